This design comes from an exercise in tuning for small area on the open sky130 flow, not from production work.
In this exercise RTL edits were held to simulation tests only and were not proved equivalent to the original.
Runs are listed by start time; runs that overlapped did not see each other's results, and the first one shown may already differ from the original design.
The series may have gaps, and a smaller design here may also do less where the tests do not look.
No activity file was given, so power comes from the tool's default toggle rates.

==> flow/design.v <==
`timescale 1ns / 1ps
module topModule(
    input         topCLK,  
    input         rst,  
    input         switch0,  
    input         buttonUp,  
    input         buttonDown,  
    output  LED_Red, 
    output  LED_Red2,
    output  LED_Blue,
    output  LED_Blue2, 
    input         Temperature_SDA_in,  
    output        Temperature_SDA_out,  
    output        Temperature_SDA_oe,  
    output        Temperature_SCL,  
    output [6:0]  SEG,  
    output [7:0]  AN  
    );
    wire clk2;  
    wire clk2_rise;  
    wire [7:0] celsius_8_bits;  
    wire [7:0] fahrenheit_8_bits;  
    i2c i1(
        .CLK(topCLK),
        .rst(rst),
        .CE(clk2_rise),
        .Temperature_8_Bit(celsius_8_bits),
        .SDA_in(Temperature_SDA_in),
        .SDA_out(Temperature_SDA_out),
        .SDA_oe(Temperature_SDA_oe),
        .SCL(Temperature_SCL)
    );
    clock_divider c1(
        .main_clk(topCLK),
        .rst(rst),
        .slow_clk(clk2),
        .slow_clk_rise(clk2_rise)
    );    
    seven_seg_decoder s1(
        .main_clk(topCLK),
        .rst(rst),
        .switch0(switch0),
        .buttonUp(buttonUp),
        .buttonDown(buttonDown),
        .LED_Red(LED_Red),
        .LED_Red2(LED_Red2),
        .LED_Blue(LED_Blue),
        .LED_Blue2(LED_Blue2),
        .celsius_8_bits(celsius_8_bits),
        .fahrenheit_8_bits(fahrenheit_8_bits),
        .SEG(SEG),
        .AN(AN)
    );    
    Temperature_Converter t1(
        .celsius(celsius_8_bits),
        .fahrenheit(fahrenheit_8_bits)
    );
endmodule
`timescale 1ns / 1ps
module i2c(
    input CLK,  
    input rst,  
    input CE,  
    input SDA_in,  
    output SDA_out,  
    output SDA_oe,  
    output [7:0] Temperature_8_Bit,  
    output SCL  
    );
    wire SDA_Direction;
    wire i_bit;
    reg [3:0] counter; 
    reg CLK_Reg;      
    assign SCL = CLK_Reg;   
    parameter [7:0] SensorAddress = 8'b1001_0111;
    reg [7:0] MSB_temp;                                  
    reg [7:0] LSB_temp;                                  
    reg o_bit;                                       
    reg [11:0] count;                               
    reg [7:0] Temperature_8_Bit_Reg;
    parameter [4:0]  POWER_UP   = 5'b00000,
                     START      = 5'b00001,
                     Address_6 = 5'b00010,
					 Address_5 = 5'b00011,
					 Address_4 = 5'b00100,
					 Address_3 = 5'b00101,
					 Address_2 = 5'b00110,
					 Address_1 = 5'b00111,
					 Address_0 = 5'b01000,
					 RW     = 5'b01001,
                     Acknowledge_Receive    = 5'b01010,
                     MSB_7  = 5'b01011,
					 MSB_6	= 5'b01100,
					 MSB_5	= 5'b01101,
					 MSB_4	= 5'b01110,
					 MSB_3	= 5'b01111,
					 MSB_2	= 5'b10000,
					 MSB_1	= 5'b10001,
					 MSB_0	= 5'b10010,
                     Acknowledge_Send   = 5'b10011,
                     LSB_7  = 5'b10100,
					 LSB_6	= 5'b10101,
					 LSB_5	= 5'b10110,
					 LSB_4	= 5'b10111,
					 LSB_3	= 5'b11000,
					 LSB_2	= 5'b11001,
					 LSB_1	= 5'b11010,
					 LSB_0	= 5'b11011,
                     NACK   = 5'b11100;      
    reg [4:0] state_reg;                   
    always @(posedge CLK) begin
        if (rst) begin
            counter <= 4'b0;
            CLK_Reg <= 1'b1;
            MSB_temp <= 8'b0;
            LSB_temp <= 8'b0;
            o_bit <= 1'b1;
            count <= 12'b0;
            state_reg <= POWER_UP;
        end
        else if (CE) begin
            if(counter == 9) begin
                counter <= 4'b0;
                CLK_Reg <= ~CLK_Reg;
            end
            else
                counter <= counter + 1;
			count <= count + 1;
            case(state_reg)
                POWER_UP    : begin
                                if(count == 12'd1999)
                                    state_reg <= START;
                end
                START       : begin
                                if(count == 12'd2004)
                                    o_bit <= 1'b0;  
                                if(count == 12'd2013)
                                    state_reg <= Address_6; 
                end
                Address_6  : begin
                                o_bit <= SensorAddress[7];
                                if(count == 12'd2033)
                                    state_reg <= Address_5;
                end
				Address_5  : begin
                                o_bit <= SensorAddress[6];
                                if(count == 12'd2053)
                                    state_reg <= Address_4;
                end
				Address_4  : begin
                                o_bit <= SensorAddress[5];
                                if(count == 12'd2073)
                                    state_reg <= Address_3;
                end
				Address_3  : begin
                                o_bit <= SensorAddress[4];
                                if(count == 12'd2093)
                                    state_reg <= Address_2;
                end
				Address_2  : begin
                                o_bit <= SensorAddress[3];
                                if(count == 12'd2113)
                                    state_reg <= Address_1;
                end
				Address_1  : begin
                                o_bit <= SensorAddress[2];
                                if(count == 12'd2133)
                                    state_reg <= Address_0;
                end
				Address_0  : begin
                                o_bit <= SensorAddress[1];
                                if(count == 12'd2153)
                                    state_reg <= RW;
                end
				RW     : begin
                                o_bit <= SensorAddress[0];
				if(count == 12'd2169)
                                    state_reg <= Acknowledge_Receive;
                end
                Acknowledge_Receive     : begin
                                if(count == 12'd2189)
                                    state_reg <= MSB_7;
                end
                MSB_7     : begin
                                MSB_temp[7] <= i_bit;
                                if(count == 12'd2209)
                                    state_reg <= MSB_6;
                end
				MSB_6     : begin
                                MSB_temp[6] <= i_bit;
                                if(count == 12'd2229)
                                    state_reg <= MSB_5;
                end
				MSB_5     : begin
                                MSB_temp[5] <= i_bit;
                                if(count == 12'd2249)
                                    state_reg <= MSB_4;
                end
				MSB_4     : begin
                                MSB_temp[4] <= i_bit;
                                if(count == 12'd2269)
                                    state_reg <= MSB_3;
                end
				MSB_3     : begin
                                MSB_temp[3] <= i_bit;
                                if(count == 12'd2289)
                                    state_reg <= MSB_2;
                end
				MSB_2     : begin
                                MSB_temp[2] <= i_bit;
                                if(count == 12'd2309)
                                    state_reg <= MSB_1;
                end
				MSB_1     : begin
                                MSB_temp[1] <= i_bit;
                                if(count == 12'd2329)
                                    state_reg <= MSB_0;
                end
				MSB_0     : begin
								o_bit <= 1'b0;
                                MSB_temp[0] <= i_bit;
                                if(count == 12'd2349)
                                    state_reg <= Acknowledge_Send;
                end
                Acknowledge_Send   : begin
                                if(count == 12'd2369)
                                    state_reg <= LSB_7;
                end
                LSB_7    : begin
                                LSB_temp[7] <= i_bit;
                                if(count == 12'd2389)
									state_reg <= LSB_6;
                end
                LSB_6    : begin
                                LSB_temp[6] <= i_bit;
                                if(count == 12'd2409)
									state_reg <= LSB_5;
                end
				LSB_5    : begin
                                LSB_temp[5] <= i_bit;
                                if(count == 12'd2429)
									state_reg <= LSB_4;
                end
				LSB_4    : begin
                                LSB_temp[4] <= i_bit;
                                if(count == 12'd2449)
									state_reg <= LSB_3;
                end
				LSB_3    : begin
                                LSB_temp[3] <= i_bit;
                                if(count == 12'd2469)
									state_reg <= LSB_2;
                end
				LSB_2    : begin
                                LSB_temp[2] <= i_bit;
                                if(count == 12'd2489)
									state_reg <= LSB_1;
                end
				LSB_1    : begin
                                LSB_temp[1] <= i_bit;
                                if(count == 12'd2509)
									state_reg <= LSB_0;
                end
				LSB_0    : begin
								o_bit <= 1'b1;
                                LSB_temp[0] <= i_bit;
                                if(count == 12'd2529)
									state_reg <= NACK;
                end
                NACK        : begin
                                if(count == 12'd2559) begin
									count <= 12'd2000;
                                    state_reg <= START;
								end
                end
            endcase     
        end
    end      
    always @(posedge CLK)
        if (rst)
            Temperature_8_Bit_Reg <= 8'b0;
        else if(CE && state_reg == NACK)
            Temperature_8_Bit_Reg <= { MSB_temp[6:0], LSB_temp[7] };
    assign SDA_Direction = (state_reg == POWER_UP || state_reg == START || state_reg == Address_6 || state_reg == Address_5 ||
					  state_reg == Address_4 || state_reg == Address_3 || state_reg == Address_2 || state_reg == Address_1 ||
                      state_reg == Address_0 || state_reg == RW || state_reg == Acknowledge_Send || state_reg == NACK) ? 1 : 0;
    assign SDA_oe = SDA_Direction;
    assign SDA_out = o_bit;
    assign i_bit = SDA_in;
    assign Temperature_8_Bit = Temperature_8_Bit_Reg;
endmodule
`timescale 1ns / 1ps
module clock_divider(
    input main_clk,
    input rst,
    output slow_clk,
    output slow_clk_rise
    );
    reg [7:0] counter;
    reg clk_reg;
    always @(posedge main_clk) begin
        if (rst) begin
            counter <= 8'h00;
            clk_reg <= 1'b1;
        end
        else if(counter == 249) begin
            counter <= 8'h00;
            clk_reg <= ~clk_reg;
        end
        else
            counter <= counter + 1;
    end
    assign slow_clk = clk_reg;
    assign slow_clk_rise = (counter == 249) && !clk_reg;
endmodule
`timescale 1ns / 1ps
module seven_seg_decoder(
    input main_clk,
    input rst,
    input switch0,
    input buttonUp,
    input buttonDown, 
    input [7:0] celsius_8_bits, 
    input [7:0] fahrenheit_8_bits,
    output reg LED_Red, 
    output reg LED_Red2,
    output reg LED_Blue,
    output reg LED_Blue2,
    output reg [6:0] SEG, 
    output reg [7:0] AN  
    );
    reg [7:0] valueF;  
    wire [3:0] valueF_tens, valueF_ones;
    assign valueF_tens = valueF / 10;  
    assign valueF_ones = valueF % 10;  
    reg [7:0] valueC;  
    wire [3:0] valueC_tens, valueC_ones;
    assign valueC_tens = valueC / 10;  
    assign valueC_ones = valueC % 10;  
    wire [3:0] celsius_tens, celsius_ones; 
    assign celsius_tens = celsius_8_bits / 10;  
    assign celsius_ones = celsius_8_bits % 10;  
    wire [3:0] fahrenheit_tens, fahrenheit_ones;
    assign fahrenheit_tens = fahrenheit_8_bits / 10;  
    assign fahrenheit_ones = fahrenheit_8_bits % 10;  
    parameter ZERO  = 7'b000_0001;   
    parameter ONE   = 7'b100_1111;   
    parameter TWO   = 7'b001_0010;   
    parameter THREE = 7'b000_0110;   
    parameter FOUR  = 7'b100_1100;   
    parameter FIVE  = 7'b010_0100;   
    parameter SIX   = 7'b010_0000;   
    parameter SEVEN = 7'b000_1111;   
    parameter EIGHT = 7'b000_0000;   
    parameter NINE  = 7'b000_0100;   
    parameter DEG   = 7'b001_1100;   
    parameter C     = 7'b011_0001;   
    parameter F     = 7'b011_1000;   
    parameter BLANK = 7'b111_1111;   
    reg [2:0] anode_select;
    reg [16:0] anode_timer;
    reg buttonUp_prev;
    reg buttonDown_prev;
    reg [7:0] debounce_counter;
    always @(posedge main_clk) begin
    if (rst) begin
        LED_Red = 1'b0;
        LED_Red2 = 1'b0;
        LED_Blue = 1'b0;
        LED_Blue2 = 1'b0;
        valueF <= 8'b0101_0000;
        valueC <= 8'b0000_1111;
        debounce_counter <= 8'b0000_0000;
        buttonUp_prev <= 1'b0;
        buttonDown_prev <= 1'b0;
    end
    else if (switch0 == 1'b0) begin
        if (valueF < fahrenheit_8_bits) begin
            LED_Red = 1'b0;
            LED_Red2 = 1'b0;
            LED_Blue = 1'b1; 
            LED_Blue2 = 1'b1;
            end
        if(valueF > fahrenheit_8_bits) begin
            LED_Red = 1'b1;
            LED_Red2 = 1'b1;
            LED_Blue = 1'b0;
            LED_Blue2 = 1'b0;
            end
        if(valueF == fahrenheit_8_bits) begin
            LED_Red = 1'b0;
            LED_Red2 = 1'b0;
            LED_Blue = 1'b0;
            LED_Blue2 = 1'b0;
            end
        if (buttonUp != buttonUp_prev) begin
            debounce_counter <= 8'b0000_0000;
        end else if (buttonUp && (debounce_counter == 8'b0000_0000)) begin
                valueF <= valueF + 1;  
            debounce_counter <= 8'b1111_1111;
        end
        if (buttonDown != buttonDown_prev) begin
            debounce_counter <= 8'b0000_0000;
        end else if (buttonDown && (debounce_counter == 8'b0000_0000)) begin
                valueF <= valueF - 1;  
            debounce_counter <= 8'b1111_1111;
        end
        buttonUp_prev <= buttonUp;
        buttonDown_prev <= buttonDown;
    end
    else if (switch0 == 1'b1) begin 
        if (valueC < celsius_8_bits) begin
            LED_Red = 1'b0;
            LED_Red2 = 1'b0;
            LED_Blue = 1'b1;
            LED_Blue2 = 1'b1;
            end
        if(valueC > celsius_8_bits) begin
            LED_Red = 1'b1;
            LED_Red2 = 1'b1;
            LED_Blue = 1'b0;
            LED_Blue2 = 1'b0;
            end
        if(valueC == celsius_8_bits) begin
            LED_Red = 1'b0;
            LED_Red2 = 1'b0;
            LED_Blue = 1'b0;
            LED_Blue2 = 1'b0;
            end
        if (buttonUp != buttonUp_prev) begin
            debounce_counter <= 8'b0000_0000;
        end else if (buttonUp && (debounce_counter == 8'b0000_0000)) begin
                valueC <= valueC + 1;  
            debounce_counter <= 8'b1111_1111;
        end
        if (buttonDown != buttonDown_prev) begin
            debounce_counter <= 8'b0000_0000;
        end else if (buttonDown && (debounce_counter == 8'b0000_0000)) begin
                valueC <= valueC - 1;  
            debounce_counter <= 8'b1111_1111;
        end
        buttonUp_prev <= buttonUp;
        buttonDown_prev <= buttonDown;
    end
end
    always @(posedge main_clk) begin
        if (rst) begin
            anode_timer <= 0;
            anode_select <= 0;
        end
        else if(anode_timer == 99_999) begin
            anode_timer <= 0;
            anode_select <=  anode_select + 1;
        end
        else
            anode_timer <=  anode_timer + 1;
    end
    always @(anode_select) begin
        case(anode_select)
            3'o0 : AN = 8'b1111_1110;
            3'o1 : AN = 8'b1111_1101;
            3'o2 : AN = 8'b1111_1011;
            3'o3 : AN = 8'b1111_0111;
            3'o4 : AN = 8'b1110_1111;
            3'o5 : AN = 8'b1101_1111;
            3'o6 : AN = 8'b1011_1111;
            3'o7 : AN = 8'b0111_1111;
        endcase
    end    
    always @* 
        case(anode_select)
            3'o0 : begin
                        if (switch0 == 1)
                            SEG = C;
                        else
                            SEG = F;
                   end
            3'o1 : SEG = DEG;
            3'o2 : begin
                        if (switch0 == 1'b1)
                            case(celsius_ones)
                                4'b0000 : SEG = ZERO;
                                4'b0001 : SEG = ONE;
                                4'b0010 : SEG = TWO;
                                4'b0011 : SEG = THREE;
                                4'b0100 : SEG = FOUR;
                                4'b0101 : SEG = FIVE;
                                4'b0110 : SEG = SIX;
                                4'b0111 : SEG = SEVEN;
                                4'b1000 : SEG = EIGHT;
                                4'b1001 : SEG = NINE;
                                default : SEG = BLANK;
                            endcase
                        else
                            case(fahrenheit_ones)
                                4'b0000 : SEG = ZERO;
                                4'b0001 : SEG = ONE;
                                4'b0010 : SEG = TWO;
                                4'b0011 : SEG = THREE;
                                4'b0100 : SEG = FOUR;
                                4'b0101 : SEG = FIVE;
                                4'b0110 : SEG = SIX;
                                4'b0111 : SEG = SEVEN;
                                4'b1000 : SEG = EIGHT;
                                4'b1001 : SEG = NINE;
                                default : SEG = BLANK;
                            endcase
                    end
            3'o3 : begin 
                        if (switch0 == 1'b1)
                            case(celsius_tens)
                                4'b0000 : SEG = ZERO;
                                4'b0001 : SEG = ONE;
                                4'b0010 : SEG = TWO;
                                4'b0011 : SEG = THREE;
                                4'b0100 : SEG = FOUR;
                                4'b0101 : SEG = FIVE;
                                4'b0110 : SEG = SIX;
                                4'b0111 : SEG = SEVEN;
                                4'b1000 : SEG = EIGHT;
                                4'b1001 : SEG = NINE;
                                default : SEG = BLANK;
                            endcase
                        else
                            case(fahrenheit_tens)
                                4'b0000 : SEG = ZERO;
                                4'b0001 : SEG = ONE;
                                4'b0010 : SEG = TWO;
                                4'b0011 : SEG = THREE;
                                4'b0100 : SEG = FOUR;
                                4'b0101 : SEG = FIVE;
                                4'b0110 : SEG = SIX;
                                4'b0111 : SEG = SEVEN;
                                4'b1000 : SEG = EIGHT;
                                4'b1001 : SEG = NINE;
                                default : SEG = BLANK;
                            endcase
                    end
            3'o4 : begin
                        if (switch0 == 1)
                            SEG = C;
                        else
                            SEG = F;
                   end
            3'o5 : SEG = DEG;
            3'o6 : begin
                        if (switch0 == 1'b1)
                            case(valueC_ones)
                                4'b0000 : SEG = ZERO;
                                4'b0001 : SEG = ONE;
                                4'b0010 : SEG = TWO;
                                4'b0011 : SEG = THREE;
                                4'b0100 : SEG = FOUR;
                                4'b0101 : SEG = FIVE;
                                4'b0110 : SEG = SIX;
                                4'b0111 : SEG = SEVEN;
                                4'b1000 : SEG = EIGHT;
                                4'b1001 : SEG = NINE;
                                default : SEG = BLANK;
                            endcase
                        else
                            case(valueF_ones)
                                4'b0000 : SEG = ZERO;
                                4'b0001 : SEG = ONE;
                                4'b0010 : SEG = TWO;
                                4'b0011 : SEG = THREE;
                                4'b0100 : SEG = FOUR;
                                4'b0101 : SEG = FIVE;
                                4'b0110 : SEG = SIX;
                                4'b0111 : SEG = SEVEN;
                                4'b1000 : SEG = EIGHT;
                                4'b1001 : SEG = NINE;
                                default : SEG = BLANK;
                            endcase
                    end
            3'o7 : begin 
                        if (switch0 == 1'b1)
                            case(valueC_tens)
                                4'b0000 : SEG = ZERO;
                                4'b0001 : SEG = ONE;
                                4'b0010 : SEG = TWO;
                                4'b0011 : SEG = THREE;
                                4'b0100 : SEG = FOUR;
                                4'b0101 : SEG = FIVE;
                                4'b0110 : SEG = SIX;
                                4'b0111 : SEG = SEVEN;
                                4'b1000 : SEG = EIGHT;
                                4'b1001 : SEG = NINE;
                                default : SEG = BLANK;
                            endcase
                        else
                            case(valueF_tens)
                                4'b0000 : SEG = ZERO;
                                4'b0001 : SEG = ONE;
                                4'b0010 : SEG = TWO;
                                4'b0011 : SEG = THREE;
                                4'b0100 : SEG = FOUR;
                                4'b0101 : SEG = FIVE;
                                4'b0110 : SEG = SIX;
                                4'b0111 : SEG = SEVEN;
                                4'b1000 : SEG = EIGHT;
                                4'b1001 : SEG = NINE;
                                default : SEG = BLANK;
                            endcase
                    end    
        endcase  
endmodule
`timescale 1ns / 1ps
module Temperature_Converter(
    input [7:0] celsius,
    output [7:0] fahrenheit
    );
    Convert_To_F f1(.celsius_value(celsius), .fahrenheit_value(fahrenheit)); 
endmodule
`timescale 1ns / 1ps
module Convert_To_F(
    input [7:0] celsius_value,
    output reg [15:0] fahrenheit_value
    );
    reg [15:0] temp;
    reg [15:0] temp2;
    always @(*) begin
        temp = celsius_value * 9;  
        temp2 = temp / 5;  
        fahrenheit_value = temp2 + 32;  
    end
endmodule
==> flow/constraint.sdc <==
create_clock -name core_clock -period 20.0 [get_ports {topCLK}]
set_input_delay 4.0000 -clock core_clock [delete_from_list [all_inputs] [get_ports {topCLK}]]
set_output_delay 4.0000 -clock core_clock [all_outputs]
set_load 0.01 [all_outputs]
==> flow/config.mk <==
export PLATFORM = sky130hd
export DESIGN_NAME = topModule
export DESIGN_NICKNAME = topModule
export VERILOG_FILES = /design/flow/design.v
export SDC_FILE = /design/flow/constraint.sdc
export NUM_CORES = 4
export LEC_CHECK = 0
export CAP_MARGIN = 20
export CORE_MARGIN = 2
export CORE_UTILIZATION = 40
export SLEW_MARGIN = 20
==> flow/run.sh <==
#!/bin/bash
# synth_recipe.tcl (not shown) runs the flow's synth.tcl, then flattens the netlist and writes it again
# the make line also repeats each setting of config.mk as NAME=value (left out here)
make -C /OpenROAD-flow-scripts/flow DESIGN_CONFIG=/design/flow/config.mk WORK_HOME=/design/flow/orfs CLKGATE_MAP_FILE= SYNTH_SCRIPT=/design/flow/synth_recipe.tcl finish
==> impl_metrics.env, run 1 <==
export IMPL_status="no timing/DRC/antenna violations"
export IMPL_cts_tree="yes"
export IMPL_ant_nets=0
export IMPL_yosysSeqAreaShare=0.169
export IMPL_drv_slew=0
export IMPL_wire_per_inst_um=15.4
export IMPL_holdWs_ps=451
export IMPL_rows=62
export IMPL_dieArea_um2=30100
export IMPL_regMostFlops="s1.anode_timer"
export IMPL_portBuffers=27
export IMPL_period_share=0.825
export IMPL_largest_register_ffs=17
export IMPL_crit_path_frequent_cell="ha_1"
export IMPL_synth_warnings=5
export IMPL_grt_pass1_wl_um=49800
export IMPL_max_stage_delay_ps=770
export IMPL_postCtsHoldBufs=0
export IMPL_clock_skew_ps=8.67
export IMPL_synth_cell_types=106
export IMPL_antenna_found_initial=0
export IMPL_cp_data_arrival_time_ps=12490
export IMPL_reg_top3="s1.anode_timer x17, i1.count x12"
export IMPL_async_reset_ff_frac=0
export IMPL_dieHeight_um=173
export IMPL_drive_gt1_frac=0.0629
export IMPL_cp_max_fo=19
export IMPL_clock_path_buffers=2
export IMPL_fp_coreArea_um2=28500
export IMPL_ir_worst_vdd_uv=49.2
export IMPL_grt_max_degree=66
export IMPL_gr_total_overflow=0
export IMPL_yosysTopAreaCell="dfxtp_1"
export IMPL_cp_slowest_cell="dfxtp_1"
export IMPL_hold_path_class="flop to flop"
export IMPL_crit_path_end_kind="output port"
export IMPL_synth_main_ff_cell="dfxtp_1"
export IMPL_num_vias=11283
export IMPL_avgSynthCellArea_um2=7.23
export IMPL_finalWirelength_um=29700
export IMPL_areaGrowthSynthToFinish_pct=6.23
export IMPL_p_leak_nw=4.49
export IMPL_nets=1654
export IMPL_layout_commonest_cell="nor2_1"
export IMPL_utilization=0.428
export IMPL_first_pass_iters=5
export IMPL_crit_type="flop to output port"
export IMPL_die_w_um=173
export IMPL_finalHoldViolations=0
export IMPL_powerDensity_nw_per_um2=37.2
export IMPL_cp_required_ps=16000
export IMPL_cts_made_buffers=9
export IMPL_worstMarginPinSlew_ps=921
export IMPL_start_kind="flop"
export IMPL_timing_setup_tns_ps=0
export IMPL_first_global_vias=10207
export IMPL_netlist_instances=1588
export IMPL_ys_ff_latch=97
export IMPL_synth_area_um2=11500
export IMPL_drv_cap=0
export IMPL_synth_top_cell_area_share=0.169
export IMPL_final_cell_mix="162 x nor2_1, 148 x nand2_1, 114 x a21oi_1, 109 x ha_1, 97 x dfxtp_1"
export IMPL_synthTopCellsByArea="dfxtp_1 17%, ha_1 12%, nor2_1 5.3%, a21oi_1 5.0%, nand2_1 4.8%"
export IMPL_post_cts_repair_setup_buffers=0
export IMPL_antenna_cells=0
export IMPL_ios=28
export IMPL_dpl_hpwl_um=22000
export IMPL_cts_sinks=97
export IMPL_fin_crit_ps=16490
export IMPL_synth_edf_count=0
export IMPL_root_buffer="clkbuf_16"
export IMPL_grt_use_total=0.192
export IMPL_clk_pin_slew_worst_paths_ps=70
export IMPL_vias_per_cell=5.86
export IMPL_start_util=0.403
export IMPL_syn_nets=1704
export IMPL_gp_congestion=0.893
export IMPL_slew_headroom=0.382
export IMPL_rsz0062_at_grt="false"
export IMPL_ctsResizeCount=0
export IMPL_drc_errors=0
export IMPL_setup_viol=0
export IMPL_drt_iter0_drc=916
export IMPL_clock_latency_ps=340
export IMPL_clock_fmax_mhz=60.6
export IMPL_htree_levels=3
power breakdown:
group | internal [W] | switching (W)
Combinational | 0.0000299 | 0.0000464
Sequential | 0.000196 | 0.00000506
Clock | 0.000101 | 0.0000762
metrics by stage:
stage | setup slack [ps] | cells | instance area, um2 | total power [W]
2_1_floorplan | 6370 | 1588 | 11500 | 0.000264
3_5_place_dp | 4090 | 1911 | 11900 | 0.000281
4_1_cts | 3640 | 1926 | 12200 | 0.000459
5_1_grt | 2480 | 1926 | 12200 | 0.000478
3_3_place_gp | 4490 | 1911 | 11900 | 0.000279
6_report | 3510 | 1926 | 12200 | 0.000454
final timing paths:
kind | cells past startpoint | start | to | slack [ps]
worst min register to register | 2 | i1.MSB_temp[4] | i1.Temperature_8_Bit_Reg[5] | 450
worst max register to register | 39 | i1.Temperature_8_Bit_Reg[2] | s1.LED_Blue2 | 9850
worst min-delay path | 2 | i1.MSB_temp[4] | i1.Temperature_8_Bit_Reg[5] | 450
worst max-delay path | 41 | i1.Temperature_8_Bit_Reg[2] | SEG[1] | 3510
layer usage:
metal,vias up,share of wire,global-route usage
met5,-,0,0
met4,0,0.016,0.0473
met3,48,0.043,0.0147
met2,306,0.45,0.316
met1,5211,0.49,0.272
li1,5718,-,-
synth_stat cells (all sizes together), types with 32 or more instances:
cell / count
a21oi: 117
dfxtp: 97
ha: 109
xnor2: 49
nand2: 149
nand3: 70
clkbuf: 77
nor4: 32
xor2: 32
nor2: 162
inv: 70
nor3: 53
o21ai: 90
worst max-delay path: cells and delay by family (launching register included):
family | cells | cell delay (ps)
adders and majority gates | 7 | 1980
DFF | 1 | 770
AOI/OAI and AO/OA | 16 | 4260
xor gates and xnor gates | 1 | 550
buffers and inverters | 4 | 760
and+or+nand+nor | 13 | 3830
logic make-up (layout without fill, tap and decap cells):
| logic type | Yosys count | in the layout | share of synthesized area |
|---|---|---|---|
| mux | 39 | 39 | 0.0350 |
| compound gates | 441 | 441 | 0.264 |
| flops | 97 | 97 | 0.169 |
| fa+ha+maj | 119 | 119 | 0.129 |
| buf+inv | 169 | 123 | 0.0590 |
| simple gates | 642 | 642 | 0.283 |
| xor+xnor | 81 | 81 | 0.0618 |
final cells by class:
class | count | area (um2)
flip-flops and latches | 97 | 1940
multi-input cells | 1322 | 8870
inverters | 73 | 279
well taps | 384 | 480
clock buffers | 10 | 239
clock inverters | 5 | 62.6
repair buffers | 35 | 320
fillers | 2943 | 16300
==> run 2, diff against run 1 <==
==> flow/design.v (replaced) <==
`timescale 1ns / 1ps
module topModule(
    input         topCLK,
    input         rst,
    input         switch0,
    input         buttonUp,
    input         buttonDown,
    output        LED_Red,
    output        LED_Red2,
    output        LED_Blue,
    output        LED_Blue2,
    input         Temperature_SDA_in,
    output        Temperature_SDA_out,
    output        Temperature_SDA_oe,
    output        Temperature_SCL,
    output [6:0]  SEG,
    output [7:0]  AN
    );
    reg [8:0] a;
    reg [3:0] r;
    reg [4:0] bhi;
    reg [2:0] sel;
    reg [7:0] q;
    wire ce   = (a == 9'd499);
    wire r9   = (r == 4'd9);
    wire dec  = ce & r9;
    always @(posedge topCLK) begin
        if (rst) begin
            a <= 9'd0;
            r <= 4'd0;
            bhi <= 5'd0;
            sel <= 3'd0;
            q <= 8'd0;
        end else begin
            a <= ce ? 9'd0 : a + 9'd1;
            if (ce)
                r <= r9 ? 4'd0 : r + 4'd1;
            if (dec) begin
                bhi <= (bhi == 5'd19) ? 5'd0 : bhi + 5'd1;
                if (bhi == 5'd19)
                    sel <= sel + 3'd1;
                q <= (q == 8'd255) ? 8'd200 : q + 8'd1;
            end
        end
    end
    wire h = (r >= 4'd5);
    assign Temperature_SCL = ~q[0];
    assign Temperature_SDA_oe = (q < 8'd217) | (q == 8'd235) | (q == 8'd236) | (q >= 8'd253);
    reg sda_o;
    always @* begin
        case (q)
            8'd200: sda_o = ~h;
            8'd201: sda_o = h;
            8'd203: sda_o = ~h;
            8'd204, 8'd205, 8'd206: sda_o = 1'b0;
            8'd207: sda_o = h;
            8'd209: sda_o = ~h;
            8'd210: sda_o = 1'b0;
            8'd211: sda_o = h;
            8'd235, 8'd236: sda_o = 1'b0;
            default: sda_o = 1'b1;
        endcase
    end
    assign Temperature_SDA_out = sda_o;
    reg [7:0] acc;
    wire samp = dec & ~q[0] & ((q[7:4] == 4'hE & q[3:1] != 3'd6) | q == 8'd222);
    always @(posedge topCLK)
        if (samp)
            acc <= {acc[6:0], Temperature_SDA_in};
    reg [7:0] tc;
    always @(posedge topCLK)
        if (rst)
            tc <= 8'd0;
        else if (ce & (q >= 8'd253))
            tc <= acc;
    wire [15:0] f9 = tc * 9;
    wire [15:0] f95 = f9 / 5;
    wire [7:0] tf = f95[7:0] + 8'd32;
    reg [7:0] vF, vC;
    reg bu_p, bd_p, db;
    wire [7:0] tsel = switch0 ? tc : tf;
    wire [7:0] spsel = switch0 ? vC : vF;
    wire up_act = (buttonUp == bu_p) & buttonUp & ~db;
    wire dn_act = (buttonDown == bd_p) & buttonDown & ~db;
    wire [7:0] spnew = dn_act ? spsel - 8'd1 : spsel + 8'd1;
    reg red, blue;
    always @(posedge topCLK) begin
        if (rst) begin
            vF <= 8'd80;
            vC <= 8'd15;
            bu_p <= 1'b0;
            bd_p <= 1'b0;
            db <= 1'b0;
            red <= 1'b0;
            blue <= 1'b0;
        end else begin
            if (up_act | dn_act) begin
                if (switch0) vC <= spnew;
                else vF <= spnew;
            end
            if (buttonDown != bd_p) db <= 1'b0;
            else if (buttonDown & ~db) db <= 1'b1;
            else if (buttonUp != bu_p) db <= 1'b0;
            else if (buttonUp & ~db) db <= 1'b1;
            bu_p <= buttonUp;
            bd_p <= buttonDown;
            red <= spsel > tsel;
            blue <= spsel < tsel;
        end
    end
    assign LED_Red = red;
    assign LED_Red2 = red;
    assign LED_Blue = blue;
    assign LED_Blue2 = blue;
    assign AN = ~(8'd1 << sel);
    wire [7:0] dv = sel[2] ? spsel : tsel;
    wire [3:0] ones = dv % 10;
    wire [7:0] tens = dv / 10;
    wire [3:0] dig = sel[0] ? tens[3:0] : ones;
    reg [6:0] dseg;
    always @* begin
        case (dig)
            4'd0: dseg = 7'b0000001;
            4'd1: dseg = 7'b1001111;
            4'd2: dseg = 7'b0010010;
            4'd3: dseg = 7'b0000110;
            4'd4: dseg = 7'b1001100;
            4'd5: dseg = 7'b0100100;
            4'd6: dseg = 7'b0100000;
            4'd7: dseg = 7'b0001111;
            4'd8: dseg = 7'b0000000;
            4'd9: dseg = 7'b0000100;
            default: dseg = 7'b1111111;
        endcase
    end
    assign SEG = sel[1] ? dseg : (sel[0] ? 7'b0011100 : (switch0 ? 7'b0110001 : 7'b0111000));
endmodule
--- a/flow/config.mk
+++ b/flow/config.mk
@@ -7,2 +7,3 @@
 export LEC_CHECK = 0
+export ABC_AREA = 1
 export CAP_MARGIN = 20
==> run 2 against run 1 <==
Still clean on timing, DRC and antenna. Synthesized cell count is 40% lower. Flip-flop and latch count is 31 lower. Non-clock buffer count is 7 lower. Combinational power is about 40% higher. Cell count is 39% lower. Global-route usage is 1.8 points lower. Count of clock-buffer cells in the layout is 1 lower. Wire length is 54% lower. Clock skew is 1.7 ps higher. Fmax is 8.8% higher. Register-to-register slack better by 2900 ps. Sequential share of layout area is 4.7 points higher. Largest cell class unchanged. Largest power group is now clock.
==> impl_metrics.env, run 2 <==
export IMPL_synthTopCellsByArea="dfxtp_1 19%, nand2_1 15%, ha_1 11%, inv_1 8.4%, nand3_1 6.7%"
export IMPL_drive_gt1_frac=0.104
export IMPL_yosysTopAreaCell="dfxtp_1"
export IMPL_worstReg2RegStart="tc[1]"
export IMPL_rows=45
export IMPL_p_leak_nw=3.37
export IMPL_swShare=0.338
export IMPL_drt_iter0_drc=337
export IMPL_synth_warnings=1
export IMPL_synth_area_um2=6070
export IMPL_synth_top_cell_area_share=0.191
export IMPL_layout_commonest_cell="nand2_1"
export IMPL_synth_xor_area_frac=0.0260
export IMPL_drv_slew=0
export IMPL_yosys_cell_count_top_type="nand2_1"
export IMPL_synth_common_cells="236 x nand2_1, 136 x inv_1, 81 x nand3_1, 67 x nor2_1"
export IMPL_drc_errors=0
export IMPL_holdWs_ps=444
export IMPL_clock_path_buffers=2
export IMPL_cp_data_arrival_time_ps=11150
export IMPL_muxShareOfSynthArea=0
export IMPL_finalWirelength_um=13600
export IMPL_p_sw_w=0.000132
export IMPL_avgSynthCellArea_um2=6.35
export IMPL_htree_levels=3
export IMPL_stdcell_area_um2=6790
export IMPL_antenna_found_initial=0
export IMPL_vias_per_cell=4.89
export IMPL_synth_top_family_by_area="simple AND/OR/NAND/NOR gates"
export IMPL_crit_type="input pin to output port"
export IMPL_setup_viol=0
export IMPL_hold_path_class="flop to flop"
export IMPL_netlist_instances=956
export IMPL_postCtsHoldBufs=0
export IMPL_regMostFlops="a"
export IMPL_cts_made_buffers=9
export IMPL_seq_power_share=0.354
export IMPL_first_global_vias=5280
export IMPL_synth_compound_area_frac=0.141
export IMPL_cp_slowest_cell="clkdlybuf4s50_1"
export IMPL_ant_nets=0
export IMPL_grt_pass1_wl_um=23700
export IMPL_cp_required_ps=16000
export IMPL_gr_total_overflow=0
export IMPL_clock_fmax_mhz=66.0
export IMPL_largest_register_ffs=9
export IMPL_power_total_w=0.000392
export IMPL_status="no timing/DRC/antenna violations"
export IMPL_areaGrowthSynthToFinish_pct=12.0
export IMPL_slew_headroom=0.408
export IMPL_fin_crit_ps=15150
export IMPL_num_vias=5737
export IMPL_root_buffer="clkbuf_16"
export IMPL_crit_path_end_kind="output port"
export IMPL_powerDensity_nw_per_um2=57.7
export IMPL_clk_pin_slew_worst_paths_ps=60
export IMPL_synth_fa_ha_area_frac=0.118
export IMPL_synth_edf_count=8
export IMPL_hp_start="a[0]"
export IMPL_portBuffers=27
export IMPL_grt_use_total=0.174
export IMPL_worstSetupStartpoint="switch0"
export IMPL_syn_nets=1018
export IMPL_synth_simple_area_share=0.372
export IMPL_clock_skew_ps=10.4
export IMPL_dieArea_um2=16200
export IMPL_post_cts_repair_setup_buffers=0
export IMPL_start_kind="input pin"
export IMPL_cts_tree="yes"
export IMPL_p_comb_frac=0.274
export IMPL_max_stage_delay_ps=830
export IMPL_grt_max_degree=25
export IMPL_p_int_w=0.000259
export IMPL_synth_main_ff_cell="dfxtp_1"
export IMPL_yosysSeqAreaShare=0.231
export IMPL_synth_cell_types=47
export IMPL_cp_max_fo=19
export IMPL_fp_coreArea_um2=15000
export IMPL_final_cell_mix="236 x nand2_1, 136 x inv_1, 81 x nand3_1, 67 x nor2_1"
export IMPL_rsz0062_at_grt="false"
export IMPL_gp_congestion=0.851
export IMPL_ys_ff_latch=66
export IMPL_post_dp_cell_area_um2=6520
export IMPL_start_util=0.404
export IMPL_first_pass_iters=5
export IMPL_finalHoldViolations=0
export IMPL_ctsResizeCount=0
export IMPL_period_share=0.758
export IMPL_timing_setup_tns_ps=0
export IMPL_nets=1043
export IMPL_antenna_cells=0
export IMPL_async_reset_ff_frac=0
export IMPL_clock_latency_ps=330
export IMPL_dpl_hpwl_um=10900
export IMPL_clkPwrFrac=0.372
export IMPL_wire_per_inst_um=11.6
export IMPL_die_w_um=127
export IMPL_ir_worst_vdd_uv=50.3
export IMPL_cts_sinks=66
export IMPL_ios=28
export IMPL_drv_cap=0
export IMPL_dieHeight_um=127
export IMPL_worstMarginPinSlew_ps=889
export IMPL_crit_path_frequent_cell="nand2_1"
==> run 2: cell count changes after synthesis, sizes merged, moves of 30 or more <==
cell,before,now
nor3,53,15
ha,109,54
a21oi,117,59
xnor2,49,4
nor2,162,75
dfxtp,97,58
nor4,32,2
inv,70,159
clkbuf,77,10
mux2i,30,0
nand2,149,266
==> run 2: power by group through the flow <==
stage	sequential (W)	clock, W	combinational (W)
after CTS	0.000139	0.000149	0.000107
after global routing	0.000139	0.000155	0.000122
after floorplan	0.000141	0	0.0000848
after global placement	0.000142	0	0.000107
final	0.000139	0.000146	0.000107
after detailed placement	0.000142	0	0.000106
==> run 2: worst paths after layout <==
| kind | slack, ps | depth (start not counted) | endpoint |
|---|---|---|---|
| worst max-delay path | 4850 | 46 | SEG[5] |
| worst min register to register | 440 | 1 | a[0] |
| worst min-delay path | 440 | 1 | a[0] |
| worst max register to register | 12710 | 63 | red |
==> run 2: final cells by class <==
type	count	area, um2
tap	188	235
fill	1594	8240
sequential	66	1400
timing repair buffer	28	278
inverter	163	614
multi-input combinational	713	3990
clock inverter	7	50.0
clock buffer	9	225
==> run 2: kinds of logic after synthesis <==
group | count (synthesis)
flip-flops | 66
AO/OA/AOI/OAI | 152
adder cells (fa/ha/maj) | 56
AND/OR/NAND/NOR | 487
buffers and inverters | 177
XOR/XNOR | 18
==> run 2: stage by stage <==
step | worst slack, ps | utilization | std cells
6_report | 4850 | 0.452 | 1174
5_1_grt | 4000 | 0.452 | 1174
4_1_cts | 4810 | 0.452 | 1174
3_5_place_dp | 4850 | 0.434 | 1158
3_3_place_gp | 5080 | 0.434 | 1158
2_1_floorplan | 7120 | - | 956
==> run 2: per-layer routing <==
layer	vias up	GRT usage	routed length, um
met5	-	0	0
met4	0	0.0569	252
met3	17	0.0197	323
met2	76	0.287	5960
met1	2494	0.239	7080
li1	3150	-	-
==> run 2: worst max-delay path: cells and delay by family <==
| family | cells | cell delay, ps |
|---|---|---|
| and+or+nand+nor | 25 | 2680 |
| adders and majority gates | 4 | 870 |
| AOI/OAI and AO/OA | 3 | 810 |
| buffers and inverters | 14 | 2790 |
==> run 3, diff against run 2 <==
==> flow/flow/run.sh (new file) <==
#!/bin/bash
# Standard synthesis, then the combinational logic re-mapped with a stronger
# ABC script (flip-flops untouched), then the standard layout from there.
set -euo pipefail
W=$(pwd)
R=$W/orfs/results/$FLOW_PLATFORM/topModule/base
LIB=$FLOW_HOME/platforms/$FLOW_PLATFORM/lib/sky130_fd_sc_hd__tt_025C_1v80.lib
YOSYS=$(command -v yosys || echo /OpenROAD-flow-scripts/tools/install/yosys/bin/yosys)

bash standard.sh "$R/1_2_yosys.v" > "$W/std_synth.log" 2>&1
cp "$R/1_2_yosys.v" "$W/std_1_2_yosys.v"

sed -e "s#@LIB@#$LIB#g" -e "s#@IN@#$W/std_1_2_yosys.v#" -e "s#@TOP@#$FLOW_TOP#" \
    -e "s#@ABC@#$W/flow/deepsyn.abc#" -e "s#@STAT0@#$W/reopt_stat_in.txt#" \
    -e "s#@STAT@#$W/reopt_stat.txt#" -e "s#@OUT@#$W/reopt.v#" \
    "$W/flow/reopt.ys" > "$W/reopt_run.ys"
"$YOSYS" -l "$W/reopt.log" -q "$W/reopt_run.ys" > /dev/null 2>&1
cp "$W/reopt.v" "$R/1_2_yosys.v"
touch "$R/1_2_yosys.sdc"

bash standard.sh finish > "$W/std_layout.log" 2>&1
==> flow/flow/deepsyn.abc (new file) <==
strash
&get -n
&deepsyn -T 60
&put
dch -f
amap
topo
==> flow/flow/reopt.ys (new file) <==
# Re-map the combinational logic of the standard synthesis netlist with a
# stronger ABC script. Flip-flops stay as they are (same instances, names
# and cell types); only the gates between them are rebuilt.
read_liberty -ignore_miss_func @LIB@
blackbox *__df* *__edf* *__sdf* *__sedf* *__dl*
read_verilog -defer @IN@
hierarchy -top @TOP@
flatten
opt_clean
tee -o @STAT0@ stat
abc -liberty @LIB@ -script @ABC@ -dont_use *lpflow* -dont_use *probe*
opt_clean -purge
hilomap -singleton -hicell sky130_fd_sc_hd__conb_1 HI -locell sky130_fd_sc_hd__conb_1 LO
splitnets
opt_clean -purge
rename -hide w:*$func$*
tee -o @STAT@ stat -liberty @LIB@
write_verilog -noattr -nohex -nodec @OUT@
==> flow/standard.sh (new file) <==
#!/bin/bash
# synth_recipe.tcl (not shown) runs the flow's synth.tcl, then flattens the netlist and writes it again
# the make line also repeats each setting of config.mk as NAME=value (left out here)
make -C /OpenROAD-flow-scripts/flow DESIGN_CONFIG=/design/flow/config.mk WORK_HOME=/design/flow/orfs CLKGATE_MAP_FILE= SYNTH_SCRIPT=/design/flow/synth_recipe.tcl "${@:-finish}"
removed: flow/run.sh
==> run 3 against run 2 <==
Largest cell class unchanged. Combinational power decreased by about 70%. Global-route usage grew 1.7 points. Final area decreased by 35%. Register-to-register slack better by 1400 ps. Synthesized cell count fell by 44%. Non-clock buffer count up 1. Clock skew is 1.1 ps higher. Power decreased by 26%. Utilization is 2.8 points higher.
==> impl_metrics.env, run 3 <==
export IMPL_htree_levels=3
export IMPL_grt_use_total=0.191
export IMPL_portBuffers=27
export IMPL_final_cell_mix="111 x nor2_1, 82 x clkinv_1, 58 x dfxtp_1, 48 x o21ai_0, 43 x nand2_1"
export IMPL_clk_pin_slew_worst_paths_ps=70
export IMPL_crit_family="buffers and inverters"
export IMPL_dpl_hpwl_um=6960
export IMPL_drv_slew=0
export IMPL_syn_nets=546
export IMPL_cts_sinks=66
export IMPL_drv_cap=0
export IMPL_regMostFlops="a"
export IMPL_period_share=0.695
export IMPL_gp_congestion=0.875
export IMPL_ctsResizeCount=0
export IMPL_timing_setup_tns_ps=0
export IMPL_cts_made_buffers=9
export IMPL_finalWirelength_um=9180
export IMPL_powerDensity_nw_per_um2=65.6
export IMPL_crit_type="input pin to output port"
export IMPL_gr_total_overflow=0
export IMPL_synth_area_um2=3770
export IMPL_nets=586
export IMPL_vias_per_cell=5.63
export IMPL_clock_fmax_mhz=71.9
export IMPL_postCtsHoldBufs=0
export IMPL_synth_warnings=1
export IMPL_layout_commonest_cell="nor2_1"
export IMPL_cts_tree="yes"
export IMPL_rows=35
export IMPL_ios=28
export IMPL_clock_latency_ps=340
export IMPL_grt_max_degree=35
export IMPL_clock_skew_ps=11.4
export IMPL_fill_cells=901
export IMPL_max_stage_delay_ps=480
export IMPL_post_cts_repair_setup_buffers=0
export IMPL_dieArea_um2=10200
export IMPL_num_vias=3912
export IMPL_fp_coreArea_um2=9200
export IMPL_ant_nets=0
export IMPL_start_util=0.410
export IMPL_cp_data_arrival_time_ps=9910
export IMPL_antenna_cells=0
export IMPL_areaGrowthSynthToFinish_pct=16.9
export IMPL_crit_path_end_kind="output port"
export IMPL_netlist_instances=540
export IMPL_clock_path_buffers=2
export IMPL_rsz0062_at_grt="false"
export IMPL_cp_slowest_cell="a31oi_1"
export IMPL_slew_headroom=0.354
export IMPL_hold_path_class="flop to flop"
export IMPL_fin_crit_ps=13910
export IMPL_status="no timing/DRC/antenna violations"
export IMPL_cp_max_fo=24
export IMPL_worstMarginPinSlew_ps=962
export IMPL_path_buf_inv=8
export IMPL_avgSynthCellArea_um2=6.99
export IMPL_cp_required_ps=16000
export IMPL_die_w_um=101
export IMPL_dieHeight_um=101
export IMPL_wire_per_inst_um=13.2
export IMPL_ir_worst_vdd_uv=34.4
export IMPL_drc_errors=0
export IMPL_setup_viol=0
export IMPL_largest_register_ffs=9
export IMPL_antenna_found_initial=0
export IMPL_drive_gt1_frac=0.0257
export IMPL_holdWs_ps=442
export IMPL_drt_iter0_drc=292
export IMPL_first_pass_iters=5
export IMPL_p_leak_nw=1.44
export IMPL_root_buffer="clkbuf_8"
export IMPL_finalHoldViolations=0
export IMPL_first_global_vias=3603
export IMPL_start_kind="input pin"
export IMPL_grt_pass1_wl_um=15900
## run 3: metrics by stage
step / util / total power, W / instance area (um2) / worst slack, ps / std cells
global placement: 0.456 / 0.000171 / 4200 / 6560 / 680
finish: 0.480 / 0.000289 / 4410 / 6090 / 695
CTS: 0.480 / 0.000293 / 4410 / 6190 / 695
floorplan: - / 0.000162 / 3770 / 8220 / 540
detailed placement: 0.456 / 0.000172 / 4200 / 6200 / 680
global route: 0.480 / 0.000302 / 4410 / 5310 / 695
## run 3: cell type report
class / instances / area, um2 / share of cell area
clock buffers: 14 / 184 / 0.0417
well taps: 111 / 139 / 0.0315
clock inverters: 1 / 30.0 / 0.00681
flip-flops and latches: 66 / 1400 / 0.318
inverters: 82 / 308 / 0.0698
multi-input cells: 392 / 2060 / 0.468
repair buffers: 29 / 285 / 0.0647
## run 3: report_power, final
group | leakage [nW] | internal (W) | switching [W]
Sequential | 0.542 | 0.000136 | 0.00000125
Clock | 0.108 | 0.0000715 | 0.0000484
Combinational | 0.790 | 0.0000118 | 0.0000205
## run 3: final timing paths
path | slack, ps | cells past startpoint | endpoint | from
worst max-delay path | 6090 | 31 | SEG[0] | switch0
worst min-delay path | 440 | 1 | a[0] | a[0]
worst max register to register | 14070 | 30 | red | tc[4]
worst min register to register | 440 | 1 | a[0] | a[0]
## run 3: routing by layer
layer	GRT usage	wire length, um
met2	0.320	4300
met5	0	0
met4	0.0780	149
met3	0.0311	449
met1	0.245	4270
## run 3: worst register-to-register path: cells and delay by family (launching register included)
kind	cells	cell delay, ps
compound gates	12	2630
buf+inv	2	300
flops	1	420
simple gates	16	2510
==> run 4, diff against run 3 <==
--- a/flow/flow/run.sh
+++ b/flow/flow/run.sh
@@ -20,2 +20,2 @@
 
-bash standard.sh finish > "$W/std_layout.log" 2>&1
+bash standard.sh "BUFFER_PORTS_ARGS=-buffer_cell sky130_fd_sc_hd__buf_1" finish > "$W/std_layout.log" 2>&1
--- a/flow/config.mk
+++ b/flow/config.mk
@@ -11,2 +11,5 @@
 export CORE_UTILIZATION = 40
+export CTS_BUF_LIST = sky130_fd_sc_hd__clkbuf_4 sky130_fd_sc_hd__clkbuf_8
+export CTS_CLUSTER_DIAMETER = 100
+export CTS_CLUSTER_SIZE = 30
 export SLEW_MARGIN = 20
==> run 4 against run 3 <==
Still clean. Fmax up 6.4%. Combinational power down 7.4%. First-iteration DRC count down 23%. Wire length down 0.89%. Cell count up 0.14%. Sequential power about the same. Highest routed layer unchanged.
==> impl_metrics.env, run 4 <==
export IMPL_status="no timing/DRC/antenna violations"
export IMPL_ff2ff_path_depth=30
export IMPL_setup_viol=0
export IMPL_gp_congestion=0.900
export IMPL_ir_worst_vdd_uv=44.3
export IMPL_areaGrowthSynthToFinish_pct=11.9
export IMPL_drv_slew=0
export IMPL_post_cts_repair_setup_buffers=0
export IMPL_gr_total_overflow=0
export IMPL_timing_setup_tns_ps=0
export IMPL_clock_fmax_mhz=76.5
export IMPL_cts_tree="yes"
export IMPL_cp_data_arrival_time_ps=9070
export IMPL_start_util=0.410
export IMPL_portBuffers=27
export IMPL_powerDensity_nw_per_um2=65.8
export IMPL_post_place_cells=680
export IMPL_finalWirelength_um=9090
export IMPL_antenna_found_initial=0
export IMPL_fin_crit_ps=13070
export IMPL_first_pass_iters=4
export IMPL_antenna_cells=0
export IMPL_start_kind="input pin"
export IMPL_drive_gt1_frac=0.0308
export IMPL_first_global_vias=3499
export IMPL_num_vias=3824
export IMPL_cts_sinks=66
export IMPL_vias_per_cell=5.49
export IMPL_avgSynthCellArea_um2=6.99
export IMPL_postCtsHoldBufs=0
export IMPL_htree_levels=3
export IMPL_synth_area_um2=3770
export IMPL_slew_headroom=0.365
export IMPL_utilization=0.459
export IMPL_clock_path_buffers=2
export IMPL_final_cells=696
export IMPL_setup_ws_ps=6930
export IMPL_r2r_end="red"
export IMPL_p_leak_nw=1.36
export IMPL_max_stage_delay_ps=520
export IMPL_crit_path_end_kind="output port"
export IMPL_pre_cts_ws_ps=7000
export IMPL_root_buffer="clkbuf_8"
export IMPL_finalHoldViolations=0
export IMPL_dpl_hpwl_um=6850
export IMPL_worstMarginPinSlew_ps=945
export IMPL_worstHoldEndpoint="a[0]"
export IMPL_grt_use_total=0.190
export IMPL_crit_type="input pin to output port"
export IMPL_worstHoldPathCells=1
export IMPL_ios=28
export IMPL_layout_commonest_cell="nor2_1"
export IMPL_rsz0062_at_grt="false"
export IMPL_ctsResizeCount=0
export IMPL_hp_start="a[0]"
export IMPL_clock_latency_ps=350
export IMPL_rows=35
export IMPL_largest_register_ffs=9
export IMPL_die_w_um=101
export IMPL_regArea_um2=1400
export IMPL_fp_coreArea_um2=9200
export IMPL_cp_slowest_cell="a31oi_1"
export IMPL_dieHeight_um=101
export IMPL_cts_made_buffers=9
export IMPL_grt_pass1_wl_um=15600
export IMPL_wire_per_inst_um=13.1
export IMPL_clock_skew_ps=7.09
export IMPL_cp_required_ps=16000
export IMPL_drc_errors=0
export IMPL_hold_path_class="flop to flop"
export IMPL_cp_max_fo=24
export IMPL_netlist_instances=540
export IMPL_final_cell_mix="111 x nor2_1, 82 x clkinv_1, 58 x dfxtp_1, 48 x o21ai_0, 43 x nand2_1"
export IMPL_nets=586
export IMPL_holdWs_ps=447
export IMPL_fill_cells=987
export IMPL_r2r_slack_ps=14110
export IMPL_multi_input_area_um2=2060
export IMPL_grt_max_degree=35
export IMPL_drv_cap=0
export IMPL_worstReg2RegStart="tc[4]"
export IMPL_synth_warnings=1
export IMPL_ant_nets=0
export IMPL_syn_nets=546
export IMPL_clk_pin_slew_worst_paths_ps=70
export IMPL_dieArea_um2=10200
export IMPL_period_share=0.654
export IMPL_regMostFlops="a"
export IMPL_drt_iter0_drc=224
==> run 4: cell types whose count changed in the layout (fill, tap and decap cells not counted), sizes merged <==
cell,before,now
clkbuf,14,9
inv,0,1
clkdlybuf4s50,27,0
clkinv,82,87
buf,2,29
==> run 4: cell type report <==
class	instances	area share
Clock buffer	9	0.0293
Clock inverter	7	0.0163
Inverter	82	0.0729
Multi-Input combinational cell	392	0.489
Sequential cell	66	0.332
Tap cell	111	0.0329
Timing Repair Buffer	29	0.0276
==> run 4: layer usage <==
metal | wire [um] | GRT usage | vias to the layer above
li1 | - | - | 2036
met1 | 4320 | 0.245 | 1695
met2 | 4200 | 0.314 | 82
met3 | 429 | 0.0345 | 11
met4 | 146 | 0.0769 | 0
met5 | 0 | 0 | -
==> run 4: worst max path at each step <==
stage	cells past startpoint	to	start	slack (ps)
final	31	SEG[0]	switch0	6930
after global routing	31	SEG[0]	switch0	6120
after CTS	31	SEG[0]	switch0	6980
after detailed placement	31	SEG[0]	switch0	7000
after global placement	31	SEG[0]	switch0	7270
after floorplan	28	SEG[0]	switch0	8220
==> run 4: worst max-delay path, delay by kind of cell <==
| kind | cells | cell delay (ps) |
|---|---|---|
| AOI/OAI and AO/OA | 12 | 2120 |
| and+or+nand+nor | 11 | 1510 |
| buffers and inverters | 8 | 1420 |
==> run 4: through the flow <==
stage               power (W)  instance area [um2]
floorplan            0.000162                 3770
global placement     0.000169                 4030
detailed placement   0.000170                 4030
CTS                  0.000281                 4220
global route         0.000292                 4220
finish               0.000278                 4220
==> run 4: power by group <==
group	internal, W	total, W	switching, W
combinational	0.00000990	0.0000300	0.0000201
sequential	0.000136	0.000137	0.00000121
clock	0.0000573	0.000111	0.0000536
total	0.000203	0.000278	0.0000749
==> run 5, diff against run 4 <==
--- a/flow/design.v
+++ b/flow/design.v
@@ -19,3 +19,4 @@
     reg [8:0] a;
-    reg [3:0] r;
+    reg h;
+    reg [2:0] m;
     reg [4:0] bhi;
@@ -23,4 +24,5 @@
     reg [7:0] q;
-    wire ce   = (a == 9'd499);
-    wire r9   = (r == 4'd9);
+    wire ce   = (a == 9'd478);
+    wire m4   = (m == 3'd4);
+    wire r9   = h & m4;
     wire dec  = ce & r9;
@@ -28,5 +30,6 @@
         if (rst) begin
-            a <= 9'd0;
-            r <= 4'd0;
-            bhi <= 5'd0;
+            a <= 9'h1FF;
+            h <= 1'b0;
+            m <= 3'd0;
+            bhi <= 5'h1F;
             sel <= 3'd0;
@@ -34,8 +37,11 @@
         end else begin
-            a <= ce ? 9'd0 : a + 9'd1;
-            if (ce)
-                r <= r9 ? 4'd0 : r + 4'd1;
+            a <= ce ? 9'h1FF : {a[7:0], a[8] ^ a[4]};
+            if (ce) begin
+                m <= m4 ? 3'd0 : m + 3'd1;
+                if (m4)
+                    h <= ~h;
+            end
             if (dec) begin
-                bhi <= (bhi == 5'd19) ? 5'd0 : bhi + 5'd1;
-                if (bhi == 5'd19)
+                bhi <= (bhi == 5'd2) ? 5'h1F : {bhi[3:0], bhi[4] ^ bhi[2]};
+                if (bhi == 5'd2)
                     sel <= sel + 3'd1;
@@ -45,3 +51,2 @@
     end
-    wire h = (r >= 4'd5);
     assign Temperature_SCL = ~q[0];
@@ -75,5 +80,14 @@
             tc <= acc;
-    wire [15:0] f9 = tc * 9;
-    wire [15:0] f95 = f9 / 5;
-    wire [7:0] tf = f95[7:0] + 8'd32;
+    wire [7:0] c5k = tc / 5;
+    wire [2:0] c5m = tc % 5;
+    reg [1:0] c5g;
+    always @* begin
+        case (c5m)
+            3'd0, 3'd1: c5g = 2'd0;
+            3'd2: c5g = 2'd1;
+            3'd3: c5g = 2'd2;
+            default: c5g = 2'd3;
+        endcase
+    end
+    wire [7:0] tf = tc + {c5k[5:0], 2'b00} + c5g + 8'd32;
     reg [7:0] vF, vC;
@@ -114,7 +128,18 @@
     assign LED_Blue2 = blue;
+    function [3:0] add3(input [3:0] x);
+        add3 = (x >= 4'd5) ? x + 4'd3 : x;
+    endfunction
     assign AN = ~(8'd1 << sel);
     wire [7:0] dv = sel[2] ? spsel : tsel;
-    wire [3:0] ones = dv % 10;
-    wire [7:0] tens = dv / 10;
-    wire [3:0] dig = sel[0] ? tens[3:0] : ones;
+    wire [3:0] s1 = add3({1'b0, dv[7:5]});
+    wire [3:0] s2 = add3({s1[2:0], dv[4]});
+    wire [3:0] s3 = add3({s2[2:0], dv[3]});
+    wire [3:0] s4 = add3({s3[2:0], dv[2]});
+    wire [3:0] s5 = add3({1'b0, s1[3], s2[3], s3[3]});
+    wire [3:0] s6 = add3({s4[2:0], dv[1]});
+    wire [3:0] s7 = add3({s5[2:0], s4[3]});
+    wire [1:0] hun = {s5[3], s7[3]};
+    wire [3:0] ones = {s6[2:0], dv[0]};
+    wire [3:0] tens = {s7[2:0], s6[3]} + {hun, 1'b0} + {hun, 3'b000};
+    wire [3:0] dig = sel[0] ? tens : ones;
     reg [6:0] dseg;
--- a/flow/config.mk
+++ b/flow/config.mk
@@ -11,5 +11,3 @@
 export CORE_UTILIZATION = 40
-export CTS_BUF_LIST = sky130_fd_sc_hd__clkbuf_4 sky130_fd_sc_hd__clkbuf_8
-export CTS_CLUSTER_DIAMETER = 100
-export CTS_CLUSTER_SIZE = 30
+export CTS_BUF_LIST = sky130_fd_sc_hd__clkbuf_8
 export SLEW_MARGIN = 20
==> run 5 against run 4 <==
Still clean. Critical path depth is 7 lower. Synthesized area is 3.6% lower. Die area is 3.5% lower. Setup slack worse by 450 ps. Sequential share of layout area rose by 0.89 points. Count of clock-buffer cells in the layout unchanged. Via count fell by 2.9%. Hold slack hardly changed. Global-route usage is essentially flat. Final area down 2.6%. Sequential power is essentially flat. Clock power up 14%. Critical endpoint is now SEG[5]. Largest power group unchanged.
==> impl_metrics.env, run 5 <==
export IMPL_drv_slew=0
export IMPL_grt_use_total=0.190
export IMPL_worstMarginPinSlew_ps=773
export IMPL_path_buf_inv=5
export IMPL_gp_congestion=0.918
export IMPL_hp_start="a[3]"
export IMPL_slew_headroom=0.485
export IMPL_grt_busiest_layer="met2"
export IMPL_use_met3=0.0365
export IMPL_post_cts_repair_setup_buffers=0
export IMPL_dpl_hpwl_um=6780
export IMPL_worstHoldPathCells=1
export IMPL_hold_path_class="flop to flop"
export IMPL_clock_skew_ps=13.6
export IMPL_ff2ff_path_depth=24
export IMPL_drc_errors=0
export IMPL_areaGrowthSynthToFinish_pct=13.1
export IMPL_cp_required_ps=16000
export IMPL_crit_type="input pin to output port"
export IMPL_clock_latency_ps=350
export IMPL_status="no timing/DRC/antenna violations"
export IMPL_gr_total_overflow=0
export IMPL_antenna_found_initial=0
export IMPL_crit_family="compound AO/OA/AOI/OAI gates"
export IMPL_portBuffers=27
export IMPL_seq_power_share=0.479
export IMPL_drive_gt1_frac=0.0324
export IMPL_fin_crit_ps=13520
export IMPL_grt_max_degree=39
export IMPL_wire_per_inst_um=13.6
export IMPL_avgSynthCellArea_um2=7.12
export IMPL_met2_usage=0.320
export IMPL_crit_path_frequent_cell="nor2_1"
export IMPL_p_comb_frac=0.074
export IMPL_clock_fmax_mhz=74.0
export IMPL_cts_sinks=66
export IMPL_post_place_cells=648
export IMPL_antenna_cells=0
export IMPL_max_stage_delay_ps=680
export IMPL_clkPwrFrac=0.447
export IMPL_die_w_um=99.3
export IMPL_layout_commonest_cell="nor2_1"
export IMPL_grt_use_met1=0.246
export IMPL_fill_cells=915
export IMPL_regMostFlops="a"
export IMPL_clock_path_buffers=2
export IMPL_finalWirelength_um=9030
export IMPL_p_leak_nw=1.33
export IMPL_worstReg2RegStart="tc[7]"
export IMPL_rsz0062_at_grt="false"
export IMPL_cts_tree="yes"
export IMPL_multi_input_area_um2=1930
export IMPL_num_vias=3713
export IMPL_crit_path_end_kind="output port"
export IMPL_final_cells=664
export IMPL_vias_per_cell=5.59
export IMPL_setup_viol=0
export IMPL_path_cells="buf_1 > clkinv_1 > o22ai_1 > clkinv_1 > o22ai_1 > nor2b_1 > nor2_1 > a221oi_1 > clkinv_1 > nor2_1 > nand2_1 > o311a_1 > nor2_1 > nand3_1 > a311oi_1 > and2_0 > a21oi_1 > nand2_1 > nor2_1 > a21oi_1 > o21ai_0 > o21ai_0 > o31a_1 > buf_1"
export IMPL_timing_setup_tns_ps=0
export IMPL_p_int_w=0.000213
export IMPL_first_pass_iters=7
export IMPL_fp_coreArea_um2=8760
export IMPL_regArea_um2=1400
export IMPL_clk_pin_slew_worst_paths_ps=80
export IMPL_htree_levels=3
export IMPL_synth_area_um2=3640
export IMPL_stdcell_area_um2=4110
export IMPL_ctsResizeCount=0
export IMPL_ir_worst_vdd_uv=41.3
export IMPL_drt_iter0_drc=236
export IMPL_ios=28
export IMPL_first_global_vias=3565
export IMPL_dieHeight_um=99.3
export IMPL_drv_cap=0
export IMPL_root_buffer="clkbuf_8"
export IMPL_syn_nets=517
export IMPL_netlist_instances=511
export IMPL_cp_max_fo=20
export IMPL_ant_nets=0
export IMPL_final_cell_mix="109 x nor2_1, 81 x clkinv_1, 58 x dfxtp_1, 36 x nand2_1, 35 x o22ai_1"
export IMPL_start_kind="input pin"
export IMPL_rows=34
export IMPL_start_util=0.415
export IMPL_worstSetupStartpoint="switch0"
export IMPL_dieArea_um2=9870
export IMPL_synth_warnings=1
export IMPL_holdWs_ps=446
export IMPL_cp_slowest_cell="clkinv_1"
export IMPL_grt_pass1_wl_um=15600
export IMPL_powerDensity_nw_per_um2=69.3
export IMPL_postCtsHoldBufs=0
export IMPL_post_dp_cell_area_um2=3890
export IMPL_p_sw_w=0.0000713
export IMPL_largest_register_ffs=9
export IMPL_cts_made_buffers=9
export IMPL_nets=557
export IMPL_cp_data_arrival_time_ps=9520
export IMPL_crit_cells=24
export IMPL_finalHoldViolations=0
export IMPL_swShare=0.251
export IMPL_period_share=0.676
[run 5: changes by cell type in the layout (fill, tap and decap cells not counted), sizes merged, moves of 3 or more]
cell,change
clkinv,-4
a221oi,-3
or2,-4
nand2,-7
a211oi,-4
a21oi,+3
o21ai,-16
nand3,-11
o22ai,+12
or3,+8
o22a,+3
[run 5: worst paths after layout]
kind | endpoint | slack (ps)
setup / recovery | SEG[5] | 6480
hold reg to reg | a[4] | 450
hold / removal | a[4] | 450
setup reg to reg | red | 15200
[run 5: area by class of cell]
| class | count | share of cell area |
|---|---|---|
| tap | 108 | 0.0329 |
| sequential | 66 | 0.341 |
| multi-input combinational | 364 | 0.470 |
| clock inverter | 7 | 0.0243 |
| timing repair buffer | 29 | 0.0283 |
| inverter | 81 | 0.0740 |
| clock buffer | 9 | 0.0301 |
[run 5: power groups by stage]
stage	clock network (W)	registers, W	logic (W)
floorplan	0	0.000140	0.0000141
global placement	0	0.000139	0.0000203
detailed placement	0	0.000139	0.0000208
CTS	0.000131	0.000136	0.0000209
global route	0.000137	0.000137	0.0000238
finish	0.000127	0.000136	0.0000211
[run 5: metal layers]
| metal | part of all wire | vias up |
|---|---|---|
| met5 | 0 | - |
| met4 | 0.013 | 0 |
| met3 | 0.043 | 11 |
| met2 | 0.45 | 82 |
| met1 | 0.49 | 1704 |
| li1 | - | 1916 |
[run 5: per-stage QoR]
step	setup slack, ps	util	power, W
5_1_grt	5820	0.469	0.000297
3_5_place_dp	6560	0.444	0.000160
6_report	6480	0.469	0.000285
4_1_cts	6530	0.469	0.000288
3_3_place_gp	6780	0.444	0.000160
2_1_floorplan	8170	-	0.000154
==> run 6, diff against run 5 <==
==> flow/flow/run.sh (replaced) <==
#!/bin/bash
# Standard synthesis, then the combinational logic re-mapped with a stronger
# ABC script (flip-flops untouched: same instances, names and cell types),
# then the standard layout from the re-mapped netlist.
set -euo pipefail
W=$(pwd)
R=$W/orfs/results/$FLOW_PLATFORM/topModule/base
LIB=$FLOW_HOME/platforms/$FLOW_PLATFORM/lib/sky130_fd_sc_hd__tt_025C_1v80.lib
YOSYS=$(command -v yosys || echo /OpenROAD-flow-scripts/tools/install/yosys/bin/yosys)

bash standard.sh "$R/1_2_yosys.v" > "$W/std_synth.log" 2>&1
cp "$R/1_2_yosys.v" "$W/std_1_2_yosys.v"

# Several ABC runs with different seeds in parallel; keep the smallest.
SEEDS="1 2 3 4"
for s in $SEEDS; do
  printf 'strash\n&get -n\n&deepsyn -T %s -S %s\n&put\ndch -f\namap\ntopo\n' "${DEEPSYN_T:-150}" "$s" > "$W/reopt_$s.abc"
  sed -e "s#@LIB@#$LIB#g" -e "s#@IN@#$W/std_1_2_yosys.v#" -e "s#@TOP@#$FLOW_TOP#" \
      -e "s#@ABC@#$W/reopt_$s.abc#" -e "s#@STAT0@#$W/reopt_stat_in_$s.txt#" \
      -e "s#@STAT@#$W/reopt_stat_$s.txt#" -e "s#@OUT@#$W/reopt_$s.v#" \
      "$W/flow/reopt.ys" > "$W/reopt_run_$s.ys"
  "$YOSYS" -l "$W/reopt_$s.log" -q "$W/reopt_run_$s.ys" > /dev/null 2>&1 &
done
wait
best=""; besta=""
for s in $SEEDS; do
  a=$(sed -n "s/.*Chip area for module '\\\\$FLOW_TOP': *\([0-9.]*\).*/\1/p" "$W/reopt_stat_$s.txt" | head -1)
  echo "seed $s area $a" >> "$W/reopt_choice.txt"
  if [[ -n "$a" ]] && { [[ -z "$besta" ]] || awk "BEGIN{exit !($a < $besta)}"; }; then best=$s; besta=$a; fi
done
echo "chosen seed $best area $besta" >> "$W/reopt_choice.txt"
cp "$W/reopt_$best.v" "$R/1_2_yosys.v"
touch "$R/1_2_yosys.sdc"

# Clock tree: as ORFS's default call, with clkbuf_8 only and without dummy loads.
CTS="-sink_clustering_enable -repair_clock_nets -buf_list sky130_fd_sc_hd__clkbuf_8 -dont_use_dummy_load"
bash standard.sh "BUFFER_PORTS_ARGS=-buffer_cell sky130_fd_sc_hd__buf_1" "CTS_ARGS=$CTS" finish > "$W/std_layout.log" 2>&1
--- a/flow/config.mk
+++ b/flow/config.mk
@@ -11,3 +11,2 @@
 export CORE_UTILIZATION = 40
-export CTS_BUF_LIST = sky130_fd_sc_hd__clkbuf_8
 export SLEW_MARGIN = 20
removed: flow/flow/deepsyn.abc
==> run 6 against run 5 <==
Sequential share of layout area rose by 1.6 points. Clock skew is 0.52 ps lower. Combinational power is 21% lower. Setup slack got worse by 380 ps. Flip-flop and latch count is the same. Fmax is 2.7% lower. Power shrank 17%. Count of clock-buffer cells in the layout did not move. Die area shrank 2.3%. Non-clock buffer count unchanged. Synthesized area shrank 2.4%. Utilization is 1.7 points lower.
==> impl_metrics.env, run 6 <==
export IMPL_final_cell_mix="89 x nor2_1, 82 x clkinv_1, 58 x dfxtp_1, 38 x nand2_1, 37 x o22ai_1"
export IMPL_clock_fmax_mhz=72.0
export IMPL_drv_cap=0
export IMPL_antenna_cells=0
export IMPL_period_share=0.695
export IMPL_nets=539
export IMPL_wire_per_inst_um=13.4
export IMPL_dieHeight_um=98.2
export IMPL_ir_worst_vdd_uv=42.6
export IMPL_dieArea_um2=9640
export IMPL_powerDensity_nw_per_um2=60.5
export IMPL_regArea_um2=1400
export IMPL_start_kind="input pin"
export IMPL_layout_commonest_cell="nor2_1"
export IMPL_hold_path_class="flop to flop"
export IMPL_setup_ws_ps=6100
export IMPL_antenna_found_initial=0
export IMPL_regMostFlops="a"
export IMPL_crit_type="input pin to output port"
export IMPL_start_util=0.409
export IMPL_timing_setup_tns_ps=0
export IMPL_post_dp_cell_area_um2=3800
export IMPL_path_cells="buf_1 > clkinv_1 > o21ai_0 > o22ai_1 > o21ai_0 > nand2_1 > clkinv_1 > nor3_1 > a31oi_1 > clkinv_1 > o21ai_0 > a21oi_1 > a222oi_1 > clkinv_1 > nand2_1 > o22ai_1 > nor3b_1 > clkinv_1 > a2111oi_0 > a21oi_1 > o21ai_0 > or3_1 > o22ai_1 > buf_1"
export IMPL_cp_slowest_cell="buf_1"
export IMPL_slew_headroom=0.399
export IMPL_clk_pin_slew_worst_paths_ps=70
export IMPL_first_global_vias=3261
export IMPL_max_stage_delay_ps=660
export IMPL_p_leak_nw=1.26
export IMPL_portBuffers=27
export IMPL_cts_tree="yes"
export IMPL_finalWirelength_um=8570
export IMPL_synth_warnings=1
export IMPL_vias_per_cell=5.57
export IMPL_areaGrowthSynthToFinish_pct=10.6
export IMPL_grt_pass1_wl_um=14800
export IMPL_grt_use_total=0.186
export IMPL_ctsResizeCount=0
export IMPL_cts_sinks=66
export IMPL_cp_required_ps=16000
export IMPL_cp_data_arrival_time_ps=9900
export IMPL_clock_latency_ps=340
export IMPL_syn_nets=499
export IMPL_worstMarginPinSlew_ps=902
export IMPL_postCtsHoldBufs=0
export IMPL_fin_crit_ps=13900
export IMPL_ant_nets=0
export IMPL_setup_viol=0
export IMPL_drive_gt1_frac=0.0207
export IMPL_crit_path_frequent_cell="clkinv_1"
export IMPL_finalHoldViolations=0
export IMPL_netlist_instances=493
export IMPL_crit_path_end_kind="output port"
export IMPL_die_w_um=98.2
export IMPL_multi_input_area_um2=1840
export IMPL_gr_total_overflow=0
export IMPL_fill_cells=923
export IMPL_rows=34
export IMPL_root_buffer="clkbuf_8"
export IMPL_first_pass_iters=7
export IMPL_htree_levels=3
export IMPL_clock_path_buffers=2
export IMPL_crit_family="compound AO/OA/AOI/OAI gates"
export IMPL_num_vias=3561
export IMPL_rsz0062_at_grt="false"
export IMPL_synth_area_um2=3550
export IMPL_stdcell_area_um2=3930
export IMPL_dpl_hpwl_um=6370
export IMPL_largest_register_ffs=9
export IMPL_drc_errors=0
export IMPL_ios=28
export IMPL_drt_iter0_drc=146
export IMPL_drv_slew=0
export IMPL_status="no timing/DRC/antenna violations"
export IMPL_gp_congestion=0.885
export IMPL_path_buf_inv=7
export IMPL_post_cts_repair_setup_buffers=0
export IMPL_cts_made_buffers=9
export IMPL_grt_max_degree=36
export IMPL_fp_coreArea_um2=8680
export IMPL_avgSynthCellArea_um2=7.20
export IMPL_pre_cts_ws_ps=6260
export IMPL_clock_skew_ps=13.1
export IMPL_cp_max_fo=20
run 6: metrics by stage:
step           hold WS [ps]  total power (W)  instances  utilization
2_1_floorplan           409         0.000151        493            -
3_3_place_gp            423         0.000156        630        0.438
3_5_place_dp            422         0.000156        630        0.438
4_1_cts                 438         0.000240        639        0.452
5_1_grt                 444         0.000248        639        0.452
6_report                435         0.000238        639        0.452
run 6: area by class of cell:
class / instances / area share
repair buffers: 29 / 0.0296
well taps: 108 / 0.0344
flip-flops and latches: 66 / 0.357
inverters: 82 / 0.0784
clock buffers: 9 / 0.0316
multi-input cells: 345 / 0.469
run 6: final timing paths:
check / from / to / slack [ps] / depth (start not counted)
setup / recovery: switch0 / SEG[5] / 6100 / 24
hold / removal: a[7] / a[8] / 430 / 1
setup reg to reg: tc[7] / red / 15580 / 22
hold reg to reg: a[7] / a[8] / 430 / 1
run 6: layer usage:
| metal | GRT usage | part of all wire | up-vias |
|---|---|---|---|
| met3 | 0.0351 | 0.040 | 5 |
| li1 | - | - | 1857 |
| met5 | 0 | 0 | - |
| met1 | 0.250 | 0.48 | 1640 |
| met4 | 0.0611 | 0.0078 | 0 |
| met2 | 0.302 | 0.47 | 59 |
run 6: power by group:
group,leakage [nW],internal (W),switching [W]
Sequential,0.542,0.000136,0.00000110
Clock,0.0647,0.0000401,0.0000442
Combinational,0.656,0.00000508,0.0000115
==> run 7, diff against run 6 <==
--- a/flow/config.mk
+++ b/flow/config.mk
@@ -8,5 +8,6 @@
 export ABC_AREA = 1
-export CAP_MARGIN = 20
+export CAP_MARGIN = 5
 export CORE_MARGIN = 2
-export CORE_UTILIZATION = 40
-export SLEW_MARGIN = 20
+export CORE_UTILIZATION = 55
+export PLACE_DENSITY = 0.7
+export SLEW_MARGIN = 5
==> run 7 against run 6 <==
Utilization increased by 17 points. Setup slack better by 650 ps. Combinational power barely moved. Fmax is 4.9% higher. Largest power group unchanged. First-iteration DRC count grew 27%. Power down 0.86%. Count of clock-buffer cells in the layout unchanged. Die area shrank 26%.
==> impl_metrics.env, run 7 <==
export IMPL_rsz0062_at_grt="false"
export IMPL_cts_sinks=66
export IMPL_start_util=0.565
export IMPL_num_vias=3631
export IMPL_first_global_vias=3251
export IMPL_worstMarginPinSlew_ps=778
export IMPL_cp_slowest_cell="a222oi_1"
export IMPL_grt_max_degree=36
export IMPL_portBuffers=27
export IMPL_fp_coreArea_um2=6280
export IMPL_synth_area_um2=3550
export IMPL_powerDensity_nw_per_um2=60.5
export IMPL_layout_commonest_cell="nor2_1"
export IMPL_regMostFlops="a"
export IMPL_crit_path_end_kind="output port"
export IMPL_cts_made_buffers=9
export IMPL_clock_path_buffers=2
export IMPL_drive_gt1_frac=0.0226
export IMPL_fill_cells=588
export IMPL_syn_nets=499
export IMPL_start_kind="input pin"
export IMPL_antenna_cells=0
export IMPL_postCtsHoldBufs=0
export IMPL_clock_latency_ps=330
export IMPL_drv_slew=0
export IMPL_ctsResizeCount=0
export IMPL_ios=28
export IMPL_status="no timing/DRC/antenna violations"
export IMPL_dieArea_um2=7110
export IMPL_holdWs_ps=435
export IMPL_dieHeight_um=84.3
export IMPL_hold_path_class="flop to flop"
export IMPL_htree_levels=3
export IMPL_r2r_slack_ps=15620
export IMPL_final_cell_mix="89 x nor2_1, 82 x clkinv_1, 58 x dfxtp_1, 38 x nand2_1, 37 x o22ai_1"
export IMPL_ir_worst_vdd_uv=42.1
export IMPL_cp_required_ps=16000
export IMPL_antenna_found_initial=0
export IMPL_setup_ws_ps=6750
export IMPL_grt_use_total=0.239
export IMPL_wire_per_inst_um=13.5
export IMPL_clk_pin_slew_worst_paths_ps=60
export IMPL_cts_tree="yes"
export IMPL_crit_path_frequent_cell="clkinv_1"
export IMPL_first_pass_iters=6
export IMPL_avgSynthCellArea_um2=7.20
export IMPL_cp_data_arrival_time_ps=9250
export IMPL_rows=29
export IMPL_cp_max_fo=20
export IMPL_timing_setup_tns_ps=0
export IMPL_post_cts_repair_setup_buffers=0
export IMPL_drv_cap=0
export IMPL_die_w_um=84.3
export IMPL_areaGrowthSynthToFinish_pct=9.69
export IMPL_largest_register_ffs=9
export IMPL_drc_errors=0
export IMPL_crit_type="input pin to output port"
export IMPL_drt_iter0_drc=185
export IMPL_power_total_w=0.000236
export IMPL_fin_crit_ps=13250
export IMPL_stdcell_area_um2=3890
export IMPL_period_share=0.662
export IMPL_dpl_hpwl_um=6170
export IMPL_finalWirelength_um=8220
export IMPL_pre_cts_ws_ps=6880
export IMPL_ant_nets=0
export IMPL_netlist_instances=493
export IMPL_clock_skew_ps=17.9
export IMPL_p_leak_nw=1.27
export IMPL_finalHoldViolations=0
export IMPL_setup_viol=0
export IMPL_grt_pass1_wl_um=14300
export IMPL_vias_per_cell=5.96
export IMPL_slew_headroom=0.475
export IMPL_synth_warnings=1
export IMPL_nets=540
export IMPL_gp_congestion=0.906
export IMPL_root_buffer="clkbuf_8"
export IMPL_post_dp_cell_area_um2=3770
export IMPL_max_stage_delay_ps=560
export IMPL_gr_total_overflow=0
export IMPL_clock_fmax_mhz=75.5
export IMPL_path_cells="buf_1 > buf_4 > clkinv_1 > o22ai_1 > clkinv_1 > a31oi_1 > o21ai_0 > a222oi_1 > clkinv_1 > nand2_1 > o22ai_1 > nor3b_1 > clkinv_1 > a2111oi_0 > a21oi_1 > o21ai_0 > or3_1 > o22ai_1 > buf_1"
## run 7: per-stage QoR
stage,utilization,instances
after floorplan,-,493
after global placement,0.601,600
after detailed placement,0.601,600
after CTS,0.620,609
after global routing,0.620,609
final,0.620,609
## run 7: area by class of cell
cell class,count,area (um2),share of cell area
inverters,82,308,0.0790
repair buffers,30,124,0.0318
well taps,77,96.3,0.0247
flip-flops and latches,66,1400,0.360
clock buffers,9,124,0.0318
multi-input cells,345,1840,0.473
## run 7: metal layers
metal	GRT usage	vias to the layer above	routed length, um	share of wire
li1	-	1874	-	-
met1	0.327	1658	3980	0.48
met2	0.390	92	3880	0.47
met3	0.0442	7	304	0.037
met4	0.0664	0	56	0.0068
met5	0	-	0	0
## run 7: final timing paths
path / start / endpoint / depth (start not counted)
worst max register to register: tc[7] / red / 22
worst max-delay path: switch0 / SEG[5] / 19
worst min-delay path: a[3] / a[4] / 1
worst min register to register: a[3] / a[4] / 1
## run 7: worst max-delay path: cells and delay by family
family                 cells  cell delay [ps]
AOI/OAI and AO/OA          9             2910
and+or+nand+nor            3              780
buffers and inverters      7             1550
## run 7: report_power, final
part | leakage [nW] | internal (W) | switching, W
logic | 0.661 | 0.00000522 | 0.0000116
clock network | 0.0647 | 0.0000400 | 0.0000420
registers | 0.542 | 0.000136 | 0.00000109
total | 1.27 | 0.000181 | 0.0000547
==> run 8, diff against run 7 <==
--- a/flow/flow/run.sh
+++ b/flow/flow/run.sh
@@ -34,4 +34,4 @@
 
-# Clock tree: as ORFS's default call, with clkbuf_8 only and without dummy loads.
-CTS="-sink_clustering_enable -repair_clock_nets -buf_list sky130_fd_sc_hd__clkbuf_8 -dont_use_dummy_load"
+# Clock tree: as ORFS's default call, with clkbuf_4 only and without dummy loads.
+CTS="-sink_clustering_enable -repair_clock_nets -buf_list sky130_fd_sc_hd__clkbuf_4 -dont_use_dummy_load"
 bash standard.sh "BUFFER_PORTS_ARGS=-buffer_cell sky130_fd_sc_hd__buf_1" "CTS_ARGS=$CTS" finish > "$W/std_layout.log" 2>&1
--- a/flow/config.mk
+++ b/flow/config.mk
@@ -8,6 +8,6 @@
 export ABC_AREA = 1
-export CAP_MARGIN = 5
+export CAP_MARGIN = 20
 export CORE_MARGIN = 2
-export CORE_UTILIZATION = 55
-export PLACE_DENSITY = 0.7
-export SLEW_MARGIN = 5
+export CORE_UTILIZATION = 80
+export PLACE_DENSITY = 0.9
+export SLEW_MARGIN = 20
==> run 8 against run 7 <==
First-iteration DRC count rose to 2.9 times the previous value. Sequential power is essentially flat. Utilization increased by 26 points. Synthesized cell count stayed put. Synthesized area stayed put. Via count is 8.8% higher. Cell count down 4.3%. Fmax decreased by 3.9%. Non-clock buffer count down 1. Global-route usage grew 17 points. Count of clock-buffer cells in the layout did not move. Critical path depth shrank 1. Critical endpoint unchanged. Largest cell class unchanged.
==> impl_metrics.env, run 8 <==
export IMPL_status="no timing/DRC/antenna violations"
export IMPL_die_w_um=70.6
export IMPL_dieHeight_um=70.6
export IMPL_portBuffers=27
export IMPL_antenna_found_initial=0
export IMPL_cp_slowest_cell="clkinv_1"
export IMPL_post_cts_repair_setup_buffers=0
export IMPL_worstReg2RegStart="tc[7]"
export IMPL_wire_per_inst_um=16.7
export IMPL_first_global_vias=3499
export IMPL_drt_iter0_drc=544
export IMPL_clkPwrFrac=0.296
export IMPL_hold_path_class="flop to flop"
export IMPL_start_kind="input pin"
export IMPL_synth_warnings=1
export IMPL_setup_viol=0
export IMPL_num_vias=3950
export IMPL_finalWirelength_um=9750
export IMPL_pre_cts_ws_ps=6380
export IMPL_p_leak_nw=1.24
export IMPL_first_pass_iters=5
export IMPL_crit_type="input pin to output port"
export IMPL_root_buffer="clkbuf_4"
export IMPL_ir_worst_vdd_uv=55.9
export IMPL_clock_skew_ps=37.5
export IMPL_p_comb_frac=0.080
export IMPL_clk_pin_slew_worst_paths_ps=120
export IMPL_crit_path_end_kind="output port"
export IMPL_htree_levels=3
export IMPL_nets=539
export IMPL_start_util=0.821
export IMPL_rows=24
export IMPL_grt_max_degree=36
export IMPL_drc_errors=0
export IMPL_largest_register_ffs=9
export IMPL_clock_latency_ps=430
export IMPL_setup_ws_ps=6220
export IMPL_gr_total_overflow=0
export IMPL_period_share=0.689
export IMPL_max_stage_delay_ps=630
export IMPL_ant_nets=0
export IMPL_ctsResizeCount=0
export IMPL_netlist_instances=493
export IMPL_rsz0062_at_grt="false"
export IMPL_postCtsHoldBufs=0
export IMPL_drv_cap=0
export IMPL_fp_coreArea_um2=4320
export IMPL_areaGrowthSynthToFinish_pct=7.01
export IMPL_synth_area_um2=3550
export IMPL_seq_power_share=0.624
export IMPL_powerDensity_nw_per_um2=57.7
export IMPL_antenna_cells=0
export IMPL_worstMarginPinSlew_ps=860
export IMPL_dieArea_um2=4990
export IMPL_crit_family="compound AO/OA/AOI/OAI gates"
export IMPL_regMostFlops="a"
export IMPL_vias_per_cell=6.78
export IMPL_avgSynthCellArea_um2=7.20
export IMPL_gp_congestion=0.975
export IMPL_finalHoldViolations=0
export IMPL_timing_setup_tns_ps=0
export IMPL_cts_made_buffers=9
export IMPL_dpl_hpwl_um=6530
export IMPL_crit_path_frequent_cell="clkinv_1"
export IMPL_fill_cells=235
export IMPL_final_cell_mix="89 x nor2_1, 82 x clkinv_1, 58 x dfxtp_1, 38 x nand2_1, 37 x o22ai_1"
export IMPL_clock_fmax_mhz=72.5
export IMPL_clock_path_buffers=2
export IMPL_multi_input_area_um2=1840
export IMPL_cp_data_arrival_time_ps=9780
export IMPL_grt_use_total=0.407
export IMPL_layout_commonest_cell="nor2_1"
export IMPL_p_int_w=0.000161
export IMPL_cp_required_ps=16000
export IMPL_cts_tree="yes"
export IMPL_regArea_um2=1400
export IMPL_grt_pass1_wl_um=16200
export IMPL_path_cells="buf_1 > clkinv_1 > o22ai_1 > clkinv_1 > a31oi_1 > o21ai_0 > a222oi_1 > clkinv_1 > nand2_1 > o22ai_1 > nor3b_1 > clkinv_1 > a2111oi_0 > a21oi_1 > o21ai_0 > or3_1 > o22ai_1 > buf_1"
export IMPL_ios=28
export IMPL_syn_nets=499
export IMPL_p_sw_w=0.0000576
export IMPL_cp_max_fo=20
export IMPL_worstSetupStartpoint="switch0"
export IMPL_fin_crit_ps=13780
export IMPL_drive_gt1_frac=0.0207
export IMPL_drv_slew=0
export IMPL_cts_sinks=66
export IMPL_swShare=0.263
export IMPL_hp_start="acc[5]"
export IMPL_slew_headroom=0.419
export IMPL_path_buf_inv=6
-- run 8: metal layers --
layer / global-route usage / vias to the layer above / wire length (um)
li1: - / 1870 / -
met5: 0 / - / 0
met3: 0.0570 / 51 / 897
met1: 0.535 / 1767 / 3770
met2: 0.670 / 262 / 4720
met4: 0.189 / 0 / 362
-- run 8: metrics by stage --
stage               hold WS (ps)  total power, W  instance area, um2  std cells   util
global placement             424        0.000155                3730        574  0.863
CTS                          433        0.000215                3800        583  0.878
floorplan                    409        0.000151                3550        493      -
global route                 442        0.000222                3800        583  0.878
detailed placement           444        0.000156                3730        574  0.863
finish                       424        0.000219                3800        583  0.878
-- run 8: cell type report --
type | count | area share
Sequential cell | 66 | 0.369
Inverter | 82 | 0.0810
Clock buffer | 9 | 0.0178
Timing Repair Buffer | 29 | 0.0306
Multi-Input combinational cell | 345 | 0.485
Tap cell | 52 | 0.0171
-- run 8: path summary, 6_finish.rpt --
kind                            cells past startpoint  slack (ps)      to
worst max-delay path                               18        6220  SEG[5]
worst min-delay path                                0         420  acc[6]
worst max register to register                     22       15580     red
worst min register to register                      0         420  acc[6]
-- run 8: worst reg2reg max path: stages (launching register included) --
cell and delay [ps]:
dfxtp_1 430, clkinv_1 150, nor2_1 200, o22ai_1 130, nand2_1 100, o21ai_0 80, nor2_1 310, clkinv_1 150
nor2_1 210, o22ai_1 100, a22oi_1 330, clkinv_1 100, o21ai_0 330, nor2_1 140, a211oi_1 320, nor2_1 70
o32ai_1 380, o22ai_1 190, nor3_1 220, o21a_1 160, nor2_1 40, nor2_1 90, nor2_1 50
-- run 8: power by group through the flow --
stage | clock (W) | sequential, W | combinational, W
CTS | 0.0000617 | 0.000137 | 0.0000170
floorplan | 0 | 0.000140 | 0.0000109
global placement | 0 | 0.000140 | 0.0000156
detailed placement | 0 | 0.000140 | 0.0000165
global route | 0.0000658 | 0.000137 | 0.0000191
finish | 0.0000648 | 0.000137 | 0.0000175
==> run 9, diff against run 8 <==
==> flow/flow/run.sh (replaced) <==
#!/bin/bash
# Standard synthesis, then the combinational logic re-mapped with a stronger
# ABC script (flip-flops untouched: same instances, names and cell types),
# then the standard layout from the re-mapped netlist.
set -euo pipefail
W=$(pwd)
R=$W/orfs/results/$FLOW_PLATFORM/topModule/base
LIB=$FLOW_HOME/platforms/$FLOW_PLATFORM/lib/sky130_fd_sc_hd__tt_025C_1v80.lib
YOSYS=$(command -v yosys || echo /OpenROAD-flow-scripts/tools/install/yosys/bin/yosys)

bash standard.sh "$R/1_2_yosys.v" > "$W/std_synth.log" 2>&1
cp "$R/1_2_yosys.v" "$W/std_1_2_yosys.v"

# Two rounds of ABC runs with different seeds in parallel, each round starting
# from the smallest netlist so far; keep the smallest.
area_of() { sed -n "s/.*Chip area for module '\\\\$FLOW_TOP': *\([0-9.]*\).*/\1/p" "$1" | head -1; }
cur="$W/std_1_2_yosys.v"
best=""; besta=""
for round in 1 2; do
  for s in 1 2 3 4; do
    t="r${round}s$s"
    printf 'strash\n&get -n\n&deepsyn -T %s -S %s\n&put\ndch -f\namap\ntopo\n' "${DEEPSYN_T:-120}" "$s" > "$W/reopt_$t.abc"
    sed -e "s#@LIB@#$LIB#g" -e "s#@IN@#$cur#" -e "s#@TOP@#$FLOW_TOP#" \
        -e "s#@ABC@#$W/reopt_$t.abc#" -e "s#@STAT0@#$W/reopt_stat_in_$t.txt#" \
        -e "s#@STAT@#$W/reopt_stat_$t.txt#" -e "s#@OUT@#$W/reopt_$t.v#" \
        "$W/flow/reopt.ys" > "$W/reopt_run_$t.ys"
    "$YOSYS" -l "$W/reopt_$t.log" -q "$W/reopt_run_$t.ys" > /dev/null 2>&1 &
  done
  wait
  for s in 1 2 3 4; do
    t="r${round}s$s"
    a=$(area_of "$W/reopt_stat_$t.txt" || true)
    echo "$t area $a" >> "$W/reopt_choice.txt"
    if [[ -n "$a" ]] && { [[ -z "$besta" ]] || awk "BEGIN{exit !($a < $besta)}"; }; then best=$t; besta=$a; fi
  done
  cur="$W/reopt_$best.v"
done
echo "chosen $best area $besta" >> "$W/reopt_choice.txt"
cp "$W/reopt_$best.v" "$R/1_2_yosys.v"
touch "$R/1_2_yosys.sdc"

# Clock tree: as ORFS's default call, with clkbuf_4 only and without dummy loads.
CTS="-sink_clustering_enable -repair_clock_nets -buf_list sky130_fd_sc_hd__clkbuf_4 -dont_use_dummy_load"
bash standard.sh "BUFFER_PORTS_ARGS=-buffer_cell sky130_fd_sc_hd__buf_1" "CTS_ARGS=$CTS" finish > "$W/std_layout.log" 2>&1
==> run 9 against run 8 <==
Wire length is 10% lower. Synthesized area is 0.85% lower. Critical path depth is 6 higher. Still clean. Flip-flop and latch count stayed put.
==> impl_metrics.env, run 9 <==
export IMPL_start_kind="input pin"
export IMPL_cts_sinks=66
export IMPL_nets=523
export IMPL_largest_register_ffs=9
export IMPL_areaGrowthSynthToFinish_pct=7.22
export IMPL_first_pass_iters=5
export IMPL_start_util=0.820
export IMPL_timing_setup_tns_ps=0
export IMPL_cp_required_ps=16000
export IMPL_ant_nets=0
export IMPL_hold_path_class="flop to flop"
export IMPL_worstSetupStartpoint="switch0"
export IMPL_pre_cts_ws_ps=6570
export IMPL_clock_fmax_mhz=73.0
export IMPL_antenna_found_initial=0
export IMPL_portBuffers=27
export IMPL_ctsResizeCount=0
export IMPL_drv_slew=0
export IMPL_utilization=0.879
export IMPL_setup_viol=0
export IMPL_synth_warnings=1
export IMPL_use_met3=0.0447
export IMPL_dpl_hpwl_um=6150
export IMPL_postCtsHoldBufs=0
export IMPL_vias_per_cell=6.60
export IMPL_rsz0062_at_grt="false"
export IMPL_die_w_um=70.3
export IMPL_finalHoldViolations=0
export IMPL_setup_ws_ps=6310
export IMPL_avgSynthCellArea_um2=7.38
export IMPL_grt_pass1_wl_um=14400
export IMPL_grt_use_met1=0.423
export IMPL_htree_levels=3
export IMPL_cts_tree="yes"
export IMPL_gr_total_overflow=0
export IMPL_first_global_vias=3390
export IMPL_path_buf_inv=6
export IMPL_root_buffer="clkbuf_4"
export IMPL_hp_start="a[3]"
export IMPL_drc_errors=0
export IMPL_slew_headroom=0.456
export IMPL_p_leak_nw=1.24
export IMPL_regMostFlops="a"
export IMPL_synth_area_um2=3520
export IMPL_r2r_end="red"
export IMPL_drv_cap=0
export IMPL_status="no timing/DRC/antenna violations"
export IMPL_crit_cells=24
export IMPL_clock_skew_ps=27.4
export IMPL_period_share=0.685
export IMPL_wire_per_inst_um=15.4
export IMPL_drive_gt1_frac=0.0233
export IMPL_clock_latency_ps=420
export IMPL_grt_busiest_layer="met2"
export IMPL_cp_max_fo=19
export IMPL_finalWirelength_um=8760
export IMPL_met2_usage=0.634
export IMPL_post_dp_cell_area_um2=3700
export IMPL_stdcell_area_um2=3770
export IMPL_cp_slowest_cell="clkinv_1"
export IMPL_r2r_slack_ps=13540
export IMPL_syn_nets=483
export IMPL_worstReg2RegStart="tc[5]"
export IMPL_ir_worst_vdd_uv=57.1
export IMPL_grt_use_total=0.356
export IMPL_cp_data_arrival_time_ps=9690
export IMPL_dieArea_um2=4950
export IMPL_clk_pin_slew_worst_paths_ps=80
export IMPL_fin_crit_ps=13690
export IMPL_endpoint="SEG[5]"
export IMPL_ff2ff_path_depth=35
export IMPL_netlist_instances=477
export IMPL_final_cell_mix="90 x nor2_1, 75 x clkinv_1, 58 x dfxtp_1, 34 x a21oi_1, 30 x o21ai_0"
export IMPL_dieHeight_um=70.3
export IMPL_layout_commonest_cell="nor2_1"
export IMPL_fp_coreArea_um2=4290
export IMPL_crit_type="input pin to output port"
export IMPL_path_cells="buf_1 > clkinv_1 > o22ai_1 > clkinv_1 > nor3_1 > a31oi_1 > nor2_1 > clkinv_1 > nand2_1 > nor2_1 > o32ai_1 > nor2_1 > or4_1 > nor2_1 > or2_0 > a31oi_1 > nor2b_1 > a2111oi_0 > a21oi_1 > o21ai_0 > clkinv_1 > nand3b_1 > o22ai_1 > buf_1"
export IMPL_post_cts_repair_setup_buffers=0
export IMPL_ios=28
export IMPL_powerDensity_nw_per_um2=58.2
export IMPL_crit_family="buffers and inverters"
export IMPL_rows=24
export IMPL_gp_congestion=1.00
export IMPL_antenna_cells=0
export IMPL_clock_path_buffers=2
export IMPL_grt_max_degree=37
export IMPL_crit_path_end_kind="output port"
export IMPL_drt_iter0_drc=439
export IMPL_worstMarginPinSlew_ps=816
export IMPL_cts_made_buffers=9
export IMPL_max_stage_delay_ps=640
export IMPL_num_vias=3740
[run 9: cell types whose count changed in the layout (fill, tap and decap cells not counted), moves of 4 or more]
cell	change
or2_0	+4
o21ai_0	+5
nor3_1	-5
a21oi_1	+9
clkinv_1	-7
a32o_1	+8
nand2_1	-9
o22ai_1	-17
[run 9: area by class of cell]
class                   count  area, um2
well taps                  52       65.1
flip-flops and latches     66       1400
fillers                   234        520
clock buffers               9       67.6
inverters                  75        282
repair buffers             29        116
multi-input cells         336       1840
[run 9: worst reg2reg max path, delay by kind of cell (launching register included)]
family,cells,cell delay [ps]
buf+inv,4,580
flops,1,460
simple gates,17,2420
compound gates,14,2950
[run 9: per-stage QoR]
step	power [W]	hold WS [ps]	std cells
4_1_cts	0.000218	452	567
3_5_place_dp	0.000161	428	558
2_1_floorplan	0.000155	409	477
3_3_place_gp	0.000160	424	558
5_1_grt	0.000225	460	567
6_report	0.000220	443	567
[run 9: worst min path at each step]
stage	to	slack (ps)	cells after the start
after floorplan	a[8]	410	1
after global placement	a[7]	420	1
after detailed placement	a[7]	430	1
after CTS	a[4]	450	2
after global routing	acc[5]	460	0
final	a[4]	440	2
[run 9: where the power goes]
part           internal [W]  switching (W)
registers          0.000136     0.00000124
logic            0.00000694      0.0000157
clock network     0.0000209      0.0000395
total              0.000163      0.0000565
[run 9: per-layer routing]
metal / vias to the layer above / share of wire
met5: - / 0
met4: 0 / 0.025
met3: 39 / 0.065
met2: 163 / 0.50
met1: 1723 / 0.41
li1: 1815 / -
==> run 10, diff against run 9 <==
--- a/flow/flow/run.sh
+++ b/flow/flow/run.sh
@@ -13,11 +13,17 @@
 
-# Two rounds of ABC runs with different seeds in parallel, each round starting
-# from the smallest netlist so far; keep the smallest.
+# Rounds of ABC runs (deepsyn with different seeds, then area mapping) in
+# parallel, each round starting from the smallest netlist so far; keep the
+# smallest.
 area_of() { sed -n "s/.*Chip area for module '\\\\$FLOW_TOP': *\([0-9.]*\).*/\1/p" "$1" | head -1; }
+MAPA="amap -F 2 -A 8 -C 2000"
+MAPB="amap -F 4 -A 16 -C 5000"
 cur="$W/std_1_2_yosys.v"
 best=""; besta=""
-for round in 1 2; do
-  for s in 1 2 3 4; do
-    t="r${round}s$s"
-    printf 'strash\n&get -n\n&deepsyn -T %s -S %s\n&put\ndch -f\namap\ntopo\n' "${DEEPSYN_T:-120}" "$s" > "$W/reopt_$t.abc"
+for round in 1 2 3; do
+  for j in 1 2 3 4; do
+    t="r${round}j$j"
+    seed=$(( (round - 1) * 4 + j ))
+    map="$MAPA"
+    if [[ $round -gt 1 && $((j % 2)) -eq 0 ]]; then map="$MAPB"; fi
+    printf 'strash\n&get -n\n&deepsyn -T %s -S %s\n&put\ndch -f\n%s\ntopo\n' "${DEEPSYN_T:-120}" "$seed" "$map" > "$W/reopt_$t.abc"
     sed -e "s#@LIB@#$LIB#g" -e "s#@IN@#$cur#" -e "s#@TOP@#$FLOW_TOP#" \
@@ -29,4 +35,4 @@
   wait
-  for s in 1 2 3 4; do
-    t="r${round}s$s"
+  for j in 1 2 3 4; do
+    t="r${round}j$j"
     a=$(area_of "$W/reopt_stat_$t.txt" || true)
==> run 10 against run 9 <==
The run now fails in global placement without I/O. Synthesized area fell by 1.5%. Synthesized cell count fell by 3.1%.
==> impl_metrics.env, run 10 <==
export IMPL_firstError="[ERROR GPL-0301] Utilization 100.216 % exceeds 100%."
export IMPL_failed_stage="global placement without I/O"
export IMPL_syn_nets=468
export IMPL_synth_area_um2=3470
export IMPL_synth_warnings=1
export IMPL_rows=23
export IMPL_start_util=0.848
export IMPL_netlist_instances=462
export IMPL_dieHeight_um=69.8
export IMPL_avgSynthCellArea_um2=7.50
export IMPL_die_w_um=69.8
export IMPL_status="aborted with a tool error"
==> run 11, diff against run 10 <==
--- a/flow/flow/run.sh
+++ b/flow/flow/run.sh
@@ -27,3 +27,3 @@
     if [[ $round -gt 1 && $((j % 2)) -eq 0 ]]; then map="$MAPB"; fi
-    printf 'strash\n&get -n\n&deepsyn -T %s -S %s\n&put\ndch -f\n%s\ntopo\n' "${DEEPSYN_T:-120}" "$seed" "$map" > "$W/reopt_$t.abc"
+    printf 'strash\n&get -n\n&deepsyn -T %s -S %s\n&put\ndch -f\n%s\ntopo\n' "${DEEPSYN_T:-240}" "$seed" "$map" > "$W/reopt_$t.abc"
     sed -e "s#@LIB@#$LIB#g" -e "s#@IN@#$cur#" -e "s#@TOP@#$FLOW_TOP#" \
==> run 11 against run 10 <==
Synthesized area increased by 0.90%. Now clean on timing, DRC and antenna. Synthesized cell count increased by 3.0%.
==> impl_metrics.env, run 11 <==
export IMPL_status="no timing/DRC/antenna violations"
export IMPL_seq_power_share=0.629
export IMPL_nets=523
export IMPL_fin_crit_ps=13500
export IMPL_cp_max_fo=19
export IMPL_ir_worst_vdd_uv=54.3
export IMPL_hold_path_class="flop to flop"
export IMPL_htree_levels=3
export IMPL_grt_max_degree=34
export IMPL_crit_family="compound AO/OA/AOI/OAI gates"
export IMPL_start_util=0.814
export IMPL_max_stage_delay_ps=600
export IMPL_setup_viol=0
export IMPL_cts_made_buffers=9
export IMPL_vias_per_cell=6.72
export IMPL_wire_per_inst_um=15.9
export IMPL_antenna_found_initial=0
export IMPL_clk_pin_slew_worst_paths_ps=90
export IMPL_root_buffer="clkbuf_4"
export IMPL_die_w_um=70.1
export IMPL_avgSynthCellArea_um2=7.35
export IMPL_dieArea_um2=4920
export IMPL_cts_sinks=66
export IMPL_clock_fmax_mhz=74.1
export IMPL_crit_path_end_kind="output port"
export IMPL_crit_type="input pin to output port"
export IMPL_regMostFlops="a"
export IMPL_grt_use_total=0.384
export IMPL_p_comb_frac=0.089
export IMPL_setup_ws_ps=6500
export IMPL_grt_pass1_wl_um=15300
export IMPL_cp_required_ps=16000
export IMPL_start_kind="input pin"
export IMPL_clock_path_buffers=2
export IMPL_synth_warnings=1
export IMPL_fill_cells=239
export IMPL_synth_area_um2=3500
export IMPL_cp_data_arrival_time_ps=9500
export IMPL_finalWirelength_um=9000
export IMPL_cp_slowest_cell="clkinv_1"
export IMPL_worstMarginPinSlew_ps=803
export IMPL_path_cells="buf_1 > clkinv_1 > a21oi_1 > nor2_1 > nor2_1 > nor2_1 > a21oi_1 > o22ai_1 > o22ai_1 > clkinv_1 > o21ai_0 > o32ai_1 > a32oi_1 > o21ai_0 > a21oi_1 > clkinv_1 > or2_0 > a211oi_1 > clkinv_1 > o21a_1 > o21ai_0 > or3_1 > o21ai_0 > buf_1"
export IMPL_post_cts_repair_setup_buffers=0
export IMPL_p_sw_w=0.0000556
export IMPL_gp_congestion=1.08
export IMPL_rsz0062_at_grt="false"
export IMPL_gr_total_overflow=0
export IMPL_finalHoldViolations=0
export IMPL_drv_cap=0
export IMPL_dpl_hpwl_um=6420
export IMPL_areaGrowthSynthToFinish_pct=7.33
export IMPL_largest_register_ffs=9
export IMPL_num_vias=3810
export IMPL_drc_errors=0
export IMPL_p_leak_nw=1.22
export IMPL_swShare=0.255
export IMPL_path_buf_inv=6
export IMPL_drive_gt1_frac=0.0233
export IMPL_drv_slew=0
export IMPL_period_share=0.675
export IMPL_ctsResizeCount=0
export IMPL_slew_headroom=0.465
export IMPL_timing_setup_tns_ps=0
export IMPL_netlist_instances=476
export IMPL_dieHeight_um=70.1
export IMPL_clkPwrFrac=0.282
export IMPL_layout_commonest_cell="nor2_1"
export IMPL_antenna_cells=0
export IMPL_postCtsHoldBufs=0
export IMPL_multi_input_area_um2=1830
export IMPL_syn_nets=482
export IMPL_first_global_vias=3441
export IMPL_cts_tree="yes"
export IMPL_first_pass_iters=5
export IMPL_ant_nets=0
export IMPL_powerDensity_nw_per_um2=58.1
export IMPL_rows=24
export IMPL_fp_coreArea_um2=4290
export IMPL_holdWs_ps=452
export IMPL_p_int_w=0.000162
export IMPL_ios=28
export IMPL_regArea_um2=1400
export IMPL_clock_skew_ps=18.8
export IMPL_portBuffers=27
export IMPL_clock_latency_ps=410
export IMPL_pre_cts_ws_ps=6690
export IMPL_drt_iter0_drc=352
export IMPL_final_cell_mix="83 x nor2_1, 72 x clkinv_1, 58 x dfxtp_1, 35 x a21oi_1, 33 x o22ai_1"
-- run 11: path summary, 6_finish.rpt --
| check | from | to | slack, ps | cells after the start |
|---|---|---|---|---|
| worst min register to register | a[7] | a[8] | 450 | 1 |
| worst max register to register | tc[5] | blue | 15210 | 24 |
| worst max-delay path | switch0 | SEG[5] | 6500 | 24 |
| worst min-delay path | a[7] | a[8] | 450 | 1 |
-- run 11: final cells by class --
cell class / count / area share
inverter: 72 / 0.0720
tap: 52 / 0.0173
multi-input combinational: 338 / 0.486
timing repair buffer: 30 / 0.0330
clock buffer: 9 / 0.0180
sequential: 66 / 0.373
-- run 11: power groups by stage --
stage / clock network [W] / logic (W) / registers, W
floorplan: 0 / 0.0000125 / 0.000140
global placement: 0 / 0.0000176 / 0.000140
detailed placement: 0 / 0.0000185 / 0.000140
CTS: 0.0000600 / 0.0000187 / 0.000137
global route: 0.0000657 / 0.0000213 / 0.000137
finish: 0.0000615 / 0.0000193 / 0.000137
-- run 11: routing by layer --
layer	GRT usage	wire length [um]	vias to the layer above	part of all wire
met1	0.472	3610	1712	0.40
met2	0.666	4480	240	0.50
met3	0.0794	660	34	0.073
met5	0	0	-	0
met4	0.141	242	0	0.027
li1	-	-	1824	-
-- run 11: stage by stage --
stage	utilization	std cells	cell area (um2)	total power, W
floorplan	-	476	3500	0.000153
global placement	0.858	558	3690	0.000158
detailed placement	0.858	558	3690	0.000159
CTS	0.874	567	3750	0.000216
global route	0.874	567	3750	0.000224
finish	0.874	567	3750	0.000218
==> run 12, diff against run 11 <==
--- a/flow/config.mk
+++ b/flow/config.mk
@@ -10,3 +10,3 @@
 export CORE_MARGIN = 2
-export CORE_UTILIZATION = 80
+export CORE_UTILIZATION = 76
 export PLACE_DENSITY = 0.9
==> run 12 against run 11 <==
Utilization down 1.8 points. Wire length shrank 1.8%. Still clean. Fmax fell by 0.57%. Flip-flop and latch count did not move. Sequential share of layout area unchanged. Largest cell class unchanged. Via count fell by 1.5%. First-iteration DRC count fell by 4.3%. Power fell by 0.53%.
==> impl_metrics.env, run 12 <==
export IMPL_synth_area_um2=3500
export IMPL_p_int_w=0.000162
export IMPL_ctsResizeCount=0
export IMPL_wire_per_inst_um=15.6
export IMPL_layout_commonest_cell="nor2_1"
export IMPL_ant_nets=0
export IMPL_ios=28
export IMPL_slew_headroom=0.453
export IMPL_timing_setup_tns_ps=0
export IMPL_start_kind="input pin"
export IMPL_grt_use_total=0.367
export IMPL_num_vias=3753
export IMPL_r2r_end="blue"
export IMPL_setup_viol=0
export IMPL_ir_worst_vdd_uv=73.8
export IMPL_cts_sinks=66
export IMPL_holdWs_ps=433
export IMPL_cp_data_arrival_time_ps=9580
export IMPL_status="no timing/DRC/antenna violations"
export IMPL_largest_register_ffs=9
export IMPL_fin_crit_ps=13580
export IMPL_clock_path_buffers=2
export IMPL_post_cts_repair_setup_buffers=0
export IMPL_period_share=0.679
export IMPL_p_comb_frac=0.089
export IMPL_clock_latency_ps=410
export IMPL_crit_path_end_kind="output port"
export IMPL_avgSynthCellArea_um2=7.35
export IMPL_rsz0062_at_grt="false"
export IMPL_netlist_instances=476
export IMPL_fill_cells=261
export IMPL_htree_levels=3
export IMPL_fp_coreArea_um2=4380
export IMPL_swShare=0.251
export IMPL_dpl_hpwl_um=6610
export IMPL_finalWirelength_um=8840
export IMPL_cp_required_ps=16000
export IMPL_final_cell_mix="83 x nor2_1, 72 x clkinv_1, 58 x dfxtp_1, 35 x a21oi_1, 33 x o22ai_1"
export IMPL_cp_slowest_cell="clkinv_1"
export IMPL_drt_iter0_drc=337
export IMPL_postCtsHoldBufs=0
export IMPL_dieHeight_um=71.8
export IMPL_crit_type="input pin to output port"
export IMPL_hp_start="acc[2]"
export IMPL_worstMarginPinSlew_ps=820
export IMPL_crit_family="compound AO/OA/AOI/OAI gates"
export IMPL_worstHoldEndpoint="acc[3]"
export IMPL_dieArea_um2=5160
export IMPL_regMostFlops="a"
export IMPL_clock_fmax_mhz=73.6
export IMPL_finalHoldViolations=0
export IMPL_cts_made_buffers=9
export IMPL_areaGrowthSynthToFinish_pct=7.33
export IMPL_drv_slew=0
export IMPL_gr_total_overflow=0
export IMPL_clk_pin_slew_worst_paths_ps=110
export IMPL_antenna_cells=0
export IMPL_clkPwrFrac=0.279
export IMPL_rows=24
export IMPL_p_leak_nw=1.22
export IMPL_hold_path_class="flop to flop"
export IMPL_r2r_slack_ps=15230
export IMPL_max_stage_delay_ps=620
export IMPL_path_cells="buf_1 > clkinv_1 > a21oi_1 > nor2_1 > nor2_1 > nor2_1 > a21oi_1 > o22ai_1 > o22ai_1 > clkinv_1 > o21ai_0 > o32ai_1 > a32oi_1 > o21ai_0 > a21oi_1 > clkinv_1 > or2_0 > a211oi_1 > clkinv_1 > o21a_1 > o21ai_0 > or3_1 > o21ai_0 > buf_1"
export IMPL_gp_congestion=1.06
export IMPL_root_buffer="clkbuf_4"
export IMPL_drc_errors=0
export IMPL_power_total_w=0.000217
export IMPL_cp_max_fo=19
export IMPL_cts_tree="yes"
export IMPL_worstHoldPathCells=0
export IMPL_clock_skew_ps=33.1
export IMPL_die_w_um=71.8
export IMPL_nets=523
export IMPL_first_pass_iters=6
export IMPL_antenna_found_initial=0
export IMPL_drv_cap=0
export IMPL_synth_warnings=1
export IMPL_seq_power_share=0.632
export IMPL_grt_pass1_wl_um=15000
export IMPL_grt_max_degree=34
export IMPL_p_sw_w=0.0000544
export IMPL_path_buf_inv=6
export IMPL_first_global_vias=3387
export IMPL_start_util=0.798
export IMPL_drive_gt1_frac=0.0233
export IMPL_ff2ff_path_depth=24
export IMPL_portBuffers=27
export IMPL_syn_nets=482
export IMPL_powerDensity_nw_per_um2=57.8
export IMPL_vias_per_cell=6.62
export IMPL_worstReg2RegStart="tc[5]"
-- run 12: cell counts in the layout (fill, tap and decap cells not counted) --
Identical to the previous run, type by type.
-- run 12: worst max path at each step --
stage | from | endpoint | slack (ps) | cells after the start
after detailed placement | switch0 | SEG[5] | 6690 | 24
final | switch0 | SEG[5] | 6420 | 24
after CTS | switch0 | SEG[5] | 6670 | 24
after global routing | switch0 | SEG[5] | 5770 | 24
after global placement | switch0 | SEG[5] | 7010 | 24
after floorplan | switch0 | SEG[5] | 8100 | 22
-- run 12: layout make-up --
class                      instances  area [um2]  area share
sequential                        66        1400       0.373
clock buffer                       9        67.6      0.0180
multi-input combinational        338        1830       0.486
tap                               52        65.1      0.0173
timing repair buffer              30         124      0.0330
inverter                          72         270      0.0720
-- run 12: power groups by stage --
| stage | registers, W | logic (W) | clock network [W] |
|---|---|---|---|
| 3_3_place_gp | 0.000140 | 0.0000177 | 0 |
| 5_1_grt | 0.000137 | 0.0000215 | 0.0000646 |
| 3_5_place_dp | 0.000140 | 0.0000187 | 0 |
| 6_report | 0.000137 | 0.0000193 | 0.0000604 |
| 2_1_floorplan | 0.000140 | 0.0000125 | 0 |
| 4_1_cts | 0.000137 | 0.0000188 | 0.0000598 |
-- run 12: per-layer routing --
metal  GRT usage  share of wire  vias to the layer above
li1            -              -                     1823
met1       0.443           0.41                     1715
met2       0.637           0.49                      169
met3      0.0577          0.062                       46
met4       0.176          0.038                        0
met5           0              0                        -
-- run 12: stage by stage --
step	cell area, um2	std cells	worst slack [ps]	utilization
after floorplan	3500	476	8100	-
after global placement	3690	558	7010	0.841
after detailed placement	3690	558	6690	0.841
after CTS	3750	567	6670	0.856
after global routing	3750	567	5770	0.856
final	3750	567	6420	0.856

-- afterwards: timing with drivers on the ports --
How much do the figures lean on ideal ports? The routed layouts below were timed once more, with nothing changed but the port constraints.
Step 1: set_driving_cell puts a clkbuf_16 on topCLK and a buf_2 on each other input, an assumption about the parent block.
Step 2 times the ports against the registers' clock, not the clock port: input delays grow and output delays shrink by t, the midpoint of the rising clock arrivals with the driver on.
Slacks: ideal ports / drivers / drivers and shift; pairs: ideal ports / drivers.
run | t (ns) | slack for setup (ns) | latest minus earliest clock arrival (ns) | worst slew at a driven data input, ns
run 1 | 0.380 | 3.508 / 3.467 / 3.846 | 0.009 / 0.009 | 0.03
run 2 | 0.362 | 4.849 / 4.804 / 4.804 | 0.011 / 0.010 | 0.05
run 3 | 0.360 | 6.094 / 6.068 / 6.068 | 0.013 / 0.014 | 0.03
run 4 | 0.376 | 6.928 / 6.906 / 6.906 | 0.007 / 0.007 | 0.03
run 5 | 0.373 | 6.480 / 6.450 / 6.450 | 0.014 / 0.014 | 0.03
run 6 | 0.366 | 6.102 / 6.071 / 6.071 | 0.013 / 0.014 | 0.03
run 7 | 0.351 | 6.751 / 6.720 / 6.720 | 0.018 / 0.018 | 0.04
run 8 | 0.439 | 6.216 / 6.185 / 6.185 | 0.037 / 0.037 | 0.03
run 9 | 0.426 | 6.306 / 6.278 / 6.278 | 0.027 / 0.027 | 0.03
run 11 | 0.429 | 6.497 / 6.454 / 6.454 | 0.019 / 0.019 | 0.04
run 12 | 0.416 | 6.420 / 6.384 / 6.384 | 0.033 / 0.033 | 0.03
After both steps setup and hold are still met in every run listed. For run 2, which loses most, drivers alone change the setup slack by -0.045 ns; drivers and shift together by -0.045 ns.
